Context: an optimization exercise on an open-source flow, tuned for small area, a short achievable clock period and few clock cycles. The choices shown serve that exercise and are no tape-out recipe.
Only simulation tests tie the RTL to the original design; equivalence was not proved.
Runs are listed by start time; runs that overlapped did not see each other's results, and the first one shown may already differ from the original design.
Not every run is shown, and edits may drop behaviour that the tests do not exercise.

## flow/design.v

```verilog
`timescale 1ns / 1ps
`timescale 1ns / 1ps
 `timescale 1ns / 1ps
module ALU(
    input [3:0] ALUOp,
	 input isvari,
    input [31:0] A,
    input [31:0] B,
	 input [31:0] Instr,
    output reg [31:0] ALUout
    );
	 wire [4:0] s;
	 assign s = isvari ? A[4:0] : Instr[10:6];
	 always@(*) begin
	     case(ALUOp)
		      4'b0000  : ALUout = A + B;
				4'b0001  : ALUout = A - B;
				4'b0010   : ALUout = A | B;
				4'b0011  : ALUout = A & B;
				4'b0100  : ALUout = A ^ B;
				4'b0101  : ALUout = ~(A | B);
				4'b0110  : ALUout = ($signed(A) < $signed(B))? 32'b1 : 32'b0;
				4'b0111 : ALUout = (A < B)? 32'b1 : 32'b0;
				4'b1000  : ALUout = B << s;
				4'b1001  : ALUout = B >> s;
				4'b1010  : ALUout = $signed(B) >>> s;
				default:  ALUout= 32'b0;
		  endcase
	 end
endmodule
`timescale 1ns / 1ps
module CMP(
    input [31:0] A,
    input [31:0] B,
    output zero,
	 output isge,
	 output isgreat
    );
	 assign zero = (A==B)? 1'b1 : 1'b0;
	 assign isge = ($signed(A) >= $signed(0))? 1'b1 : 1'b0;
	 assign isgreat = ($signed(A) > $signed(0))? 1'b1 : 1'b0;
endmodule
`timescale 1ns / 1ps
 `timescale 1ns / 1ps
module ControllerD(
    input [5:0] op,
    input [5:0] funct,
	 input [31:0] Instr_D,
	 input zero,
	 input isge,
	 input isgreat,
    output [1:0] EXTOp,
    output [2:0] NPCOp,
	 output [1:0] M1Sel,
    output [1:0] Tuse_rs,
    output [1:0] Tuse_rt,
	 output isjump,
	 output ismuldiv
    );
	 wire add,addu,sub,subu,andr,orr,xorr,norr,slt,sltu;
	 wire sll,srl,sra,sllv,srlv,srav;
	 wire addi,addiu,andi,ori,xori,lui,slti,sltiu;
	 wire lb,lbu,lh,lhu,lw;
	 wire sb,sh,sw;
	 wire beq,bne,blez,bgtz,bltz,bgez;
	 wire j,jal,jalr,jr;
	 wire mfhi,mflo,mthi,mtlo;
	 wire mult,multu,div,divu;
	 assign add  = (op==6'b000000)&&(funct==6'b100000),
	        addu = (op==6'b000000)&&(funct==6'b100001),
			  sub  = (op==6'b000000)&&(funct==6'b100010),
			  subu = (op==6'b000000)&&(funct==6'b100011),
			  andr = (op==6'b000000)&&(funct==6'b100100),
			  orr  = (op==6'b000000)&&(funct==6'b100101),
			  xorr = (op==6'b000000)&&(funct==6'b100110),
			  norr = (op==6'b000000)&&(funct==6'b100111),
			  slt  = (op==6'b000000)&&(funct==6'b101010),
			  sltu = (op==6'b000000)&&(funct==6'b101011);
	 assign sll  = (op==6'b000000)&&(funct==6'b000000),
	        srl  = (op==6'b000000)&&(funct==6'b000010),
			  sra  = (op==6'b000000)&&(funct==6'b000011),
			  sllv = (op==6'b000000)&&(funct==6'b000100),
			  srlv = (op==6'b000000)&&(funct==6'b000110),
			  srav = (op==6'b000000)&&(funct==6'b000111);
	 assign addi = (op==6'b001000),
	        addiu = (op==6'b001001),
			  andi = (op==6'b001100),
			  ori  = (op==6'b001101),
			  xori = (op==6'b001110),
			  lui  = (op==6'b001111),
			  slti = (op==6'b001010),
			  sltiu = (op==6'b001011);
	 assign lb  = (op==6'b100000),
	        lbu = (op==6'b100100),
	        lh  = (op==6'b100001),
			  lhu = (op==6'b100101),
			  lw  = (op==6'b100011);
	 assign sw  = (op==6'b101011),
           sb  = (op==6'b101000),
           sh  = (op==6'b101001);   
    assign beq  = (op==6'b000100),
           bne  = (op==6'b000101),
			  blez = (op==6'b000110),
			  bgtz = (op==6'b000111),
			  bltz = (op==6'b000001)&&(Instr_D[20:16]==5'b0),
			  bgez = (op==6'b000001)&&(Instr_D[20:16]==5'b1);
	 assign j    = (op==6'b000010),
	        jal  = (op==6'b000011),
	        jr   = (op==6'b000000)&&(funct==6'b001000),
	        jalr = (op==6'b000000)&&(funct==6'b001001);  
	 assign mfhi = (op==6'b000000)&&(funct==6'b010000),
	        mflo = (op==6'b000000)&&(funct==6'b010010),
			  mthi = (op==6'b000000)&&(funct==6'b010001),
			  mtlo = (op==6'b000000)&&(funct==6'b010011);
	 assign mult  = (op==6'b000000)&&(funct==6'b011000),
	        multu = (op==6'b000000)&&(funct==6'b011001),
			  div   = (op==6'b000000)&&(funct==6'b011010),
			  divu  = (op==6'b000000)&&(funct==6'b011011);
    wire cal_r,cal_i,shif,shifv,load,store,branch,jump,md;
    assign cal_r = add || addu || sub || subu || andr || orr || xorr || norr || slt || sltu;
	 assign shif = sll || srl || sra; 
	 assign shifv = sllv || srlv || srav;
	 assign cal_i = addi || addiu || andi || ori || xori || lui || slti || sltiu;
	 assign load = lb || lbu || lh || lhu || lw;
	 assign store = sw || sb || sh;
	 assign branch = beq || bne || blez || bgtz || bltz || bgez;
	 assign jump = j || jal || jalr || jr;
	 assign md = mult || multu || div || divu;
    assign EXTOp = (andi || ori || xori) ? 2'b01 : 
                   lui ? 2'b10 :
						 2'b00; 
    assign NPCOp = branch ? 3'b001 : 
                   (j || jal) ? 3'b010 : 
                   (jalr || jr) ? 3'b011 : 
                   3'b000;
    assign M1Sel = (cal_r || shif || shifv || jalr || mfhi || mflo) ? 2'b01 : 
                   jal ? 2'b10 : 
                   (cal_i || load)? 2'b00 : 
                   2'b11;
	 assign Tuse_rs = (branch || jr || jalr)? 2'b00 : 
	                  (cal_r || shifv || cal_i || load || store || md || mthi || mtlo) ? 2'b01 : 
	                  2'b11;
	 assign Tuse_rt = (branch)? 2'b00 : 
	                  (cal_r || shif || shifv || md)? 2'b01 : 
	                  (store)? 2'b10 : 
							2'b11;
	 wire notequal,less,lessequal;
	 assign notequal = !zero;
	 assign less     = !isge;
	 assign lessequal = !isgreat;
	 assign isjump = (beq && zero) || (bne && notequal)|| (bgez && isge) ||
	                 (bgtz && isgreat) || (blez && lessequal) || (bltz && less) || 
						  j || jal || jr || jalr;
	 assign ismuldiv = mult || multu || div || divu || mfhi || mflo || mthi || mtlo;
endmodule
`timescale 1ns / 1ps
 `timescale 1ns / 1ps
module ControllerE(
    input [5:0] op,
    input [5:0] funct,
	 input [31:0] Instr_E,
	 output isjal,
	 output isvari,
	 output [1:0] ismd,
    output [3:0] ALUOp,
    output M3Sel,
	 output [2:0] MDop,
	 output [1:0] Tnew_E,
	 output [4:0] E_RFDst
    );
	 wire add,addu,sub,subu,andr,orr,xorr,norr,slt,sltu;
	 wire sll,srl,sra,sllv,srlv,srav;
	 wire addi,addiu,andi,ori,xori,lui,slti,sltiu;
	 wire lb,lbu,lh,lhu,lw;
	 wire sb,sh,sw;
	 wire beq,bne,blez,bgtz,bltz,bgez;
	 wire j,jal,jalr,jr;
	 wire mfhi,mflo,mthi,mtlo;
	 wire mult,multu,div,divu;
	 assign add  = (op==6'b000000)&&(funct==6'b100000),
	        addu = (op==6'b000000)&&(funct==6'b100001),
			  sub  = (op==6'b000000)&&(funct==6'b100010),
			  subu = (op==6'b000000)&&(funct==6'b100011),
			  andr = (op==6'b000000)&&(funct==6'b100100),
			  orr  = (op==6'b000000)&&(funct==6'b100101),
			  xorr = (op==6'b000000)&&(funct==6'b100110),
			  norr = (op==6'b000000)&&(funct==6'b100111),
			  slt  = (op==6'b000000)&&(funct==6'b101010),
			  sltu = (op==6'b000000)&&(funct==6'b101011);
	 assign sll  = (op==6'b000000)&&(funct==6'b000000),
	        srl  = (op==6'b000000)&&(funct==6'b000010),
			  sra  = (op==6'b000000)&&(funct==6'b000011),
			  sllv = (op==6'b000000)&&(funct==6'b000100),
			  srlv = (op==6'b000000)&&(funct==6'b000110),
			  srav = (op==6'b000000)&&(funct==6'b000111);
	 assign addi = (op==6'b001000),
	        addiu = (op==6'b001001),
			  andi = (op==6'b001100),
			  ori  = (op==6'b001101),
			  xori = (op==6'b001110),
			  lui  = (op==6'b001111),
			  slti = (op==6'b001010),
			  sltiu = (op==6'b001011);
	 assign lb  = (op==6'b100000),
	        lbu = (op==6'b100100),
	        lh  = (op==6'b100001),
			  lhu = (op==6'b100101),
			  lw  = (op==6'b100011);
	 assign sw  = (op==6'b101011),
           sb  = (op==6'b101000),
           sh  = (op==6'b101001);   
    assign beq  = (op==6'b000100),
           bne  = (op==6'b000101),
			  blez = (op==6'b000110),
			  bgtz = (op==6'b000111),
			  bltz = (op==6'b000001)&&(Instr_E[20:16]==5'b0),
			  bgez = (op==6'b000001)&&(Instr_E[20:16]==5'b1);
	 assign j    = (op==6'b000010),
	        jal  = (op==6'b000011),
	        jr   = (op==6'b000000)&&(funct==6'b001000),
	        jalr = (op==6'b000000)&&(funct==6'b001001);  
	 assign mfhi = (op==6'b000000)&&(funct==6'b010000),
	        mflo = (op==6'b000000)&&(funct==6'b010010),
			  mthi = (op==6'b000000)&&(funct==6'b010001),
			  mtlo = (op==6'b000000)&&(funct==6'b010011);
	 assign mult  = (op==6'b000000)&&(funct==6'b011000),
	        multu = (op==6'b000000)&&(funct==6'b011001),
			  div   = (op==6'b000000)&&(funct==6'b011010),
			  divu  = (op==6'b000000)&&(funct==6'b011011);
    wire cal_r,cal_i,shif,shifv,load,store,branch,jump,md;
    assign cal_r = add || addu || sub || subu || andr || orr || xorr || norr || slt || sltu;
	 assign shif = sll || srl || sra;
	 assign shifv = sllv || srlv || srav;
	 assign cal_i = addi || addiu || andi || ori || xori || lui || slti || sltiu;
	 assign load = lb || lbu || lh || lhu || lw;
	 assign store = sw || sb || sh;
	 assign branch = beq || bne || blez || bgtz || bltz || bgez;
	 assign jump = j || jal || jalr || jr;
    assign md = mult || multu || div || divu;
	 assign M3Sel = (cal_i || load || store)? 1'b1 : 1'b0;
    assign ALUOp = (sub || subu) ?  4'b0001 : 
	                (orr || ori) ?   4'b0010 : 
						 (andr || andi)?  4'b0011 : 
						 (xorr || xori)?  4'b0100 :
						 (norr)        ?  4'b0101 :
						 (slt || slti) ?  4'b0110 :
						 (sltu || sltiu)? 4'b0111 :
						 (sll || sllv)  ? 4'b1000 :
						 (srl || srlv)  ? 4'b1001 :
						 (sra || srav)  ? 4'b1010 :
						 4'b0000;
    assign MDop = mthi  ? 3'b001 : 
	               mtlo  ? 3'b010 :
						mult  ? 3'b011 :
						multu ? 3'b100 :
						div   ? 3'b101 :
						divu  ? 3'b110 : 
						3'b000;
	 assign isjal = jal || jalr;
	 assign isvari = sllv || srlv || srav; 
	 assign ismd = mfhi ? 2'b01 : 
	               mflo ? 2'b10 :
						2'b00;
	 assign E_RFDst = (cal_r || shif || shifv || jalr || mfhi || mflo) ? Instr_E[15:11] : 
                   jal ? 31 : 
                   (cal_i || load)? Instr_E[20:16] : 5'b0; 
    assign Tnew_E = (cal_r || shif || shifv || cal_i || jal || jalr || mfhi || mflo)? 2'b01 : 
                     load ? 2'b10 : 
                     2'b00;							
endmodule
`timescale 1ns / 1ps
 `timescale 1ns / 1ps
module ControllerM(
    input [5:0] op,
	 input [5:0] funct,
	 input [31:0] Instr_M,
	 output [4:0] M_RFDst,
	 output DMWr,
	 output [1:0] STOp,
	 output [1:0] Tnew_M
    );
	 wire add,addu,sub,subu,andr,orr,xorr,norr,slt,sltu;
	 wire sll,srl,sra,sllv,srlv,srav;
	 wire addi,addiu,andi,ori,xori,lui,slti,sltiu;
	 wire lb,lbu,lh,lhu,lw;
	 wire sb,sh,sw;
	 wire beq,bne,blez,bgtz,bltz,bgez;
	 wire j,jal,jalr,jr;
	 wire mfhi,mflo,mthi,mtlo;
	 wire mult,multu,div,divu;
	 assign add  = (op==6'b000000)&&(funct==6'b100000),
	        addu = (op==6'b000000)&&(funct==6'b100001),
			  sub  = (op==6'b000000)&&(funct==6'b100010),
			  subu = (op==6'b000000)&&(funct==6'b100011),
			  andr = (op==6'b000000)&&(funct==6'b100100),
			  orr  = (op==6'b000000)&&(funct==6'b100101),
			  xorr = (op==6'b000000)&&(funct==6'b100110),
			  norr = (op==6'b000000)&&(funct==6'b100111),
			  slt  = (op==6'b000000)&&(funct==6'b101010),
			  sltu = (op==6'b000000)&&(funct==6'b101011);
	 assign sll  = (op==6'b000000)&&(funct==6'b000000),
	        srl  = (op==6'b000000)&&(funct==6'b000010),
			  sra  = (op==6'b000000)&&(funct==6'b000011),
			  sllv = (op==6'b000000)&&(funct==6'b000100),
			  srlv = (op==6'b000000)&&(funct==6'b000110),
			  srav = (op==6'b000000)&&(funct==6'b000111);
	 assign addi = (op==6'b001000),
	        addiu = (op==6'b001001),
			  andi = (op==6'b001100),
			  ori  = (op==6'b001101),
			  xori = (op==6'b001110),
			  lui  = (op==6'b001111),
			  slti = (op==6'b001010),
			  sltiu = (op==6'b001011);
	 assign lb  = (op==6'b100000),
	        lbu = (op==6'b100100),
	        lh  = (op==6'b100001),
			  lhu = (op==6'b100101),
			  lw  = (op==6'b100011);
	 assign sw  = (op==6'b101011),
           sb  = (op==6'b101000),
           sh  = (op==6'b101001);   
    assign beq  = (op==6'b000100),
           bne  = (op==6'b000101),
			  blez = (op==6'b000110),
			  bgtz = (op==6'b000111),
			  bltz = (op==6'b000001)&&(Instr_M[20:16]==5'b0),
			  bgez = (op==6'b000001)&&(Instr_M[20:16]==5'b1);
	 assign j    = (op==6'b000010),
	        jal  = (op==6'b000011),
	        jr   = (op==6'b000000)&&(funct==6'b001000),
	        jalr = (op==6'b000000)&&(funct==6'b001001);  
	 assign mfhi = (op==6'b000000)&&(funct==6'b010000),
	        mflo = (op==6'b000000)&&(funct==6'b010010),
			  mthi = (op==6'b000000)&&(funct==6'b010001),
			  mtlo = (op==6'b000000)&&(funct==6'b010011);
	 assign mult  = (op==6'b000000)&&(funct==6'b011000),
	        multu = (op==6'b000000)&&(funct==6'b011001),
			  div   = (op==6'b000000)&&(funct==6'b011010),
			  divu  = (op==6'b000000)&&(funct==6'b011011);
    wire cal_r,shif,shifv,cal_i,load,store,branch,jump,md;
    assign cal_r = add || addu || sub || subu || andr || orr || xorr || norr || slt || sltu;
	 assign shif = sll || srl || sra;
	 assign shifv = sllv || srlv || srav;
	 assign cal_i = addi || addiu || andi || ori || xori || lui || slti || sltiu;
	 assign load = lb || lbu || lh || lhu || lw;
	 assign store = sw || sb || sh;
	 assign branch = beq || bne || blez || bgtz || bltz || bgez;
	 assign jump = j || jal || jalr || jr;
	 assign md = mult || multu || div || divu;
	 assign DMWr = store;
	 assign STOp = sw ? 2'b00 : 
	               sh ? 2'b01 :
						sb ? 2'b10 : 2'b11;
	 assign M_RFDst = (cal_r || shif || shifv || jalr || mfhi || mflo) ? Instr_M[15:11] : 
                   jal ? 31 : 
                   (cal_i || load)? Instr_M[20:16] : 5'b0;
	 assign Tnew_M = load ? 2'b01 : 2'b00;
endmodule
`timescale 1ns / 1ps
 `timescale 1ns / 1ps
module ControllerW(
    input [5:0] op,
    input [5:0] funct,
	 input [31:0] Instr_W,
	 output [4:0] W_RFDst,
    output RFWr,
	 output [1:0] M2Sel,
	 output [2:0] LDOp
    );
	 wire add,addu,sub,subu,andr,orr,xorr,norr,slt,sltu;
	 wire sll,srl,sra,sllv,srlv,srav;
	 wire addi,addiu,andi,ori,xori,lui,slti,sltiu;
	 wire lb,lbu,lh,lhu,lw;
	 wire sb,sh,sw;
	 wire beq,bne,blez,bgtz,bltz,bgez;
	 wire j,jal,jalr,jr;
	 wire mfhi,mflo,mthi,mtlo;
	 wire mult,multu,div,divu;
	 assign add  = (op==6'b000000)&&(funct==6'b100000),
	        addu = (op==6'b000000)&&(funct==6'b100001),
			  sub  = (op==6'b000000)&&(funct==6'b100010),
			  subu = (op==6'b000000)&&(funct==6'b100011),
			  andr = (op==6'b000000)&&(funct==6'b100100),
			  orr  = (op==6'b000000)&&(funct==6'b100101),
			  xorr = (op==6'b000000)&&(funct==6'b100110),
			  norr = (op==6'b000000)&&(funct==6'b100111),
			  slt  = (op==6'b000000)&&(funct==6'b101010),
			  sltu = (op==6'b000000)&&(funct==6'b101011);
	 assign sll  = (op==6'b000000)&&(funct==6'b000000),
	        srl  = (op==6'b000000)&&(funct==6'b000010),
			  sra  = (op==6'b000000)&&(funct==6'b000011),
			  sllv = (op==6'b000000)&&(funct==6'b000100),
			  srlv = (op==6'b000000)&&(funct==6'b000110),
			  srav = (op==6'b000000)&&(funct==6'b000111);
	 assign addi = (op==6'b001000),
	        addiu = (op==6'b001001),
			  andi = (op==6'b001100),
			  ori  = (op==6'b001101),
			  xori = (op==6'b001110),
			  lui  = (op==6'b001111),
			  slti = (op==6'b001010),
			  sltiu = (op==6'b001011);
	 assign lb  = (op==6'b100000),
	        lbu = (op==6'b100100),
	        lh  = (op==6'b100001),
			  lhu = (op==6'b100101),
			  lw  = (op==6'b100011);
	 assign sw  = (op==6'b101011),
           sb  = (op==6'b101000),
           sh  = (op==6'b101001);   
    assign beq  = (op==6'b000100),
           bne  = (op==6'b000101),
			  blez = (op==6'b000110),
			  bgtz = (op==6'b000111),
			  bltz = (op==6'b000001)&&(Instr_W[20:16]==5'b0),
			  bgez = (op==6'b000001)&&(Instr_W[20:16]==5'b1);
	 assign j    = (op==6'b000010),
	        jal  = (op==6'b000011),
	        jr   = (op==6'b000000)&&(funct==6'b001000),
	        jalr = (op==6'b000000)&&(funct==6'b001001);  
	 assign mfhi = (op==6'b000000)&&(funct==6'b010000),
	        mflo = (op==6'b000000)&&(funct==6'b010010),
			  mthi = (op==6'b000000)&&(funct==6'b010001),
			  mtlo = (op==6'b000000)&&(funct==6'b010011);
	 assign mult  = (op==6'b000000)&&(funct==6'b011000),
	        multu = (op==6'b000000)&&(funct==6'b011001),
			  div   = (op==6'b000000)&&(funct==6'b011010),
			  divu  = (op==6'b000000)&&(funct==6'b011011);
    wire cal_r,cal_i,shif,shifv,load,store,branch,jump,md;
    assign cal_r = add || addu || sub || subu || andr || orr || xorr || norr || slt || sltu;
	 assign shif = sll || srl || sra;
	 assign shifv = sllv || srlv || srav;
	 assign cal_i = addi || addiu || andi || ori || xori || lui || slti || sltiu;
	 assign load = lb || lbu || lh || lhu || lw;
	 assign store = sw || sb || sh;
	 assign branch = beq || bne || blez || bgtz || bltz || bgez;
	 assign jump = j || jal || jalr || jr;
	 assign md = mult || multu || div || divu;
	 assign RFWr = cal_r || shif || shifv || cal_i || load || (jal || jalr) || mfhi || mflo;
	 assign M2Sel = (cal_r || shif || shifv || cal_i || mfhi || mflo) ? 2'b00 :
	               (load)? 2'b01 : 
						(jal || jalr) ? 2'b10 : 
						2'b00;
	 assign LDOp = lw ? 3'b000 : 
	               lb ? 3'b001 : 
						lbu ? 3'b010 : 
						lh ? 3'b011 :
						lhu ? 3'b100 : 3'b101;
	 assign W_RFDst = (cal_r || shif || shifv || jalr || mfhi || mflo) ? Instr_W[15:11] : 
                   jal ? 31 : 
                   (cal_i || load)? Instr_W[20:16] : 5'b0;
endmodule
`timescale 1ns / 1ps
module Dreg(
    input Clk,
    input Reset,
    input DregEn,
    input [31:0] Instr_F,
    input [31:0] PC_F,
	 input [31:0] PC4F,
    output reg [31:0] Instr_D,
    output reg [31:0] PC_D,
	 output reg [31:0] PC4D
    );
	 always@(posedge Clk) begin
	     if(Reset) begin
		      Instr_D <= 32'b0;
				PC_D <= 32'b0;
				PC4D <= 32'b0;
		  end
		  else if(DregEn) begin
		      Instr_D <= Instr_F;
				PC_D <= PC_F;
				PC4D <= PC4F;
		  end
	 end
endmodule
`timescale 1ns / 1ps
module EXT(
    input [1:0] EXTOp,
    input [15:0] imm,
    output reg [31:0] EXTout
    );
	 parameter sign   = 2'b00,  
	           unsign = 2'b01,  
				  lui    = 2'b10;  
	always@(*) begin
	     case(EXTOp)
		      sign   : EXTout = {{16{imm[15]}},imm[15:0]};
				unsign : EXTout = {16'b0,imm[15:0]};
				lui    : EXTout = {imm[15:0],16'b0};
				default: EXTout = 32'b0;
		  endcase
	 end
endmodule
`timescale 1ns / 1ps
module Ereg(
    input Clk,
    input Reset,
    input EClr,
    input [31:0] Instr_D,
	 input [31:0] PC_D,
	 input [4:0] A3D,
    input [31:0] EXToutD,
	 input [31:0] RD1D,
    input [31:0] RD2D,
    output reg [31:0] Instr_E,
	 output reg [31:0] PC_E,
	 output reg [4:0] A3E,
    output reg [31:0] RD1E,
    output reg [31:0] RD2E,
    output reg [31:0] EXToutE
    );
	 always@(posedge Clk) begin
	     if(Reset || EClr) begin
		      Instr_E <= 32'b0;
				RD1E    <= 32'b0;
				RD2E    <= 32'b0;
				A3E     <= 5'b0;
				EXToutE <= 32'b0;
				PC_E    <= 32'b0;
		  end
		  else begin
		      Instr_E <= Instr_D;
				RD1E    <= RD1D;
				RD2E    <= RD2D;
				A3E     <= A3D;
				EXToutE <= EXToutD;
				PC_E    <= PC_D;
		  end
	 end
endmodule
`timescale 1ns / 1ps
module ForwardUnit(
    input [4:0] D_rs_addr,
    input [4:0] D_rt_addr,
    input [4:0] E_rs_addr,
    input [4:0] E_rt_addr,
    input [4:0] M_rt_addr,
    input [4:0] M_RFDst,
	 input [4:0] W_RFDst,
	 input [31:0] D_rs,
	 input [31:0] D_rt,
	 input [31:0] E_rs,
	 input [31:0] E_rt,
	 input [31:0] M_rt,
    input [31:0] WDM,
	 input [31:0] WDW,
    output [31:0] FWD_D1,
    output [31:0] FWD_D2,
    output [31:0] FWD_E1,
    output [31:0] FWD_E2,
    output [31:0] FWD_M
    );
	 assign FWD_D1 = (D_rs_addr==5'b0)? 0 : 
                    (D_rs_addr==M_RFDst)? WDM : 
						  D_rs;
	 assign FWD_D2 = (D_rt_addr==5'b0)? 0 : 
	                 (D_rt_addr==M_RFDst)? WDM :
						  D_rt;
	 assign FWD_E1 = (E_rs_addr==5'b0)? 0 :
	                 (E_rs_addr==M_RFDst)? WDM :
						  (E_rs_addr==W_RFDst)? WDW :
						  E_rs;
	 assign FWD_E2 = (E_rt_addr==5'b0)? 0 :
	                 (E_rt_addr==M_RFDst)? WDM :
						  (E_rt_addr==W_RFDst)? WDW :
						  E_rt;
	 assign FWD_M = (M_rt_addr==5'b0)? 0 :
	                (M_rt_addr==W_RFDst)? WDW : 
						 M_rt;
endmodule
`timescale 1ns / 1ps
module GRF(
    input Clk,
    input Reset,
    input RFWr,
    input [4:0] A1,
    input [4:0] A2,
    input [4:0] A3,
    input [31:0] WData,
    input [31:0] WPC,
    output [31:0] RD1,
    output [31:0] RD2
    );
	 reg [31:0] GRFreg [0:31];
	 integer i;
	 always@(posedge Clk) begin
	     if(Reset) begin
		      for(i = 0; i <= 31; i = i + 1)
				GRFreg[i] <= 32'b0;
		  end
		  else if(RFWr && (A3!=5'b0)) begin
		      GRFreg[A3] <= WData;
		  end
	 end
	 assign RD1 = (A3==A1&&A3!=0&&RFWr)? WData : GRFreg[A1];
	 assign RD2 = (A3==A2&&A3!=0&&RFWr)? WData : GRFreg[A2];
endmodule
`timescale 1ns / 1ps
module Load(
    input [31:0] DMreadW,
	 input [31:0] addr,
    input [2:0] LDOp,
    output reg [31:0] LoadData
    );
	 always@(*) begin
	     case(LDOp)
		      3'b000 : LoadData = DMreadW;   
				3'b001 : begin  
				    case(addr[1:0])
					     2'b00 : LoadData = {{24{DMreadW[7]}},DMreadW[7:0]};
						  2'b01 : LoadData = {{24{DMreadW[15]}},DMreadW[15:8]};
						  2'b10 : LoadData = {{24{DMreadW[23]}},DMreadW[23:16]};
						  2'b11 : LoadData = {{24{DMreadW[31]}},DMreadW[31:24]};
					 endcase
				end
				3'b010 : begin  
				    case(addr[1:0])
					     2'b00 : LoadData = {24'b0,DMreadW[7:0]};
						  2'b01 : LoadData = {24'b0,DMreadW[15:8]};
						  2'b10 : LoadData = {24'b0,DMreadW[23:16]};
						  2'b11 : LoadData = {24'b0,DMreadW[31:24]};
					 endcase
				end
				3'b011 : begin  
				    case(addr[1:0])
					     2'b00 : LoadData = {{16{DMreadW[15]}},DMreadW[15:0]};
						  2'b10 : LoadData = {{16{DMreadW[31]}},DMreadW[31:16]};
						  default : LoadData = DMreadW;
					 endcase
				end
				3'b100 : begin  
				    case(addr[1:0])
					     2'b00 : LoadData = {16'b0,DMreadW[15:0]};
						  2'b10 : LoadData = {16'b0,DMreadW[31:16]};
						  default : LoadData = DMreadW;
					 endcase
				end
				default : LoadData = DMreadW;
		  endcase
	 end
endmodule
`timescale 1ns / 1ps
module MD_Unit(
    input Clk,
	 input Reset,
    input [31:0] D1,
    input [31:0] D2,
    input [2:0] MDop,
	 output start,
	 output reg busy,
    output [31:0] HIE,
    output [31:0] LOE
    );
	 reg [2:0] state;
	 reg [5:0] cnt;
	 reg [31:0] HI,LO;
    reg [31:0] VHI,VLO;
	 reg [31:0] DVS;
	 reg neg_q,neg_r,dz;
	 parameter IDLE = 3'b000,MUL = 3'b001,DIV = 3'b010;
    parameter mthi = 3'b001,mtlo = 3'b010,
	           mult = 3'b011,multu = 3'b100,
				  div = 3'b101,divu = 3'b110;
	 wire [32:0] trial = {VHI,VLO[31]} - {1'b0,DVS};
	 always@(posedge Clk) begin
	     if(Reset) begin
		      HI  <= 32'b0;
				LO  <= 32'b0;
				VHI <= 32'b0;
				VLO <= 32'b0;
				DVS <= 32'b0;
				neg_q <= 1'b0;
				neg_r <= 1'b0;
				dz <= 1'b0;
				state <= IDLE;
				busy  <= 1'b0;
				cnt <= 6'b0;
		  end
		  else begin
		      case(state)
				    IDLE : begin
					     case(MDop)
						      mthi : begin
								    HI <= D1;
									 busy  <= 1'b0;
									 cnt   <= 4'b0;
								end
								mtlo : begin
								    LO <= D1;
									 busy  <= 1'b0;
									 cnt   <= 4'b0;
								end
								mult : begin   
								    state <= MUL;
									 busy <= 1'b1;
									 cnt  <= 6'b1;
									 {VHI,VLO} <= $signed(D1) * $signed(D2);
								end
								multu : begin
								    state <= MUL;
									 busy <= 1'b1;
									 cnt  <= 6'b1;
									 {VHI,VLO} <= D1 * D2;
								end
								div : begin
								    state <= DIV;
									 busy <= 1'b1;
									 cnt  <= 6'b1;
									 VHI   <= 32'b0;
									 VLO   <= D1[31] ? -D1 : D1;
									 DVS   <= D2[31] ? -D2 : D2;
									 neg_q <= D1[31] ^ D2[31];
									 neg_r <= D1[31];
									 dz    <= (D2 == 32'b0);
								end
								divu : begin
								    state <= DIV;
									 busy <= 1'b1;
									 cnt  <= 6'b1;
									 VHI   <= 32'b0;
									 VLO   <= D1;
									 DVS   <= D2;
									 neg_q <= 1'b0;
									 neg_r <= 1'b0;
									 dz    <= (D2 == 32'b0);
								end
						  endcase
					 end
					 MUL : begin
					     if(cnt==5) begin
								HI <= VHI;
								LO <= VLO;
								cnt <= 6'b0;
								busy <= 1'b0;
								state <= IDLE;
						  end
						  else begin
						      cnt <= cnt + 6'b1;
						  end
					 end
					 DIV : begin
					     if(cnt==33) begin
						      HI <= neg_r ? -VHI : VHI;
								LO <= dz ? 32'hffff_ffff : neg_q ? -VLO : VLO;
								cnt <= 6'b0;
								busy <= 1'b0;
								state <= IDLE;
						  end
						  else begin
						      cnt <= cnt + 6'b1;
						      if(trial[32]) begin
						          VHI <= {VHI[30:0],VLO[31]};
						          VLO <= {VLO[30:0],1'b0};
						      end
						      else begin
						          VHI <= trial[31:0];
						          VLO <= {VLO[30:0],1'b1};
						      end
						  end
					 end
				endcase
		  end
	 end
	 assign start = (MDop==3'b011) || (MDop==3'b100) || (MDop==3'b101) || (MDop==3'b110);
	 assign HIE = HI;
	 assign LOE = LO;
endmodule
`timescale 1ns / 1ps
module MUX1(
    input [4:0] rt,
    input [4:0] rd,
    input [1:0] M1Sel,
    output [4:0] M1out
    );
	 assign M1out = (M1Sel==2'b00)? rt :
	                (M1Sel==2'b01)? rd :
						 (M1Sel==2'b10)? 31 :
						                    5'b00000; 
endmodule
`timescale 1ns / 1ps
module MUX2(
    input [31:0] ALUout,
    input [31:0] DMread,
    input [31:0] PCeg,
    input [1:0] M2Sel,
    output [31:0] M2out
    );
	 assign M2out = (M2Sel==2'b00)? ALUout : 
	                (M2Sel==2'b01)? DMread :
						 (M2Sel==2'b10)? PCeg   :
						                        32'b0;
endmodule
`timescale 1ns / 1ps
module MUX3(
    input [31:0] grf,
    input [31:0] EXTout,
    input M3Sel,
    output [31:0] M3out
    );
	 assign M3out = (M3Sel==1)? EXTout : grf;
endmodule
`timescale 1ns / 1ps
module Mreg(
    input Clk,
    input Reset,
    input [31:0] Instr_E,
    input [4:0] A3E,
    input [31:0] PC_E,
	 input [31:0] ALUoutE,
	 input [31:0] RD2E,
    output reg [31:0] Instr_M,
    output reg [4:0] A3M,
    output reg [31:0] PC_M,
    output reg [31:0] ALUoutM,
	 output reg [31:0] RD2M
    );
	 always@(posedge Clk) begin
	     if(Reset) begin
		      Instr_M <= 32'b0;
				A3M     <= 5'b0;
				PC_M    <= 32'b0;
				ALUoutM <= 32'b0;
				RD2M    <= 32'b0;
		  end
		  else begin
		      Instr_M <= Instr_E;
				A3M     <= A3E;
				PC_M    <= PC_E;
				ALUoutM <= ALUoutE;
				RD2M    <= RD2E;		   
		  end
	 end
endmodule
`timescale 1ns / 1ps
module NPC(
    input [31:0] PC,
    input [2:0] NPCOp,
    input [31:0] Instr,
    input [31:0] RA,
    output reg [31:0] NPC
    );
	 parameter PC_4 = 3'b000,
	           Branch  = 3'b001,
				  JJAL  = 3'b010,
				  JR   = 3'b011;
	 always@(*) begin
	     case(NPCOp)
		      PC_4 : NPC = PC + 4;
				Branch  : NPC = PC + {{14{Instr[15]}},Instr[15:0],2'b00};
				JJAL : NPC = {PC[31:28],Instr[25:0],2'b00};
				JR   : NPC = RA;
				default : NPC = PC + 4;	      
		  endcase
	 end
endmodule
`timescale 1ns / 1ps
module PC(
    input Clk,
    input Reset,
    input [31:0] NPC,
    input PCEn,
    output reg [31:0] PC
    );
	 always@(posedge Clk) begin
	     if (Reset) begin
		      PC <= 32'h0000_3000;
		  end
		  else if(PCEn) begin
		      PC <= NPC;
		  end
	 end
endmodule
`timescale 1ns / 1ps
module PartD(
    input Clk,
    input Reset,
	 input RFWr,
    input [31:0] Instr_D,
    input [31:0] PC_D,
	 input [31:0] PC4D,
    input [31:0] FWD_D1,
    input [31:0] FWD_D2,
	 input [31:0] PC_W,
    input [4:0] A3W,
    input [31:0] WData,
	 output [31:0] Instr_D2E,
	 output [31:0] PC_D2E,
	 output [4:0] A3D2E,
    output [31:0] EXToutD,
    output [31:0] RD1D,
    output [31:0] RD2D,	 
	 output [31:0] NPC,
	 output [4:0] D_rs_addr,
	 output [4:0] D_rt_addr,
	 output [1:0] Tuse_rs,
	 output [1:0] Tuse_rt,
	 output isjump,
	 output ismuldiv
    );
	 assign D_rs_addr = Instr_D[25:21];
	 assign D_rt_addr = Instr_D[20:16];
	 wire [1:0] EXTOp;
	 wire [2:0] NPCOp;
	 wire [1:0] M1Sel;
	 wire zero;
	 wire isge;
	 wire isgreat;
	 ControllerD CtrlD_instance(
	 .op(Instr_D[31:26]),
	 .funct(Instr_D[5:0]),
	 .Instr_D(Instr_D),
	 .zero(zero),
	 .isge(isge),
	 .isgreat(isgreat),
	 .EXTOp(EXTOp),
	 .NPCOp(NPCOp),
	 .M1Sel(M1Sel),
	 .Tuse_rs(Tuse_rs),
	 .Tuse_rt(Tuse_rt),
	 .isjump(isjump),
	 .ismuldiv(ismuldiv)
	 );
	 CMP CMP_instance(
	 .A(FWD_D1),
	 .B(FWD_D2),
	 .zero(zero),
	 .isge(isge),
	 .isgreat(isgreat)
	 );
	 wire [4:0] A1,A2;
	 assign A1 = Instr_D[25:21];
	 assign A2 = Instr_D[20:16];
	 assign Instr_D2E = Instr_D;
	 assign PC_D2E = PC_D;
	 MUX1 MUX1_instance(
	 .rt(Instr_D[20:16]),
	 .rd(Instr_D[15:11]),
	 .M1Sel(M1Sel),
	 .M1out(A3D2E)
	 );
    GRF GRF_instance(
	 .Clk(Clk),
	 .Reset(Reset),
	 .RFWr(RFWr),
	 .A1(A1),
	 .A2(A2),
	 .A3(A3W),
	 .WData(WData),
	 .WPC(PC_W),
	 .RD1(RD1D),
	 .RD2(RD2D)
	 );
	 EXT EXT_instance(
	 .EXTOp(EXTOp),
	 .imm(Instr_D[15:0]),
	 .EXTout(EXToutD)
	 );
	 NPC NPC_instance(
	 .PC(PC4D),
	 .NPCOp(NPCOp),
	 .Instr(Instr_D),
	 .RA(FWD_D1),
	 .NPC(NPC)
	 );
endmodule
`timescale 1ns / 1ps
module PartE(
    input Clk,
	 input Reset,
    input [31:0] Instr_E,
    input [31:0] PC_E,
    input [4:0] A3E,
    input [31:0] EXToutE,
	 input [31:0] FWD_E1,
	 input [31:0] FWD_E2,
	 output [4:0] E_rs_addr,
	 output [4:0] E_rt_addr,
	 output [4:0] E_RFDst,
	 output [1:0] Tnew_E,
	 output start,
	 output busy,
    output [31:0] ALUoutE,
    output [31:0] RD2E2M,
    output [31:0] Instr_E2M,
    output [31:0] PC_E2M,
    output [4:0] A3E2M
    );
	 assign E_rs_addr = Instr_E[25:21];
	 assign E_rt_addr = Instr_E[20:16];
	 wire [3:0] ALUOp;
	 wire M3Sel;
	 wire isjal;
	 wire isvari;
	 wire [2:0] MDop;
	 wire [1:0] ismd;
	 wire [4:0] E_Dst;
	 assign E_RFDst = A3E;
	 ControllerE CtrlE_instance(
	 .op(Instr_E[31:26]),
	 .funct(Instr_E[5:0]),
	 .Instr_E(Instr_E),
	 .isjal(isjal),
	 .isvari(isvari),
	 .ismd(ismd),
	 .ALUOp(ALUOp),
	 .M3Sel(M3Sel),
	 .MDop(MDop),
	 .Tnew_E(Tnew_E),
	 .E_RFDst(E_Dst)
	 );
	 wire [31:0] M3out;
	 MUX3 MUX3instance(
	 .grf(FWD_E2),
	 .EXTout(EXToutE),
	 .M3Sel(M3Sel),
	 .M3out(M3out)
	 );
	 wire [31:0] ALUout;
	 ALU ALUinstance(
	 .ALUOp(ALUOp),
	 .isvari(isvari),
	 .A(FWD_E1),
	 .B(M3out),
	 .Instr(Instr_E),
	 .ALUout(ALUout)
	 );
	 wire [31:0] HIE,LOE;
	 MD_Unit MD_instance(
	 .Clk(Clk),
	 .Reset(Reset),
	 .D1(FWD_E1),
	 .D2(FWD_E2),
	 .MDop(MDop),
	 .start(start),
	 .busy(busy),
	 .HIE(HIE),
	 .LOE(LOE)
	 );
    assign RD2E2M = FWD_E2;
	 assign Instr_E2M = Instr_E;
	 assign PC_E2M = PC_E;
	 assign A3E2M = A3E;
	 assign ALUoutE = isjal ? (PC_E + 8) : 
	                  (ismd==2'b01)? HIE : 
							(ismd==2'b10)? LOE :
							ALUout;
endmodule
`timescale 1ns / 1ps
module PartM(
    input Clk,
    input Reset,
    input [31:0] Instr_M,
    input [31:0] PC_M,
    input [4:0] A3M,
    input [31:0] ALUoutM,
    input [31:0] RD2M,
    input [31:0] FWD_M,
	 input [31:0] m_data_rdata,
	 output [31:0] m_data_addr,
	 output reg [31:0] m_data_wdata,
	 output reg [3:0] m_data_byteen,
	 output [31:0] m_inst_addr,
	 output [4:0] M_rt_addr,
	 output [4:0] M_RFDst,
	 output [1:0] Tnew_M,
    output [31:0] Instr_M2W,
    output [31:0] PC_M2W,
    output [4:0] A3M2W,
    output [31:0] DMread,
    output [31:0] ALUoutM2W
    );
	 assign M_rt_addr = Instr_M[20:16];
	 wire DMWr;
	 wire [1:0] STOp;
	 wire [4:0] M_Dst;
	 assign M_RFDst = A3M;
	 ControllerM CtrlM_instance(
	 .op(Instr_M[31:26]),
	 .funct(Instr_M[5:0]),
	 .Instr_M(Instr_M),
	 .M_RFDst(M_Dst),
	 .DMWr(DMWr),
	 .STOp(STOp),
	 .Tnew_M(Tnew_M)
	 );
	 assign m_data_addr = ALUoutM;
	 assign m_inst_addr = PC_M;
	 assign DMread = m_data_rdata;
	 always@(*) begin
	     m_data_byteen = 4'b0000;
	     m_data_wdata = FWD_M;
	     if(DMWr) begin
	         case(STOp)
	             2'b01 : begin   
	                 m_data_byteen = ALUoutM[1] ? 4'b1100 : 4'b0011;
	                 m_data_wdata = {FWD_M[15:0],FWD_M[15:0]};
	             end
	             2'b10 : begin   
	                 m_data_byteen = 4'b0001 << ALUoutM[1:0];
	                 m_data_wdata = {FWD_M[7:0],FWD_M[7:0],FWD_M[7:0],FWD_M[7:0]};
	             end
	             default : begin   
	                 m_data_byteen = 4'b1111;
	                 m_data_wdata = FWD_M;
	             end
	         endcase
	     end
	 end
	 assign Instr_M2W = Instr_M;
	 assign PC_M2W = PC_M;
	 assign A3M2W = A3M;
	 assign ALUoutM2W = ALUoutM;
endmodule
`timescale 1ns / 1ps
module PartW(
    input [31:0] Instr_W,
    input [31:0] PC_W,
    input [4:0] A3W,
    input [31:0] ALUoutW,
    input [31:0] DMread,
	 output [4:0] W_RFDst,
	 output RFWr,
    output [31:0] WData,
    output [4:0] A3W2D,
    output [31:0] PC_W2D
    );
	 wire [1:0] M2Sel;
	 wire [2:0] LDOp;
	 wire [4:0] W_Dst;
	 assign W_RFDst = A3W;
	 ControllerW CtrlW_instance(
	 .op(Instr_W[31:26]),
	 .funct(Instr_W[5:0]),
	 .Instr_W(Instr_W),
	 .W_RFDst(W_Dst),
	 .RFWr(RFWr),
	 .M2Sel(M2Sel),
	 .LDOp(LDOp)
	 );
	 wire [31:0] LoadData;
	 Load Load_instance(
	 .DMreadW(DMread),
	 .addr(ALUoutW),
	 .LDOp(LDOp),
	 .LoadData(LoadData)
	 );
	 wire [31:0] PCeg;
	 assign PCeg = PC_W + 8;
	 MUX2 MUX2_instance(
	 .ALUout(ALUoutW),
	 .DMread(LoadData),
	 .PCeg(PCeg),
	 .M2Sel(M2Sel),
	 .M2out(WData)
	 );
	 assign PC_W2D = PC_W;
	 assign A3W2D = A3W;
endmodule
`timescale 1ns / 1ps
module Stall(
    input [1:0] Tuse_rs,
    input [1:0] Tuse_rt,
    input [1:0] Tnew_E,
    input [1:0] Tnew_M,
    input [4:0] D_rs_addr,
    input [4:0] D_rt_addr,
	 input [4:0] E_RFDst,
    input [4:0] M_RFDst,
	 input start,
	 input busy,
	 input ismuldiv,
    output stall
    );
	 wire stall_rs_e,stall_rs_m;
	 wire stall_rt_e,stall_rt_m;
	 wire stall_rs,stall_rt;
	 wire stall_md;
	 assign stall_rs_e = (Tuse_rs < Tnew_E) && (D_rs_addr!=0 && D_rs_addr==E_RFDst);
	 assign stall_rs_m = (Tuse_rs < Tnew_M) && (D_rs_addr!=0 && D_rs_addr==M_RFDst);
	 assign stall_rt_e = (Tuse_rt < Tnew_E) && (D_rt_addr!=0 && D_rt_addr==E_RFDst);
	 assign stall_rt_m = (Tuse_rt < Tnew_M) && (D_rt_addr!=0 && D_rt_addr==M_RFDst);
    assign stall_rs = stall_rs_e || stall_rs_m;
	 assign stall_rt = stall_rt_e || stall_rt_m;
	 assign stall_md = ismuldiv && (start | busy);
	 assign stall = stall_rs || stall_rt || stall_md;
endmodule
`timescale 1ns / 1ps
module Wreg(
    input Clk,
    input Reset,
    input [31:0] Instr_M,
    input [4:0] A3M,
    input [31:0] PC_M,
    input [31:0] DMreadM,
	 input [31:0] ALUoutM,
    output reg [31:0] Instr_W,
    output reg [4:0] A3W,
    output reg [31:0] PC_W,
    output reg [31:0] ALUoutW,
	 output reg [31:0] DMreadW
    );
	 always@(posedge Clk) begin
	     if(Reset) begin
		      Instr_W <= 32'b0;
				A3W     <= 5'b0;
				PC_W    <= 32'b0;
				ALUoutW <= 32'b0;
				DMreadW <= 32'b0;
		  end
		  else begin
		      Instr_W <= Instr_M;
				A3W     <= A3M;		
				PC_W    <= PC_M;
				ALUoutW <= ALUoutM;
				DMreadW <= DMreadM;
		  end
	 end
endmodule
`timescale 1ns / 1ps
module mips(
    input wire clk,
    input wire reset,
    input wire [31:0] i_inst_rdata,
    output wire [31:0] i_inst_addr,
    input wire [31:0] m_data_rdata,
    output wire [31:0] m_data_addr,
    output wire [31:0] m_data_wdata,
    output wire [3:0] m_data_byteen,
    output wire [31:0] m_inst_addr,
    output wire w_grf_we,
    output wire [4:0] w_grf_addr,
    output wire [31:0] w_grf_wdata,
    output wire [31:0] w_inst_addr
    );
	 wire PCEn,DregEn,EClr;
	 wire [31:0] RD1D2E,RD2D2E;
	 wire [31:0] RD1E,RD2E;
	 wire [31:0] RD2M;
	 wire [31:0] ALUoutM;
	 wire RFWr;
	 wire [31:0] WData;
	 wire [4:0] A3W2D;
	 wire [31:0] PC_W2D;
	 wire [31:0] PC,Instr_F;
	 wire [31:0] PCin,Npcout;
	 wire [31:0] PC4F;
	 wire isjump;
	 assign PCin = isjump? Npcout : (PC+4);
	 assign PC4F = PC + 4;
	 PC PCinstance(
	 .Clk(clk),
	 .Reset(reset),
	 .NPC(PCin),
	 .PCEn(PCEn),
	 .PC(PC)
	 );
	 assign i_inst_addr = PC;
	 assign Instr_F = i_inst_rdata;
	 wire [4:0] D_rs_addr,D_rt_addr;
	 wire [4:0] E_rs_addr,E_rt_addr;
    wire [4:0] M_rt_addr;
	 wire [4:0] E_RFDst;
    wire [4:0] M_RFDst;
	 wire [4:0] W_RFDst;
	 wire [31:0] FWD_D1,FWD_D2;
	 wire [31:0] FWD_E1,FWD_E2;
	 wire [31:0] FWD_M;
	 ForwardUnit FWDinstance(
	 .D_rs_addr(D_rs_addr),
	 .D_rt_addr(D_rt_addr),
	 .E_rs_addr(E_rs_addr),
	 .E_rt_addr(E_rt_addr),
	 .M_rt_addr(M_rt_addr),
	 .M_RFDst(M_RFDst),
	 .W_RFDst(W_RFDst),
	 .D_rs(RD1D2E),
	 .D_rt(RD2D2E),
	 .E_rs(RD1E),
	 .E_rt(RD2E),
	 .M_rt(RD2M),
	 .WDM(ALUoutM),
	 .WDW(WData),
	 .FWD_D1(FWD_D1),
	 .FWD_D2(FWD_D2),
	 .FWD_E1(FWD_E1),
	 .FWD_E2(FWD_E2),
	 .FWD_M(FWD_M)
	 );
	 wire [1:0] Tuse_rs,Tuse_rt;
	 wire [1:0] Tnew_E;
	 wire [1:0] Tnew_M;
	 wire stall;
	 wire start,busy;
	 wire ismuldiv;
	 Stall stall_Unit(
	 .Tuse_rs(Tuse_rs),
	 .Tuse_rt(Tuse_rt),
	 .Tnew_E(Tnew_E),
	 .Tnew_M(Tnew_M),
	 .D_rs_addr(D_rs_addr),
	 .D_rt_addr(D_rt_addr),
	 .E_RFDst(E_RFDst),
	 .M_RFDst(M_RFDst),
	 .start(start),
	 .busy(busy),
	 .ismuldiv(ismuldiv),
	 .stall(stall)
	 );
	 assign PCEn = ~stall;
	 assign DregEn = ~stall;
	 assign EClr = stall;
	 wire [31:0] Instr_D,PC_D;
	 wire [31:0] PC4D;
	 Dreg Dreg_instance(
	 .Clk(clk),
	 .Reset(reset),
	 .DregEn(DregEn),  
	 .Instr_F(Instr_F),
	 .PC_F(PC),
	 .PC4F(PC4F),
	 .Instr_D(Instr_D),
	 .PC_D(PC_D),
	 .PC4D(PC4D)
	 );
	 wire [31:0] Instr_D2E;
	 wire [31:0] PC_D2E;
	 wire [4:0] A3D2E; 	 
	 wire [31:0] EXToutD2E;
	 PartD PartD_instance(
	 .Clk(clk),
	 .Reset(reset),
	 .RFWr(RFWr),   
	 .Instr_D(Instr_D),
	 .PC_D(PC_D),
	 .PC4D(PC4D),
	 .FWD_D1(FWD_D1),   
	 .FWD_D2(FWD_D2),   
	 .PC_W(PC_W2D),
	 .A3W(A3W2D),
	 .WData(WData),
	 .Instr_D2E(Instr_D2E),
	 .PC_D2E(PC_D2E),
	 .A3D2E(A3D2E),
	 .EXToutD(EXToutD2E),
	 .RD1D(RD1D2E),
	 .RD2D(RD2D2E),
	 .NPC(Npcout),
	 .D_rs_addr(D_rs_addr),
	 .D_rt_addr(D_rt_addr),
	 .Tuse_rs(Tuse_rs),
	 .Tuse_rt(Tuse_rt),
	 .isjump(isjump),
	 .ismuldiv(ismuldiv)
	 );
	 wire [31:0] Instr_E,PC_E;
	 wire [4:0] A3E;
	 wire [31:0] EXToutE;
	 Ereg Ereg_instance(
	 .Clk(clk),
	 .Reset(reset),
	 .EClr(EClr),   
	 .Instr_D(Instr_D2E),
	 .PC_D(PC_D2E),
	 .A3D(A3D2E),
	 .EXToutD(EXToutD2E),
	 .RD1D(FWD_D1),
	 .RD2D(FWD_D2),
	 .Instr_E(Instr_E),
	 .PC_E(PC_E),
	 .A3E(A3E), 
	 .RD1E(RD1E),
	 .RD2E(RD2E), 
	 .EXToutE(EXToutE)	 	 
	 );
	 wire [31:0] ALUoutE2M;
	 wire [31:0] Instr_E2M,PC_E2M;
	 wire [4:0] A3E2M;
	 wire [31:0] RD2E2M;
	 PartE PartE_instance(
	 .Clk(clk),
	 .Reset(reset),
	 .Instr_E(Instr_E),
	 .PC_E(PC_E),
	 .A3E(A3E),
	 .EXToutE(EXToutE),
	 .FWD_E1(FWD_E1),  
	 .FWD_E2(FWD_E2),  
	 .E_rs_addr(E_rs_addr),
	 .E_rt_addr(E_rt_addr),
	 .E_RFDst(E_RFDst),
	 .Tnew_E(Tnew_E),   
	 .start(start),
	 .busy(busy),
	 .ALUoutE(ALUoutE2M),
	 .RD2E2M(RD2E2M),
	 .Instr_E2M(Instr_E2M),
	 .PC_E2M(PC_E2M),
	 .A3E2M(A3E2M)
	 );
	 wire [31:0] Instr_M,PC_M;
	 wire [4:0] A3M;
	 Mreg Mreg_instance(
	 .Clk(clk),
	 .Reset(reset),
	 .Instr_E(Instr_E2M),
	 .A3E(A3E2M),
	 .PC_E(PC_E2M),
	 .ALUoutE(ALUoutE2M),
	 .RD2E(RD2E2M),
	 .Instr_M(Instr_M),
	 .A3M(A3M),
	 .PC_M(PC_M),
	 .ALUoutM(ALUoutM),
	 .RD2M(RD2M)
	 );
	 wire [31:0] Instr_M2W,PC_M2W;
	 wire [4:0] A3M2W;
	 wire [31:0] ALUoutM2W;
	 wire [31:0] DMreadM2W;
	 PartM PartM_instance(
	 .Clk(clk),
	 .Reset(reset),
	 .Instr_M(Instr_M),
	 .PC_M(PC_M),
	 .A3M(A3M),
	 .ALUoutM(ALUoutM),
	 .RD2M(RD2M),
	 .FWD_M(FWD_M),  
	 .m_data_rdata(m_data_rdata),
	 .m_data_addr(m_data_addr),
	 .m_data_wdata(m_data_wdata),
	 .m_data_byteen(m_data_byteen),
	 .m_inst_addr(m_inst_addr),
	 .M_rt_addr(M_rt_addr),
	 .M_RFDst(M_RFDst),
	 .Tnew_M(Tnew_M),
	 .Instr_M2W(Instr_M2W),
	 .PC_M2W(PC_M2W),
	 .A3M2W(A3M2W),
	 .DMread(DMreadM2W),
	 .ALUoutM2W(ALUoutM2W)
	 );
	 wire [31:0] Instr_W,PC_W;
	 wire [4:0] A3W;
	 wire [31:0] ALUoutW,DMreadW;
	 Wreg Wreg_instance(
	 .Clk(clk),
	 .Reset(reset),
	 .Instr_M(Instr_M2W),
	 .A3M(A3M2W),
	 .PC_M(PC_M2W),
	 .ALUoutM(ALUoutM2W),
	 .DMreadM(DMreadM2W),
	 .Instr_W(Instr_W),	 
	 .A3W(A3W),
	 .PC_W(PC_W),
	 .ALUoutW(ALUoutW),
	 .DMreadW(DMreadW)
	 );
	 PartW PartW_instance(
	 .Instr_W(Instr_W),
	 .PC_W(PC_W),
	 .A3W(A3W),
	 .ALUoutW(ALUoutW),
	 .DMread(DMreadW),
	 .W_RFDst(W_RFDst),
	 .RFWr(RFWr),
	 .WData(WData),
	 .A3W2D(A3W2D),
	 .PC_W2D(PC_W2D)
	 );
	 assign w_grf_we = RFWr;
	 assign w_grf_addr = A3W2D;
	 assign w_grf_wdata = WData;
	 assign w_inst_addr = PC_W2D;
endmodule
```

## flow/run.sh

```bash
#!/bin/bash
# synth_recipe.tcl (not shown) runs the flow's synth.tcl, then flattens the netlist and writes it again
# the make line also repeats each setting of config.mk as NAME=value (left out here)
make -C /OpenROAD-flow-scripts/flow DESIGN_CONFIG=/design/flow/config.mk WORK_HOME=/design/flow/orfs CLKGATE_MAP_FILE= SYNTH_SCRIPT=/design/flow/synth_recipe.tcl finish
```

## flow/config.mk

```make
export PLATFORM = sky130hd
export DESIGN_NAME = mips
export DESIGN_NICKNAME = mips
export VERILOG_FILES = /design/flow/design.v
export SDC_FILE = /design/flow/constraint.sdc
export NUM_CORES = 4
export LEC_CHECK = 0
export CAP_MARGIN = 20
export CORE_MARGIN = 2
export CORE_UTILIZATION = 40
export SLEW_MARGIN = 20
```

## flow/constraint.sdc

```tcl
create_clock -name core_clock -period 15.0 [get_ports {clk}]
set_input_delay 3.0000 -clock core_clock [delete_from_list [all_inputs] [get_ports {clk}]]
set_output_delay 3.0000 -clock core_clock [all_outputs]
set_load 0.01 [all_outputs]
```

==> results.ini, run 1 <==
[yosys]
async_reset_ff_frac=0
synth-seq-cells=1723
ys_types=112
ys_warn_count=12
syn_avg_cell_area_sq_um=9.46
synth_edf_count=1024
syn_inst=16014
netlist_area_sq_um=151000
ys.flop_type=edfxtp_1
synth-seq-area-share=0.295

[finish]
largest_register_ffs=1024
layout.nets=17957
top_register=PartD_instance.GRF_instance.GRFreg
final_common_cell=nor2_1
post-route-util=0.443
area_growth_pct=10.1
fin_area_sq_um=167000
drive_gt1_frac=0.0959
most-common-layout-cells=2,360 x nor2_1, 1,786 x inv_1, 1,444 x fa_1

[sta]
finalSetupViolCount=0
slew_headroom=0.0837
post-route-period-util=0.965
fmax_ghz=0.0690
hold_violations=0
tns_ns=0
rsz0062_at_grt=no
fin_crit_ns=14.48
slew_viol_final=0
clock_skew_ns=0.0892
worst_pin_slew_ns=1.37

[cts]
clk_latency_ns=0.90
clk_pin_slew_ns=0.06
cts_buffers=184
cts_sinks=1723
clockBufferDepth=4
postCtsSetupBuffers=0
hold_buffers=0
cts_resized=0
cts_max_level=4
tritoncts=done
clockRootBuffer=clkbuf_16

[route]
drc=0
drt-wirelength-per-cell_um=33.8
ant_nets=0
drt_iter0_markers=18685
num_vias=132373
drt_pre_antenna_iters=8
via_per_inst=6.30
wl_mm=711

[global_routing]
grt_pass1_vias=128426
grt_first_pass_wirelength_mm=989
antenna_found_initial=63
grt_overflow_total=0
grtUsageTotal=0.366
grt_max_degree=205

[placed_design]
place_hpwl_mm=516
placed_cell_area_sq_um=161000
port_buffers=267
gp_congestion=1.05

[critical_path]
worstPathMaxFanout=18
cpPeakStageDelay_ns=1.09
critPathLaunchType=flip-flop
cp.arrival_ns=15.21
cpMostUsedCell=fa_1
worstSetupPathType=reg -> reg
critical_path_required_ns=15.73
cp_slowest_cell=clkinv_1
endpoint_kind=flip-flop

[die]
fp-row-count=225
die_h_um=619
fp.dieW_um=619
initial_utilization=0.402
io_pins=268
dieArea_sq_um=384000
coreArea_sq_um=376000

[run]
cap_violations=0

[min_path]
hp-class=reg -> reg

[run_status]
outcome=finished clean

## per-layer routing
metal	track usage	wire length, um
met4	0.299	72300
met3	0.119	93800
met1	0.448	251000
met2	0.525	294000
met5	0.00492	392
## worst max-delay path, delay by kind of cell, from the launching register on
| kind | cells | cell delay [ns] |
|---|---|---|
| buffers and inverters | 3 | 1.20 |
| DFF | 1 | 0.52 |
| AOI/OAI and AO/OA | 15 | 5.33 |
| xor gates and xnor gates | 1 | 0.10 |
| adders and majority gates | 9 | 4.44 |
| and+or+nand+nor | 6 | 2.72 |
## final cells by class
cell class | instances | area (sq um)
Sequential cell | 1723 | 44800
Antenna cell | 42 | 105
Inverter | 1811 | 6800
Timing Repair Buffer | 766 | 6530
Fill cell | 36155 | 210000
Clock inverter | 86 | 912
Clock buffer | 236 | 5030
Multi-Input combinational cell | 11366 | 96400
Tap cell | 4994 | 6250
## through the flow
| step | instances | hold slack [ns] | setup WS, ns |
|---|---|---|---|
| floorplan | 16045 | 0.414 | 4.27 |
| global placement | 20655 | 0.440 | 1.22 |
| detailed placement | 20656 | 0.443 | 1.08 |
| CTS | 20978 | 0.452 | 1.04 |
| global route | 20987 | 0.468 | 0.178 |
| finish | 21024 | 0.452 | 0.518 |
## kinds of logic after synthesis
logic type,count (synthesis),synth area share
buffers and inverters,2956,0.0746
other,1,0.0000248
AO/OA/AOI/OAI,2881,0.127
adder cells (fa/ha/maj),2039,0.240
AND/OR/NAND/NOR,5140,0.147
multiplexers,861,0.0924
XOR/XNOR,413,0.0239
flip-flops,1723,0.295
## worst paths after layout
kind,start,to,slack (ns),cells past startpoint
worst max-delay path,Wreg_instance.Instr_W[26],PartE_instance.MD_instance.VHI[30],0.52,34
worst min-delay path,Dreg_instance.PC_D[5],Dreg_instance.PC_D[5],0.45,2
worst max register to register,Wreg_instance.Instr_W[26],PartE_instance.MD_instance.VHI[30],0.52,34
worst min register to register,Dreg_instance.PC_D[5],Dreg_instance.PC_D[5],0.45,2
## synthesized netlist by cell type (all sizes together) (168+ instances only)
cell    number  share of area
fa        1444           0.19
dfxtp      699          0.092
nor3       194         0.0065
mux2i      392          0.026
ha         595          0.049
mux4       425          0.063
a21oi      720          0.024
inv       1795          0.044
nor2b      232         0.0096
nor2      2384          0.059
edfxtp    1024           0.20
nand2     1483          0.037
a21o       168         0.0083
nand3      220         0.0073
buf        259         0.0078
clkbuf     886          0.022
o21ai      542          0.018
xnor2      265          0.015
Testbench counts, summed over its fixed seeds: cycles 81,048.
Power of run 1 is not shown: the default activity estimate is doubtful for this run.
==> run 2, diff against run 1 <==
==> flow/design.v (replaced) <==
`timescale 1ns / 1ps
module mips(
    input wire clk,
    input wire reset,
    input wire [31:0] i_inst_rdata,
    output wire [31:0] i_inst_addr,
    input wire [31:0] m_data_rdata,
    output wire [31:0] m_data_addr,
    output wire [31:0] m_data_wdata,
    output wire [3:0] m_data_byteen,
    output wire [31:0] m_inst_addr,
    output wire w_grf_we,
    output wire [4:0] w_grf_addr,
    output wire [31:0] w_grf_wdata,
    output wire [31:0] w_inst_addr
    );
    reg  [29:0] pcF;
    reg         vD;
    reg  [31:0] irD;
    reg  [29:0] pcD;
    reg  [4:0]  dstE;
    reg         ldE, stE;
    reg  [1:0]  szE;         
    reg         lsuE;        
    reg  [31:0] aE, bE;
    reg         fwdAE, fwdBE;
    reg  [15:0] immE;
    reg         useImmE;
    reg  [1:0]  extE;        
    reg  [29:0] pcE;
    reg         subE;
    reg  [2:0]  rselE;       
    reg  [1:0]  lopE;        
    reg         shLeftE, shArithE, shVarE;
    reg         brE, jrE;
    reg  [2:0]  bcE;         
    reg         mdStE, mdDivE, mdSgnE, mthiE, mtloE;
    reg  [31:0] resM;
    reg  [4:0]  dstM;
    reg         ldM;
    reg  [1:0]  szM;
    reg         lsuM;
    reg  [3:0]  beM;
    reg  [31:0] wdM;
    reg  [29:0] pcM;
    reg  [31:0] resW;
    reg  [4:0]  dstW;
    reg  [29:0] pcW;
    reg  [31:0] grf [1:31];
    reg  [31:1] gv;
    reg  [31:0] HI, LO, MDr;
    reg  [1:0]  accx;
    reg         busy, mdiv, msgn, nneg, dneg;
    reg  [4:0]  cnt;
    reg  [1:0]  ph;          
    assign i_inst_addr = {pcF, 2'b00};
    wire [5:0] op = irD[31:26];
    wire [5:0] fn = irD[5:0];
    wire [4:0] rs = irD[25:21];
    wire [4:0] rt = irD[20:16];
    wire [4:0] rd = irD[15:11];
    wire rtype   = (op == 6'b000000);
    wire d_ralu  = rtype & fn[5];                     
    wire d_sh    = rtype & (fn[5:3] == 3'b000);       
    wire d_jr    = rtype & (fn[5:1] == 5'b00100);     
    wire d_jalr  = d_jr & fn[0];
    wire d_mfmt  = rtype & (fn[5:2] == 4'b0100);
    wire d_mf    = d_mfmt & ~fn[0];
    wire d_mt    = d_mfmt & fn[0];
    wire d_md    = rtype & (fn[5:2] == 4'b0110);
    wire d_regimm= (op == 6'b000001);
    wire d_br    = d_regimm | (op[5:2] == 4'b0001);
    wire d_j     = (op[5:1] == 5'b00001);
    wire d_jal   = (op == 6'b000011);
    wire d_ialu  = (op[5:3] == 3'b001);
    wire d_ld    = (op[5:3] == 3'b100);
    wire d_st    = (op[5:3] == 3'b101);
    wire [4:0] d_dst = (d_ralu | d_sh | d_jalr | d_mf) ? rd :
                       (d_ialu | d_ld) ? rt :
                       d_jal ? 5'd31 : 5'd0;
    wire d_use_rs = ~(d_j | d_mf | (d_sh & ~fn[2]));
    wire d_use_rt = rtype | (op[5:1] == 5'b00010) | d_st;
    wire ld_haz = ldE & (((dstE == rs) & d_use_rs) | ((dstE == rt) & d_use_rt));
    wire md_last;
    wire md_haz = (d_md | d_mfmt) & (mdStE | (busy & ~md_last));
    wire stall  = vD & (ld_haz | md_haz);
    wire go     = vD & ~stall;
    wire [31:0] r1 = (rs != 5'd0 && gv[rs]) ? grf[rs] : 32'b0;
    wire [31:0] r2 = (rt != 5'd0 && gv[rt]) ? grf[rt] : 32'b0;
    wire [31:0] ldval;
    wire [31:0] valM = ldM ? ldval : resM;
    wire weE = (dstE != 5'd0);
    wire weM = (dstM != 5'd0);
    wire weW = (dstW != 5'd0);
    wire fa_e = weE & (dstE == rs);
    wire fb_e = weE & (dstE == rt);
    wire [31:0] fa = (weM & (dstM == rs)) ? valM : (weW & (dstW == rs)) ? resW : r1;
    wire [31:0] fb = (weM & (dstM == rt)) ? valM : (weW & (dstW == rt)) ? resW : r2;
    wire [31:0] A  = fwdAE ? resM : aE;
    wire [31:0] Bv = fwdBE ? resM : bE;
    wire [31:0] immx = (extE == 2'd2) ? {immE, 16'b0} :
                       (extE == 2'd1) ? {16'b0, immE} : {{16{immE[15]}}, immE};
    wire [31:0] B  = useImmE ? immx : Bv;
    wire [32:0] sum = {1'b0, A} + {1'b0, subE ? ~B : B} + {32'b0, subE};
    wire lt  = (A[31] ^ B[31]) ? A[31] : sum[31];
    wire ltu = ~sum[32];
    reg  [31:0] lg;
    always @(*) begin
        case (lopE)
            2'd0: lg = A & B;
            2'd1: lg = A | B;
            2'd2: lg = A ^ B;
            default: lg = ~(A | B);
        endcase
    end
    wire [4:0]  sa = shVarE ? A[4:0] : immE[10:6];
    wire [31:0] Brev;
    genvar gi;
    generate for (gi = 0; gi < 32; gi = gi + 1) begin : g_rev
        assign Brev[gi] = B[31-gi];
    end endgenerate
    wire [31:0] shin = shLeftE ? Brev : B;
    wire [32:0] shx  = {shArithE & B[31], shin};
    wire [32:0] shr  = $signed(shx) >>> sa;
    wire [31:0] shres;
    generate for (gi = 0; gi < 32; gi = gi + 1) begin : g_rev2
        assign shres[gi] = shLeftE ? shr[31-gi] : shr[gi];
    end endgenerate
    wire [29:0] tgt = pcE + {{14{immE[15]}}, immE} + 30'd1;
    reg [31:0] resE;
    always @(*) begin
        case (rselE)
            3'd0: resE = sum[31:0];
            3'd1: resE = {31'b0, lt};
            3'd2: resE = {31'b0, ltu};
            3'd3: resE = lg;
            3'd4: resE = shres;
            3'd5: resE = {tgt, 2'b00};
            3'd6: resE = HI;
            default: resE = LO;
        endcase
    end
    wire eq   = (A == Bv);
    wire zA   = (A == 32'b0);
    reg  cond;
    always @(*) begin
        case (bcE)
            3'd0: cond = eq;
            3'd1: cond = ~eq;
            3'd2: cond = A[31] | zA;
            3'd3: cond = ~A[31] & ~zA;
            3'd4: cond = A[31];
            default: cond = ~A[31];
        endcase
    end
    wire taken = (brE & cond) | jrE;
    wire [29:0] rtgt = jrE ? A[31:2] : tgt;
    wire [1:0] ea = sum[1:0];
    wire [3:0] be_e = ~stE ? 4'b0000 :
                      (szE == 2'd2) ? 4'b1111 :
                      (szE == 2'd1) ? (ea[1] ? 4'b1100 : 4'b0011) :
                      (4'b0001 << ea);
    wire [31:0] wd_e = (szE == 2'd0) ? {4{Bv[7:0]}} :
                       (szE == 2'd1) ? {2{Bv[15:0]}} : Bv;
    assign m_data_addr   = resM;
    assign m_data_wdata  = wdM;
    assign m_data_byteen = beM;
    assign m_inst_addr   = {pcM, 2'b00};
    wire [7:0]  lbyte = resM[1] ? (resM[0] ? m_data_rdata[31:24] : m_data_rdata[23:16])
                                : (resM[0] ? m_data_rdata[15:8]  : m_data_rdata[7:0]);
    wire [15:0] lhalf = resM[1] ? m_data_rdata[31:16] : m_data_rdata[15:0];
    assign ldval = (szM == 2'd2) ? m_data_rdata :
                   (szM == 2'd1) ? {{16{~lsuM & lhalf[15]}}, lhalf} :
                                   {{24{~lsuM & lbyte[7]}}, lbyte};
    assign w_grf_we    = weW;
    assign w_grf_addr  = dstW;
    assign w_grf_wdata = resW;
    assign w_inst_addr = {pcW, 2'b00};
    wire [35:0] mext = {{4{msgn & MDr[31]}}, MDr};
    wire mlast = (cnt == 5'd15);
    wire dz = (MDr == 32'b0);
    wire needQ = (nneg ^ dneg) & ~dz;
    reg  [35:0] P, Q, R;
    reg         cin;
    always @(*) begin
        P = 36'b0; Q = 36'b0; R = 36'b0; cin = 1'b0;
        if (!mdiv) begin
            P = {{2{accx[1]}}, accx, HI};
            Q = LO[0] ? mext : 36'b0;
            R = LO[1] ? ((mlast & msgn) ? ~{mext[34:0], 1'b0} : {mext[34:0], 1'b0}) : 36'b0;
            cin = LO[1] & mlast & msgn;
        end else if (ph == 2'd0) begin
            P = {3'b0, HI, LO[31]};
            Q = dneg ? {4'b1111, MDr} : ~{4'b0000, MDr};
            cin = ~dneg;
        end else if (ph == 2'd3) begin
            Q = ~{4'b0000, HI};
            cin = 1'b1;
        end else begin
            Q = ~{4'b0000, LO};
            cin = 1'b1;
        end
    end
    wire [35:0] S = P + Q + R + {35'b0, cin};
    wire ge = ~S[35];
    assign md_last = ~mdiv ? mlast :
                     (ph == 2'd0) ? ((cnt == 5'd31) & ~needQ & ~nneg) :
                     (ph == 2'd2) ? ~nneg :
                     (ph == 2'd3);
    always @(posedge clk) begin
        if (reset) begin
            HI <= 32'b0; LO <= 32'b0; busy <= 1'b0; mdiv <= 1'b0; cnt <= 5'd0; ph <= 2'd0;
        end else if (busy) begin
            if (!mdiv) begin
                HI <= S[33:2];
                LO <= {S[1:0], LO[31:2]};
                cnt <= cnt + 5'd1;
                if (mlast) busy <= 1'b0;
            end else begin
                case (ph)
                    2'd0: begin
                        HI <= ge ? S[31:0] : {HI[30:0], LO[31]};
                        LO <= {LO[30:0], ge};
                        cnt <= cnt + 5'd1;
                        if (cnt == 5'd31) begin
                            if (needQ) ph <= 2'd2;
                            else if (nneg) ph <= 2'd3;
                            else busy <= 1'b0;
                        end
                    end
                    2'd1: begin
                        LO <= S[31:0];
                        ph <= 2'd0;
                    end
                    2'd2: begin
                        LO <= S[31:0];
                        if (nneg) ph <= 2'd3;
                        else begin busy <= 1'b0; ph <= 2'd0; end
                    end
                    default: begin
                        HI <= S[31:0];
                        busy <= 1'b0;
                        ph <= 2'd0;
                    end
                endcase
            end
        end else if (mdStE) begin
            busy <= 1'b1;
            mdiv <= mdDivE;
            cnt  <= 5'd0;
            HI   <= 32'b0;
            if (mdDivE) begin
                LO  <= A;
                MDr <= Bv;
                ph  <= (mdSgnE & A[31]) ? 2'd1 : 2'd0;
            end else begin
                LO  <= Bv;
                MDr <= A;
            end
        end else if (mthiE) begin
            HI <= A;
        end else if (mtloE) begin
            LO <= A;
        end
    end
    always @(posedge clk) begin
        if (mdStE & ~busy) begin
            msgn <= mdSgnE;
            accx <= 2'b00;
            nneg <= mdSgnE & A[31];
            dneg <= mdSgnE & Bv[31];
        end else if (busy & ~mdiv) begin
            accx <= S[35:34];
        end
    end
    wire [29:0] jtgt = {pcF[29:26], irD[25:0]};
    always @(posedge clk) begin
        if (reset) begin
            pcF <= 30'h0000_0c00;
            vD  <= 1'b0;
        end else begin
            if (taken) pcF <= rtgt;
            else if (!stall) pcF <= (vD & d_j) ? jtgt : pcF + 30'd1;
            if (!stall) vD <= ~taken;
        end
        if (!stall) begin
            irD <= i_inst_rdata;
            pcD <= pcF;
        end
    end
    always @(posedge clk) begin
        if (reset | ~go) begin
            dstE <= 5'd0; ldE <= 1'b0; stE <= 1'b0; brE <= 1'b0; jrE <= 1'b0;
            mdStE <= 1'b0; mthiE <= 1'b0; mtloE <= 1'b0;
        end else begin
            dstE  <= d_dst;
            ldE   <= d_ld;
            stE   <= d_st;
            brE   <= d_br;
            jrE   <= d_jr;
            mdStE <= d_md;
            mthiE <= d_mt & ~fn[1];
            mtloE <= d_mt & fn[1];
        end
        aE      <= fa;
        bE      <= fb;
        fwdAE   <= fa_e;
        fwdBE   <= fb_e;
        immE    <= (d_jal | d_jalr) ? 16'd1 : irD[15:0];
        pcE     <= pcD;
        useImmE <= ~rtype;
        extE    <= (op == 6'b001111) ? 2'd2 : (op[5:2] == 4'b0011) ? 2'd1 : 2'd0;
        szE     <= (op[1:0] == 2'b11) ? 2'd2 : {1'b0, op[0]};
        lsuE    <= op[2];
        subE    <= rtype ? fn[1] : (op[5:1] == 5'b00101);
        rselE   <= (d_jal | d_jalr) ? 3'd5 :
                   d_mf ? (fn[1] ? 3'd7 : 3'd6) :
                   d_sh ? 3'd4 :
                   (rtype ? (fn[3:1] == 3'b101) : (op[5:1] == 5'b00101)) ? ((rtype ? fn[0] : op[0]) ? 3'd2 : 3'd1) :
                   ((rtype & fn[2]) | (~rtype & op[5:2] == 4'b0011)) ? 3'd3 : 3'd0;
        lopE    <= rtype ? fn[1:0] : ((op[1:0] == 2'b11) ? 2'd1 : op[1:0]);
        shLeftE <= ~fn[1];
        shArithE<= fn[0];
        shVarE  <= fn[2];
        bcE     <= d_regimm ? (rt[0] ? 3'd5 : 3'd4) : {1'b0, op[1:0]};
        mdDivE  <= fn[1];
        mdSgnE  <= ~fn[0];
    end
    always @(posedge clk) begin
        if (reset) begin
            dstM <= 5'd0; ldM <= 1'b0; beM <= 4'b0;
        end else begin
            dstM <= dstE;
            ldM  <= ldE;
            beM  <= be_e;
        end
        resM <= resE;
        szM  <= szE;
        lsuM <= lsuE;
        wdM  <= wd_e;
        pcM  <= pcE;
    end
    always @(posedge clk) begin
        if (reset) dstW <= 5'd0;
        else dstW <= dstM;
        resW <= valM;
        pcW  <= pcM;
    end
    integer k;
    always @(posedge clk) begin
        for (k = 1; k < 32; k = k + 1)
            if (weW && dstW == k) grf[k] <= resW;
    end
    always @(posedge clk) begin
        if (reset) gv <= 31'b0;
        else if (weW) gv[dstW] <= 1'b1;
    end
endmodule
==> run 2 against run 1 <==
  * Routed wire length is 40% lower
  * Worst setup slack better by 8.2 ns
  * Non-clock buffer count fell by 208
  * Clock skew fell by 0.029 ns
  * Maximum frequency increased by 130%
  * Highest routed layer unchanged
  * Global-route usage grew 4.0 points
  * Critical endpoint is now resM[0]
  * Worst hold slack got worse by 0.12 ns
  * Sequential share of layout area is 18 points higher
  * Via count down 43%
  * Largest cell class is now registers
  * Utilization is 2.2 points higher
  * Critical path depth decreased by 16
  * First-iteration DRC count shrank 25%
==> results.ini, run 2 <==
[cts]
postCtsSetupBuffers=0  ; unchanged
cts_buffers=167  ; -9.2%
tritoncts=done
clockRootBuffer=clkbuf_16
clockBufferDepth=3  ; -1
cts_resized=0  ; unchanged
hold_buffers=0  ; unchanged
cts_sinks=1544  ; -10%
clk_pin_slew_ns=0.07  ; about the same
clk_latency_ns=0.88  ; -0.02 ns
cts_max_level=4  ; unchanged

[finish]
most-common-layout-cells=1,089 x edfxtp_1, 529 x a21oi_1, 479 x nand2_1
drive_gt1_frac=0.104  ; +0.00842
multi_input_area_sq_um=36700  ; -62%
fillCellCount=18395  ; -49%
layout.nets=8003  ; -55%
area_growth_pct=15.4
seq_area_sq_um=41800  ; -6.6%
final_common_cell=edfxtp_1
top_register=grf
largest_register_ffs=992  ; -3.1%
fin_area_sq_um=93100  ; -44%

[placed_design]
placed_cell_area_sq_um=87500  ; -46%
port_buffers=261  ; -2.2%
gp_congestion=1.09  ; +3.9%
place_hpwl_mm=274  ; -47%

[global_routing]
grt_first_pass_wirelength_mm=581  ; -41%
grt_overflow_total=0  ; unchanged
grt-busiest-layer=met2
grtUsageTotal=0.406  ; +0.0402
use_met3=0.153  ; +0.0337
met2_usage=0.591  ; +0.0665
grt_max_degree=105  ; -49%
grt_pass1_vias=70409  ; -45%
antenna_found_initial=31  ; -51%
met1_usage=0.470  ; +0.0213

[sta]
worst_pin_slew_ns=1.36  ; -0.00209 ns
finalSetupViolCount=0  ; unchanged
fin_crit_ns=6.32  ; -8.16 ns
whs_ns=0.329  ; -0.123 ns
tns_ns=0  ; unchanged
post-route-period-util=0.422  ; -0.544
clock_skew_ns=0.0600  ; -0.0292 ns
rsz0062_at_grt=no
slew_viol_final=0  ; unchanged
fmax_ghz=0.158  ; +130%
hold_violations=0  ; unchanged
slew_headroom=0.0885  ; +0.00473

[critical_path]
endpoint_kind=flip-flop
worstPathMaxFanout=47  ; +29
critPathLaunchType=flip-flop
worstSetupPathType=reg -> reg
critical_path_required_ns=15.70  ; -0.03 ns
cp.arrival_ns=7.02  ; -8.19 ns

[run]
cap_violations=0  ; unchanged

[route]
drt-wirelength-per-cell_um=40.8  ; +21%
drt_pre_antenna_iters=9  ; +1
ant_nets=0  ; unchanged
drc=0  ; unchanged
wl_mm=430  ; -40%
num_vias=75443  ; -43%
via_per_inst=7.17  ; +14%
drt_iter0_markers=14019  ; -25%

[yosys]
async_reset_ff_frac=0  ; unchanged
synth-seq-area-share=0.518  ; +0.223
ys_types=97  ; -13%
synth_top_area_cell=edfxtp_1
syn_avg_cell_area_sq_um=10.7  ; +13%
syn_inst=7537  ; -53%
netlist_top_cells_count=1,089 x edfxtp_1, 566 x nor2_1, 534 x a21oi_1, 480 x nand2_1, 456 x a221oi_1
ys_top_cells_by_area=edfxtp_1 41%, dfxtp_1 11%, a221oi_1 5.0%
ys_warn_count=34  ; +22
netlist_area_sq_um=80600  ; -47%
yosysMostFrequentCell=edfxtp_1
synth-seq-cells=1544  ; -10%
synth_top_area_frac=0.406  ; +0.203
synth_edf_count=1089  ; +6.3%
ys.flop_type=edfxtp_1

[die]
coreArea_sq_um=200000  ; -47%
fp.dieW_um=453  ; -27%
initial_utilization=0.403  ; +0.000628
fp-row-count=164  ; -27%
die_h_um=453  ; -27%
dieArea_sq_um=205000  ; -47%
io_pins=268  ; unchanged

[min_path]
hp-class=reg -> reg

[run_status]
outcome=finished clean

## run 2: logic make-up after synthesis
group           count (synthesis)  share of synthesized area
compound gates               2595                      0.229
simple gates                 1822                      0.105
flops                        1544                      0.518
buf+inv                       792                     0.0382
xor+xnor                      305                     0.0331
mux                           252                     0.0369
fa+ha+maj                     226                     0.0385
other cells                     1                  0.0000465
## run 2: final cells by class
cell class | count | share of cell area
multi-input cells | 5206 | 0.394
clock buffers | 204 | 0.0472
inverters | 234 | 0.00944
clock inverters | 106 | 0.0115
repair buffers | 558 | 0.0520
diodes | 19 | 0.000511
well taps | 2656 | 0.0357
flip-flops and latches | 1544 | 0.449
## run 2: metrics by stage
step / setup WS [ns] / instances / util
2_1_floorplan: 9.60 / 7542 / -
3_3_place_gp: 8.97 / 10198 / 0.437
3_5_place_dp: 8.93 / 10198 / 0.437
4_1_cts: 8.91 / 10508 / 0.465
5_1_grt: 8.35 / 10513 / 0.465
6_report: 8.68 / 10527 / 0.465
## run 2: path summary, 6_finish.rpt
check	startpoint	to	slack (ns)	cells after the start
worst max-delay path	useImmE	resM[0]	8.68	18
worst min-delay path	pcM[2]	pcW[2]	0.33	0
worst max register to register	useImmE	resM[0]	8.68	18
worst min register to register	pcM[2]	pcW[2]	0.33	0
## run 2: critical path, cell delays in order, from the launching register on
cell      delay, ns
dfxtp_2        0.31
buf_4          0.49
clkinv_1       0.34
buf_4          0.35
nor2_2         0.40
a22o_1         0.30
xor2_1         0.22
inv_1          0.09
fa_1           0.46
nor2b_1        0.20
o31a_1         0.22
o31ai_1        0.13
o41ai_2        0.52
a41oi_1        0.43
o31ai_1        0.69
a221o_1        0.28
a21o_1         0.12
a31oi_1        0.07
or4_1          0.51
## run 2: routing by layer
metal  share of wire  up-vias
met3            0.14     2213
met1            0.33    36232
met2            0.42     7170
met5         0.00057        -
li1                -    29802
met4            0.11       26
Testbench counts for the RTL of run 2, summed over its fixed seeds: cycles 83,841.
Power of run 2 is not shown: the default activity estimate is doubtful for this run.
==> run 3, diff against run 2 <==
--- a/flow/design.v
+++ b/flow/design.v
@@ -50,9 +50,9 @@
     reg  [31:1] gv;
     reg  [31:0] HI, LO, MDr;
     reg  [1:0]  accx;
-    reg         busy, mdiv, msgn, nneg, dneg;
+    reg         sMul, sDiv, sNegLO, sNegHI, post;
+    reg         msgn, nneg, dneg, xb, qx, mlast, mneg;
     reg  [4:0]  cnt;
-    reg  [1:0]  ph;          
     assign i_inst_addr = {pcF, 2'b00};
     wire [5:0] op = irD[31:26];
     wire [5:0] fn = irD[5:0];
@@ -89,9 +89,7 @@
     wire [31:0] r2 = (rt != 5'd0 && gv[rt]) ? grf[rt] : 32'b0;
     wire [31:0] ldval;
     wire [31:0] valM = ldM ? ldval : resM;
-    wire weE = (dstE != 5'd0);
-    wire weM = (dstM != 5'd0);
-    wire weW = (dstW != 5'd0);
+    reg weE, weM, weW;
     wire fa_e = weE & (dstE == rs);
     wire fb_e = weE & (dstE == rt);
     wire [31:0] fa = (weM & (dstM == rs)) ? valM : (weW & (dstW == rs)) ? resW : r1;
@@ -176,101 +174,117 @@
     assign w_grf_addr  = dstW;
     assign w_grf_wdata = resW;
     assign w_inst_addr = {pcW, 2'b00};
-    wire [35:0] mext = {{4{msgn & MDr[31]}}, MDr};
-    wire mlast = (cnt == 5'd15);
-    wire dz = (MDr == 32'b0);
+    wire busy = sMul | sDiv | sNegLO | sNegHI;
+    wire [35:0] mext = {{4{xb}}, MDr};
+    wire dz    = (MDr == 32'b0);
     wire needQ = (nneg ^ dneg) & ~dz;
-    reg  [35:0] P, Q, R;
-    reg         cin;
-    always @(*) begin
-        P = 36'b0; Q = 36'b0; R = 36'b0; cin = 1'b0;
-        if (!mdiv) begin
-            P = {{2{accx[1]}}, accx, HI};
-            Q = LO[0] ? mext : 36'b0;
-            R = LO[1] ? ((mlast & msgn) ? ~{mext[34:0], 1'b0} : {mext[34:0], 1'b0}) : 36'b0;
-            cin = LO[1] & mlast & msgn;
-        end else if (ph == 2'd0) begin
-            P = {3'b0, HI, LO[31]};
-            Q = dneg ? {4'b1111, MDr} : ~{4'b0000, MDr};
-            cin = ~dneg;
-        end else if (ph == 2'd3) begin
-            Q = ~{4'b0000, HI};
-            cin = 1'b1;
-        end else begin
-            Q = ~{4'b0000, LO};
-            cin = 1'b1;
-        end
-    end
+    wire skipM = sMul & (LO[7:0] == 8'b0) & (cnt <= 5'd12);
+    wire skipD = sDiv & (HI == 32'b0) & (LO[31:24] == 8'b0) & ~dz & (cnt <= 5'd24);
+    wire mdone = sMul & (mlast | (skipM & (cnt == 5'd12)));
+    wire ddone = sDiv & (skipD ? (cnt == 5'd24) : (cnt == 5'd31));
+    wire qa    = (sMul & LO[0]) | sDiv;
+    wire ra    = sMul & LO[1];
+    wire [35:0] P = ({36{sMul}}   & {{2{accx[1]}}, accx, HI}) |
+                    ({36{sDiv}}   & {3'b0, HI, LO[31]}) |
+                    ({36{sNegLO}} & ~{4'b0, LO}) |
+                    ({36{sNegHI}} & ~{4'b0, HI});
+    wire qxe   = qx & sDiv;
+    wire [35:0] Q = (mext & {36{qa}}) ^ {36{qxe}};
+    wire [35:0] R = ({mext[34:0], 1'b0} & {36{ra}}) ^ {36{ra & mneg}};
+    wire cin = qxe | sNegLO | sNegHI | (ra & mneg);
     wire [35:0] S = P + Q + R + {35'b0, cin};
     wire ge = ~S[35];
-    assign md_last = ~mdiv ? mlast :
-                     (ph == 2'd0) ? ((cnt == 5'd31) & ~needQ & ~nneg) :
-                     (ph == 2'd2) ? ~nneg :
-                     (ph == 2'd3);
+    assign md_last = mdone | (ddone & ~needQ & ~nneg) | (sNegLO & post & ~nneg) | sNegHI;
+    wire mswap = (A[31:24] == 8'b0) & (Bv[31:24] != 8'b0);
     always @(posedge clk) begin
         if (reset) begin
-            HI <= 32'b0; LO <= 32'b0; busy <= 1'b0; mdiv <= 1'b0; cnt <= 5'd0; ph <= 2'd0;
-        end else if (busy) begin
-            if (!mdiv) begin
-                HI <= S[33:2];
-                LO <= {S[1:0], LO[31:2]};
-                cnt <= cnt + 5'd1;
-                if (mlast) busy <= 1'b0;
-            end else begin
-                case (ph)
-                    2'd0: begin
-                        HI <= ge ? S[31:0] : {HI[30:0], LO[31]};
-                        LO <= {LO[30:0], ge};
-                        cnt <= cnt + 5'd1;
-                        if (cnt == 5'd31) begin
-                            if (needQ) ph <= 2'd2;
-                            else if (nneg) ph <= 2'd3;
-                            else busy <= 1'b0;
-                        end
-                    end
-                    2'd1: begin
-                        LO <= S[31:0];
-                        ph <= 2'd0;
-                    end
-                    2'd2: begin
-                        LO <= S[31:0];
-                        if (nneg) ph <= 2'd3;
-                        else begin busy <= 1'b0; ph <= 2'd0; end
-                    end
-                    default: begin
-                        HI <= S[31:0];
-                        busy <= 1'b0;
-                        ph <= 2'd0;
-                    end
-                endcase
+            HI <= 32'b0; LO <= 32'b0;
+            sMul <= 1'b0; sDiv <= 1'b0; sNegLO <= 1'b0; sNegHI <= 1'b0;
+        end else begin
+            if (sMul) begin
+                if (skipM) begin
+                    HI <= {{6{accx[1]}}, accx, HI[31:8]};
+                    LO <= {HI[7:0], LO[31:8]};
+                end else begin
+                    HI <= S[33:2];
+                    LO <= {S[1:0], LO[31:2]};
+                end
+                if (mdone) sMul <= 1'b0;
             end
-        end else if (mdStE) begin
-            busy <= 1'b1;
-            mdiv <= mdDivE;
-            cnt  <= 5'd0;
-            HI   <= 32'b0;
-            if (mdDivE) begin
-                LO  <= A;
-                MDr <= Bv;
-                ph  <= (mdSgnE & A[31]) ? 2'd1 : 2'd0;
-            end else begin
-                LO  <= Bv;
-                MDr <= A;
+            if (sDiv) begin
+                if (skipD) begin
+                    LO <= {LO[23:0], 8'b0};
+                end else begin
+                    HI <= ge ? S[31:0] : {HI[30:0], LO[31]};
+                    LO <= {LO[30:0], ge};
+                end
+                if (ddone) begin
+                    sDiv <= 1'b0;
+                    if (needQ) sNegLO <= 1'b1;
+                    else if (nneg) sNegHI <= 1'b1;
+                end
+            end
+            if (sNegLO) begin
+                LO <= S[31:0];
+                sNegLO <= 1'b0;
+                if (!post) sDiv <= 1'b1;
+                else if (nneg) sNegHI <= 1'b1;
+            end
+            if (sNegHI) begin
+                HI <= S[31:0];
+                sNegHI <= 1'b0;
+            end
+            if (!busy) begin
+                if (mdStE) begin
+                    HI <= 32'b0;
+                    if (mdDivE) begin
+                        LO <= A;
+                        if (mdSgnE & A[31]) sNegLO <= 1'b1;
+                        else sDiv <= 1'b1;
+                    end else begin
+                        LO <= mswap ? A : Bv;
+                        sMul <= 1'b1;
+                    end
+                end else if (mthiE) begin
+                    HI <= A;
+                end else if (mtloE) begin
+                    LO <= A;
+                end
             end
-        end else if (mthiE) begin
-            HI <= A;
-        end else if (mtloE) begin
-            LO <= A;
         end
     end
     always @(posedge clk) begin
-        if (mdStE & ~busy) begin
-            msgn <= mdSgnE;
-            accx <= 2'b00;
-            nneg <= mdSgnE & A[31];
-            dneg <= mdSgnE & Bv[31];
-        end else if (busy & ~mdiv) begin
-            accx <= S[35:34];
+        if (!busy) begin
+            cnt   <= 5'd0;
+            accx  <= 2'b00;
+            mlast <= 1'b0;
+            mneg  <= 1'b0;
+            post  <= 1'b0;
+            if (mdStE) begin
+                msgn <= mdSgnE;
+                nneg <= mdSgnE & A[31];
+                dneg <= mdSgnE & Bv[31];
+                if (mdDivE) begin
+                    MDr <= Bv;
+                    xb  <= mdSgnE & Bv[31];
+                    qx  <= ~(mdSgnE & Bv[31]);
+                end else begin
+                    MDr <= mswap ? Bv : A;
+                    xb  <= mdSgnE & (mswap ? Bv[31] : A[31]);
+                    qx  <= 1'b0;
+                end
+            end
+        end else begin
+            if (sMul) begin
+                cnt   <= cnt + (skipM ? 5'd4 : 5'd1);
+                accx  <= skipM ? {2{accx[1]}} : S[35:34];
+                mlast <= ~mdone & (skipM ? (cnt == 5'd11) : (cnt == 5'd14));
+                mneg  <= ~mdone & msgn & (skipM ? (cnt == 5'd11) : (cnt == 5'd14));
+            end
+            if (sDiv) begin
+                cnt <= cnt + (skipD ? 5'd8 : 5'd1);
+                if (ddone) begin post <= 1'b1; qx <= 1'b0; end
+            end
         end
     end
     wire [29:0] jtgt = {pcF[29:26], irD[25:0]};
@@ -290,10 +304,11 @@
     end
     always @(posedge clk) begin
         if (reset | ~go) begin
-            dstE <= 5'd0; ldE <= 1'b0; stE <= 1'b0; brE <= 1'b0; jrE <= 1'b0;
+            dstE <= 5'd0; weE <= 1'b0; ldE <= 1'b0; stE <= 1'b0; brE <= 1'b0; jrE <= 1'b0;
             mdStE <= 1'b0; mthiE <= 1'b0; mtloE <= 1'b0;
         end else begin
             dstE  <= d_dst;
+            weE   <= (d_dst != 5'd0);
             ldE   <= d_ld;
             stE   <= d_st;
             brE   <= d_br;
@@ -328,9 +343,10 @@
     end
     always @(posedge clk) begin
         if (reset) begin
-            dstM <= 5'd0; ldM <= 1'b0; beM <= 4'b0;
+            dstM <= 5'd0; weM <= 1'b0; ldM <= 1'b0; beM <= 4'b0;
         end else begin
             dstM <= dstE;
+            weM  <= weE;
             ldM  <= ldE;
             beM  <= be_e;
         end
@@ -341,8 +357,8 @@
         pcM  <= pcE;
     end
     always @(posedge clk) begin
-        if (reset) dstW <= 5'd0;
-        else dstW <= dstM;
+        if (reset) begin dstW <= 5'd0; weW <= 1'b0; end
+        else begin dstW <= dstM; weW <= weM; end
         resW <= valM;
         pcW  <= pcM;
     end
==> run 3 against run 2 <==
  * Sequential share of layout area decreased by 0.62 points
  * Final area up 1.8%
  * Die area up 2.2%
  * First-iteration DRC count increased by 9.8%
  * Cell count is 1.9% higher
  * Synthesized cell count up 3.1%
  * Sequential cell count rose by 8
  * Area after synthesis grew 2.2%
  * Utilization shrank 0.25 points
  * Worst setup slack got worse by 0.45 ns
  * Maximum frequency down 6.7%
  * Critical endpoint is now HI[31]
==> results.ini, run 3 <==
[global_routing]
grt_overflow_total=0  ; unchanged
grt-busiest-layer=met2
grt_first_pass_wirelength_mm=609  ; +4.7%
met1_usage=0.531  ; +0.0612
met2_usage=0.574  ; -0.0173
grt_pass1_vias=72731  ; +3.3%
antenna_found_initial=32  ; +3.2%
use_met3=0.177  ; +0.0243
grt_max_degree=102  ; -2.9%
grtUsageTotal=0.416  ; +0.0100

[yosys]
netlist_area_sq_um=82500  ; +2.2%
ys_warn_count=34  ; unchanged
ys_top_cells_by_area=edfxtp_1 40%, dfxtp_1 11%, a221oi_1 5.1%
syn_inst=7769  ; +3.1%
ys.flop_type=edfxtp_1
synth-seq-cells=1552  ; +0.52%
synth_top_area_cell=edfxtp_1
yosysMostFrequentCell=edfxtp_1
netlist_top_cells_count=1,091 x edfxtp_1, 616 x nor2_1, 609 x a21oi_1, 578 x nand2_1, 480 x a221oi_1
ys_types=111  ; +14%
synth_top_area_frac=0.397  ; -0.00819
syn_avg_cell_area_sq_um=10.6  ; -0.81%
synth-seq-area-share=0.509  ; -0.00922
async_reset_ff_frac=0  ; unchanged
synth_edf_count=1091  ; +0.18%

[critical_path]
critical_path_required_ns=15.73  ; +0.03 ns
worstPathMaxFanout=51  ; +8.5%
endpoint_kind=flip-flop
worstSetupPathType=reg -> reg
cp.arrival_ns=7.51  ; +0.49 ns
critPathLaunchType=flip-flop

[finish]
post-route-util=0.463  ; -0.00245
top_register=grf
layout.nets=8171  ; +2.1%
most-common-layout-cells=1,091 x edfxtp_1, 604 x a21oi_1, 578 x nand2_1
largest_register_ffs=992  ; unchanged
final_common_cell=edfxtp_1
area_growth_pct=14.9
drive_gt1_frac=0.104  ; -0.000439

[placed_design]
gp_congestion=1.09  ; +0.56%
port_buffers=261  ; unchanged
place_hpwl_mm=288  ; +5.1%

[die]
die_h_um=458  ; +1.1%
initial_utilization=0.403  ; -0.000446
io_pins=268  ; unchanged
dieArea_sq_um=210000  ; +2.2%
coreArea_sq_um=205000  ; +2.4%
fp-row-count=166  ; +1.2%
fp.dieW_um=458  ; +1.1%

[cts]
tritoncts=done
clk_latency_ns=0.89  ; about the same
clockBufferDepth=3  ; unchanged
clockRootBuffer=clkbuf_16
postCtsSetupBuffers=0  ; unchanged
cts_max_level=4  ; unchanged
cts_resized=0  ; unchanged
cts_buffers=167  ; unchanged
cts_sinks=1552  ; +0.52%
hold_buffers=0  ; unchanged
clk_pin_slew_ns=0.06  ; about the same

[sta]
slew_headroom=0.163  ; +0.0742
fin_crit_ns=6.77  ; +0.451 ns
post-route-period-util=0.452  ; +0.0301
clock_skew_ns=0.0714  ; +0.0114 ns
finalSetupViolCount=0  ; unchanged
rsz0062_at_grt=no
worst_pin_slew_ns=1.26  ; -0.108 ns
hold_violations=0  ; unchanged
tns_ns=0  ; unchanged
slew_viol_final=0  ; unchanged
fmax_ghz=0.148  ; -6.7%

[route]
drt_pre_antenna_iters=9  ; unchanged
wl_mm=454  ; +5.6%
num_vias=78958  ; +4.7%
drt_iter0_markers=15389  ; +9.8%
drc=0  ; unchanged
via_per_inst=7.36  ; +2.7%
ant_nets=0  ; unchanged
drt-wirelength-per-cell_um=42.3  ; +3.6%

[run_status]
outcome=finished clean

[run]
cap_violations=0  ; unchanged

[min_path]
hp-class=reg -> reg

run 3: cells by family after synthesis:
| logic type | after synthesis | share of synthesized area |
|---|---|---|
| muxes | 244 | 0.0369 |
| buffers and inverters | 878 | 0.0430 |
| other | 1 | 0.0000455 |
| adders and majority gates | 223 | 0.0372 |
| AOI/OAI and AO/OA | 2729 | 0.239 |
| DFF | 1552 | 0.509 |
| xor gates and xnor gates | 266 | 0.0283 |
| and+or+nand+nor | 1876 | 0.106 |
run 3: area by class of cell:
| class | count | area (sq um) |
|---|---|---|
| sequential | 1552 | 42000 |
| clock buffer | 219 | 4580 |
| inverter | 277 | 1050 |
| antenna | 17 | 42.5 |
| timing repair buffer | 540 | 4710 |
| clock inverter | 88 | 1190 |
| fill | 18824 | 110000 |
| tap | 2688 | 3360 |
| multi-input combinational | 5344 | 37800 |
run 3: critical path, cell delays in order, from the launching register on:
cell      delay (ns)
dfxtp_1         0.31
buf_4           0.50
nand2_1         0.70
o22ai_2         0.27
buf_4           0.44
a21oi_1         0.17
fa_1            0.52
inv_1           0.04
ha_1            0.33
o211ai_1        0.12
o211a_1         0.27
nor3_1          0.51
o21a_1          0.30
a21oi_1         0.17
o211a_1         0.27
o21ai_1         0.65
nor2_1          0.33
a221o_1         0.43
o221a_2         0.24
run 3: per-layer routing:
metal	vias up	wire length, um
li1	30507	-
met1	38156	163000
met2	8064	178000
met3	2191	74300
met4	40	37600
met5	-	538
run 3: metrics by stage:
| stage | hold WS [ns] | instances | area (sq um) | setup WS, ns |
|---|---|---|---|---|
| after floorplan | 0.310 | 7774 | 82500 | 10.19 |
| after global placement | 0.317 | 10399 | 88900 | 8.48 |
| after detailed placement | 0.324 | 10400 | 88900 | 8.47 |
| after CTS | 0.337 | 10707 | 94700 | 8.45 |
| after global routing | 0.341 | 10710 | 94700 | 8.03 |
| final | 0.329 | 10725 | 94800 | 8.23 |
run 3: final timing paths:
kind | startpoint | depth (start not counted) | slack, ns | to
max | sMul | 18 | 8.23 | HI[31]
min | pcD[8] | 0 | 0.33 | pcE[8]
max reg2reg | sMul | 18 | 8.23 | HI[31]
min reg2reg | pcD[8] | 0 | 0.33 | pcE[8]
Testbench counts for the RTL of run 3, summed over its fixed seeds: cycles 78,624.
Power of run 3 is not shown: the default activity estimate is doubtful for this run.
==> run 4, diff against run 3 <==
--- a/flow/design.v
+++ b/flow/design.v
@@ -92,8 +92,8 @@
     reg weE, weM, weW;
     wire fa_e = weE & (dstE == rs);
     wire fb_e = weE & (dstE == rt);
-    wire [31:0] fa = (weM & (dstM == rs)) ? valM : (weW & (dstW == rs)) ? resW : r1;
-    wire [31:0] fb = (weM & (dstM == rt)) ? valM : (weW & (dstW == rt)) ? resW : r2;
+    wire [31:0] fa = (weM & (dstM == rs)) ? valM : r1;
+    wire [31:0] fb = (weM & (dstM == rt)) ? valM : r2;
     wire [31:0] A  = fwdAE ? resM : aE;
     wire [31:0] Bv = fwdBE ? resM : bE;
     wire [31:0] immx = (extE == 2'd2) ? {immE, 16'b0} :
@@ -179,7 +179,13 @@
     wire dz    = (MDr == 32'b0);
     wire needQ = (nneg ^ dneg) & ~dz;
     wire skipM = sMul & (LO[7:0] == 8'b0) & (cnt <= 5'd12);
-    wire skipD = sDiv & (HI == 32'b0) & (LO[31:24] == 8'b0) & ~dz & (cnt <= 5'd24);
+    wire lg8   = dneg ? ~&MDr[31:8]  : |MDr[31:8];
+    wire lg16  = dneg ? ~&MDr[31:16] : |MDr[31:16];
+    wire lg24  = dneg ? ~&MDr[31:24] : |MDr[31:24];
+    wire skipD = sDiv & ~dz & (cnt <= 5'd24) &
+                 (((HI == 32'b0) & ((LO[31:24] == 8'b0) | lg8)) |
+                  ((HI[31:8] == 24'b0) & lg16) |
+                  ((HI[31:16] == 16'b0) & lg24));
     wire mdone = sMul & (mlast | (skipM & (cnt == 5'd12)));
     wire ddone = sDiv & (skipD ? (cnt == 5'd24) : (cnt == 5'd31));
     wire qa    = (sMul & LO[0]) | sDiv;
@@ -213,6 +219,7 @@
             end
             if (sDiv) begin
                 if (skipD) begin
+                    HI <= {HI[23:0], LO[31:24]};
                     LO <= {LO[23:0], 8'b0};
                 end else begin
                     HI <= ge ? S[31:0] : {HI[30:0], LO[31]};
@@ -365,10 +372,10 @@
     integer k;
     always @(posedge clk) begin
         for (k = 1; k < 32; k = k + 1)
-            if (weW && dstW == k) grf[k] <= resW;
+            if (weM && dstM == k) grf[k] <= valM;
     end
     always @(posedge clk) begin
         if (reset) gv <= 31'b0;
-        else if (weW) gv[dstW] <= 1'b1;
+        else if (weM) gv[dstM] <= 1'b1;
     end
 endmodule
==> flow/flow/run.sh (new file) <==
#!/bin/bash
# Layout flow: the standard flow (standard.sh) step by step. Synthesis, floorplan and
# placement are run unchanged; clock tree synthesis and routing then run with
# SETUP_SLACK_MARGIN, so that ORFS's repair_timing keeps sizing and buffering the slowest
# paths until they have that much slack at the design's own clock period and constraints.
set -euo pipefail
MARGIN=10.3
bash standard.sh synth > flow_synth.log 2>&1
bash standard.sh floorplan place > flow_place.log 2>&1
bash standard.sh SETUP_SLACK_MARGIN=$MARGIN cts > flow_cts.log 2>&1
bash standard.sh SETUP_SLACK_MARGIN=$MARGIN finish > flow_finish.log 2>&1
==> flow/standard.sh (new file) <==
#!/bin/bash
# synth_recipe.tcl (not shown) runs the flow's synth.tcl, then flattens the netlist and writes it again
# the make line also repeats each setting of config.mk as NAME=value (left out here)
make -C /OpenROAD-flow-scripts/flow DESIGN_CONFIG=/design/flow/config.mk WORK_HOME=/design/flow/orfs CLKGATE_MAP_FILE= SYNTH_SCRIPT=/design/flow/synth_recipe.tcl "${@:-finish}"
--- a/flow/config.mk
+++ b/flow/config.mk
@@ -7,5 +7,7 @@
 export LEC_CHECK = 0
 export CAP_MARGIN = 20
 export CORE_MARGIN = 2
-export CORE_UTILIZATION = 40
+export CORE_UTILIZATION = 45
+export CTS_CLUSTER_DIAMETER = 100
+export CTS_CLUSTER_SIZE = 25
 export SLEW_MARGIN = 20
removed: flow/run.sh
==> run 4 against run 3 <==
  * Critical path depth is 3 higher
  * Via count fell by 0.67%
  * Largest cell class unchanged
  * Area after synthesis fell by 0.62%
  * Critical endpoint is now HI[21]
==> results.ini, run 4 <==
[critical_path]
endpoint_kind=flip-flop
worstPathMaxFanout=5  ; -90%
critical_path_required_ns=15.72  ; about the same
worstSetupPathType=reg -> reg
critPathLaunchType=flip-flop
cp.arrival_ns=5.59  ; -1.92 ns

[route]
num_vias=78428  ; -0.67%
via_per_inst=7.53  ; +2.3%
drt_pre_antenna_iters=10  ; +1
drt_iter0_markers=15614  ; +1.5%
drt-wirelength-per-cell_um=42.4  ; +0.12%
drc=0  ; unchanged
wl_mm=441  ; -2.8%
ant_nets=0  ; unchanged

[yosys]
synth-seq-cells=1552  ; unchanged
syn_inst=7783  ; +0.18%
synth_edf_count=1091  ; unchanged
ys_warn_count=34  ; unchanged
ys_types=96  ; -14%
synth-seq-area-share=0.512  ; +0.00319
synth_top_area_cell=edfxtp_1
yosysMostFrequentCell=edfxtp_1
synth_top_area_frac=0.400  ; +0.00249
netlist_top_cells_count=1,091 x edfxtp_1, 646 x nand2_1, 612 x nor2_1, 553 x a21oi_1, 496 x clkbuf_1
ys_top_cells_by_area=edfxtp_1 40%, dfxtp_1 11%, a221oi_1 3.9%
async_reset_ff_frac=0  ; unchanged
ys.flop_type=edfxtp_1
syn_avg_cell_area_sq_um=10.5  ; -0.80%
netlist_area_sq_um=81900  ; -0.62%

[die]
fp-row-count=156  ; -6.0%
dieArea_sq_um=186000  ; -12%
fp.dieW_um=431  ; -6.0%
die_h_um=431  ; -6.0%
io_pins=268  ; unchanged
coreArea_sq_um=181000  ; -12%
initial_utilization=0.453  ; +0.0507

[sta]
clock_skew_ns=0.0497  ; -0.0217 ns
post-route-period-util=0.325  ; -0.127
finalSetupViolCount=0  ; unchanged
rsz0062_at_grt=yes
fmax_ghz=0.205  ; +39%
fin_crit_ns=4.87  ; -1.90 ns
tns_ns=0  ; unchanged
slew_viol_final=0  ; unchanged
worst_pin_slew_ns=1.35  ; +0.0903 ns
slew_headroom=0.0930  ; -0.0697
hold_violations=0  ; unchanged

[cts]
clk_pin_slew_ns=0.10  ; +0.04 ns
tritoncts=done
clockBufferDepth=3  ; unchanged
cts_max_level=3  ; -1
cts_sinks=1552  ; unchanged
clockRootBuffer=clkbuf_16
clk_latency_ns=0.82  ; -0.07 ns
cts_buffers=77  ; -54%

[finish]
area_growth_pct=15.0  ; about the same
largest_register_ffs=992  ; unchanged
top_register=grf
final_common_cell=edfxtp_1
drive_gt1_frac=0.143  ; +0.0387
most-common-layout-cells=1,091 x edfxtp_1, 635 x nand2_1, 517 x nor2_1
layout.nets=8250  ; +0.97%
fillCellCount=16004  ; -15%

[placed_design]
port_buffers=261  ; unchanged
gp_congestion=1.06  ; -2.9%
place_hpwl_mm=276  ; -4.0%

[global_routing]
grt_first_pass_wirelength_mm=590  ; -3.0%
grt_pass1_vias=72588  ; -0.20%
grt_overflow_total=0  ; unchanged
grt_max_degree=80  ; -22%
grtUsageTotal=0.456  ; +0.0398
antenna_found_initial=35  ; +9.4%

[run_status]
outcome=finished clean

[run]
cap_violations=0  ; unchanged

[min_path]
hp-class=reg -> reg

run 4: changes by cell type after synthesis, sizes merged, moves of 21 or more:
cell,before,now
mux4,36,61
o21ai,345,382
a221oi,483,369
nand2,578,648
nand3,72,128
a211o,60,9
o221ai,55,32
a22oi,195,388
and3,71,38
mux2i,163,134
a21oi,613,554
a222oi,3,41
o22ai,67,46
a22o,408,334
run 4: kinds of logic (layout without fill, tap and decap cells):
logic type,count (synthesis),in the layout,share of synthesized area
compound gates,2677,2677,0.233
fa+ha+maj,223,223,0.0374
flops,1552,1552,0.512
mux,232,232,0.0389
other cells,1,22,0.0000458
xor+xnor,269,269,0.0288
buf+inv,886,1122,0.0419
simple gates,1943,1943,0.108
run 4: final cells by class:
cell class	count	area [sq um]	share of cell area
clock inverters	18	333	0.00353
well taps	2370	2970	0.0315
repair inverters	9	60.1	0.000637
multi-input cells	5350	38700	0.411
diodes	16	40.0	0.000425
repair buffers	695	6720	0.0713
flip-flops and latches	1552	42200	0.448
inverters	276	1070	0.0114
clock buffers	124	2150	0.0229
run 4: worst paths after layout:
check | to | from | slack (ns) | cells past startpoint
setup / recovery | HI[21] | sDiv | 10.13 | 21
hold / removal | pcE[17] | pcD[17] | 0.35 | 0
setup reg to reg | HI[21] | sDiv | 10.13 | 21
hold reg to reg | pcE[17] | pcD[17] | 0.35 | 0
run 4: metrics by stage:
step | util | setup WS [ns] | hold slack (ns) | cell area (sq um) | cells
floorplan | - | 9.63 | 0.310 | 82000 | 7788
global placement | 0.488 | 8.28 | 0.323 | 88300 | 10105
detailed placement | 0.488 | 8.33 | 0.327 | 88300 | 10105
CTS | 0.512 | 10.30 | 0.345 | 92500 | 10328
global route | 0.521 | 9.98 | 0.355 | 94200 | 10394
finish | 0.522 | 10.13 | 0.348 | 94300 | 10410
run 4: layer usage:
metal	track usage	routed length [um]
met5	0	331
met2	0.656	180000
met1	0.527	143000
met3	0.177	65900
met4	0.405	51900
run 4: critical path, stage by stage (launching register included):
cell        delay, ns
dfxtp_4          0.37
buf_12           0.11
clkinvlp_4       0.17
o22ai_4          0.26
buf_12           0.16
buf_12           0.12
a21oi_4          0.05
fa_1             0.58
inv_2            0.05
ha_4             0.27
o211ai_1         0.10
o211ai_1         0.43
a31oi_4          0.17
a21boi_4         0.24
buf_4            0.15
o21ai_0          0.07
a21oi_1          0.19
xor2_1           0.62
o221ai_1         0.24
a21oi_1          0.18
a221oi_1         0.07
nor2_1           0.16
run 4: timing repair:
action	in CTS	in global routing
hold endpoints to repair	0	0
gates resized for setup	383	241
cloned	16	12
setup endpoints to repair	513	446
hold buffers	0	0
pin swaps	29	102
setup buffers	65	54
Testbench counts for the RTL of run 4, summed over its fixed seeds: cycles 76,896.
Power of run 4 is not shown: the default activity estimate is doubtful for this run.
==> run 5, diff against run 4 <==
--- a/flow/flow/run.sh
+++ b/flow/flow/run.sh
@@ -4,7 +4,7 @@
 # SETUP_SLACK_MARGIN, so that ORFS's repair_timing keeps sizing and buffering the slowest
 # paths until they have that much slack at the design's own clock period and constraints.
 set -euo pipefail
-MARGIN=10.3
+MARGIN=10.4
 bash standard.sh synth > flow_synth.log 2>&1
 bash standard.sh floorplan place > flow_place.log 2>&1
 bash standard.sh SETUP_SLACK_MARGIN=$MARGIN cts > flow_cts.log 2>&1
--- a/flow/config.mk
+++ b/flow/config.mk
@@ -9,5 +9,5 @@
 export CORE_MARGIN = 2
 export CORE_UTILIZATION = 45
 export CTS_CLUSTER_DIAMETER = 100
-export CTS_CLUSTER_SIZE = 25
+export CTS_CLUSTER_SIZE = 20
 export SLEW_MARGIN = 20
==> run 5 against run 4 <==
  * Synthesized cell count is the same
  * Final area is 0.75% higher
  * Die area is the same
  * Critical path type unchanged
  * Utilization increased by 0.39 points
  * Highest routed layer unchanged
  * Clock skew grew 0.032 ns
  * Maximum frequency is 1.0% higher
  * Still clean on timing, DRC and antenna
==> results.ini, run 5 <==
[run_status]
outcome=finished clean

[cts]
clockRootBuffer=clkbuf_16
clk_latency_ns=0.85  ; +0.03 ns
cts_max_level=3  ; unchanged
cts_sinks=1552  ; unchanged
clk_pin_slew_ns=0.10  ; about the same
clockBufferDepth=3  ; unchanged
tritoncts=done
cts_buffers=94  ; +22%

[yosys]
synth_top_area_frac=0.400  ; unchanged
yosysMostFrequentCell=edfxtp_1
ys_top_cells_by_area=edfxtp_1 40%, dfxtp_1 11%, a221oi_1 3.9%
async_reset_ff_frac=0  ; unchanged
syn_inst=7783  ; unchanged
ys_warn_count=34  ; unchanged
synth_edf_count=1091  ; unchanged
netlist_top_cells_count=1,091 x edfxtp_1, 646 x nand2_1, 612 x nor2_1, 553 x a21oi_1, 496 x clkbuf_1
netlist_area_sq_um=81900  ; unchanged
synth-seq-cells=1552  ; unchanged
syn_avg_cell_area_sq_um=10.5  ; unchanged
ys_types=96  ; unchanged
ys.flop_type=edfxtp_1
synth-seq-area-share=0.512  ; unchanged
synth_top_area_cell=edfxtp_1

[die]
initial_utilization=0.453  ; unchanged
io_pins=268  ; unchanged
dieArea_sq_um=186000  ; unchanged
coreArea_sq_um=181000  ; unchanged
fp.dieW_um=431  ; unchanged
die_h_um=431  ; unchanged
fp-row-count=156  ; unchanged

[critical_path]
critical_path_required_ns=15.73  ; about the same
critPathLaunchType=flip-flop
worstPathMaxFanout=6  ; +1
worst-r2r-setup-slack_ns=10.18  ; +0.05 ns
timing.rr.start=sDiv
endpoint_kind=flip-flop
worstSetupPathType=reg -> reg
ff2ff_path_depth=24  ; +14%
r2r_end=HI[14]
cp.arrival_ns=5.56  ; -0.03 ns

[route]
wl_mm=442  ; +0.21%
highest_layer=met5
met2_length_mm=180  ; about the same
drt-wirelength-per-cell_um=42.2  ; -0.30%
via_per_inst=7.50  ; -0.43%
drc=0  ; unchanged
drt_iter0_markers=14893  ; -4.6%
num_vias=78495  ; +0.085%
drt_pre_antenna_iters=12  ; +2
route.met3.wl_mm=65.6  ; -0.36%
met1Wirelength_mm=143  ; +0.42%
ant_nets=0  ; unchanged

[finish]
fillCellCount=15922  ; -0.51%
fin_area_sq_um=95000  ; +0.75%
largest_register_ffs=992  ; unchanged
drive_gt1_frac=0.149  ; +0.00670
most-common-layout-cells=1,091 x edfxtp_1, 639 x nand2_1, 512 x nor2_1
post-route-util=0.525  ; +0.00390
layout.nets=8288  ; +0.46%
area_growth_pct=15.9
final_common_cell=edfxtp_1
top_register=grf

[global_routing]
grt_pass1_vias=73237  ; +0.89%
grt_first_pass_wirelength_mm=595  ; +0.74%
antenna_found_initial=33  ; -5.7%
grt_max_degree=80  ; unchanged
grtUsageTotal=0.459  ; +0.00337
grt_overflow_total=0  ; unchanged

[run]
cap_violations=0  ; unchanged

[min_path]
holdCritStartpoint=pcD[18]
hp-class=reg -> reg
hold_end=pcE[18]
hold_depth=0  ; unchanged

[sta]
worst_pin_slew_ns=1.21  ; -0.141 ns
rsz0062_at_grt=yes
fin_crit_ns=4.82  ; -0.0483 ns
fmax_ghz=0.207  ; +1.0%
slew_viol_final=0  ; unchanged
finalSetupViolCount=0  ; unchanged
clock_skew_ns=0.0817  ; +0.0320 ns
post-route-period-util=0.321  ; -0.00322
tns_ns=0  ; unchanged
slew_headroom=0.188  ; +0.0947
hold_violations=0  ; unchanged

[placed_design]
gp_congestion=1.06  ; unchanged
place_hpwl_mm=276  ; unchanged
port_buffers=261  ; unchanged
placed_cell_area_sq_um=88300  ; unchanged

-- run 5: cell counts after synthesis --
No cell type changed its count.
-- run 5: metal layers --
layer / up-vias / track usage
met2: 7650 / 0.658
met1: 37601 / 0.529
met3: 2633 / 0.180
met4: 26 / 0.415
li1: 30585 / -
met5: - / 0.00703
-- run 5: what timing repair did --
action / in CTS / in global routing
endpoints found under the setup margin: 672 / 472
pin swaps: 68 / 92
gates cloned: 29 / 5
buffers inserted: 70 / 64
gates resized for setup: 611 / 192
hold endpoints to repair: 0 / 0
hold buffers: 0 / 0
-- run 5: stage by stage --
| stage | hold WS [ns] | setup slack (ns) | std cells |
|---|---|---|---|
| 2_1_floorplan | 0.310 | 9.63 | 7788 |
| 3_3_place_gp | 0.323 | 8.28 | 10105 |
| 3_5_place_dp | 0.327 | 8.33 | 10105 |
| 4_1_cts | 0.341 | 10.29 | 10380 |
| 5_1_grt | 0.349 | 10.03 | 10453 |
| 6_report | 0.338 | 10.18 | 10464 |
-- run 5: area by class of cell --
cell class                 instances  area (sq um)  share of cell area
sequential                      1552         42200               0.445
multi-input combinational       5352         39000               0.410
timing repair buffer             713          6690              0.0705
tap                             2370          2970              0.0312
clock buffer                     156          2610              0.0274
inverter                         276          1070              0.0113
clock inverter                    20           330             0.00348
timing repair inverter            10          67.6            0.000711
antenna                           15          37.5            0.000395
-- run 5: how the worst max path moves through the flow --
stage | from | end | slack, ns | depth (start not counted)
global route | sDiv | HI[28] | 10.03 | 23
detailed placement | sMul | HI[25] | 8.33 | 20
floorplan | sDiv | HI[13] | 9.63 | 23
global placement | sMul | HI[25] | 8.28 | 20
finish | sDiv | HI[14] | 10.18 | 24
CTS | sDiv | HI[29] | 10.29 | 23
-- run 5: worst max-delay path, stage by stage, from the launching register on --
cell        delay [ns]
dfxtp_4           0.38
buf_12            0.12
clkinvlp_4        0.16
o22ai_4           0.27
buf_4             0.17
buf_12            0.12
a21oi_2           0.06
fa_1              0.54
inv_2             0.07
ha_4              0.22
a211oi_4          0.26
o211ai_1          0.13
buf_4             0.16
a31oi_4           0.20
a21boi_4          0.11
a311oi_4          0.34
a211oi_2          0.12
buf_4             0.17
nor2_4            0.14
buf_12            0.18
buf_16            0.15
a31oi_1           0.11
nor3_2            0.25
a22oi_1           0.12
a21oi_1           0.17
-- run 5: cell families (layout without fill, tap and decap cells) --
group | after synthesis | in the layout | share of synthesized area
AO/OA/AOI/OAI | 2677 | 2679 | 0.233
XOR/XNOR | 269 | 269 | 0.0288
adder cells (fa/ha/maj) | 223 | 223 | 0.0374
buffers and inverters | 886 | 1175 | 0.0419
flip-flops | 1552 | 1552 | 0.512
multiplexers | 232 | 232 | 0.0389
other | 1 | 21 | 0.0000458
AND/OR/NAND/NOR | 1943 | 1943 | 0.108
Power of run 5 is not shown: the default activity estimate is doubtful for this run.

-- separate check: timing with driven ports --
No port has a modelled driver above. Below, the same layouts with a new extraction and two added sets of constraints.
Step 1 assumes that a clkbuf_16 drives the clock port and a buf_2 every other input.
Step 2, shift: input delay + t, output delay - t, t = (earliest + latest rising clock arrival at the registers) / 2. This alone moves slack from input paths to output paths.
a / b / c = ideal ports / drivers / drivers and shift; a / b = the first two.
run | t, ns | setup WS [ns] | latest minus earliest clock arrival (ns)
run 1 | 0.956 | 0.518 / 0.518 / 0.518 | 0.091 / 0.091
run 2 | 0.933 | 8.677 / 8.677 / 8.677 | 0.069 / 0.069
run 3 | 0.950 | 8.226 / 8.226 / 8.226 | 0.071 / 0.071
run 4 | 0.895 | 10.131 / 10.131 / 9.426 | 0.053 / 0.054
run 5 | 0.904 | 10.179 / 10.179 / 9.496 | 0.082 / 0.082
After both steps setup and hold are still met in every run listed. For run 4, which loses most, drivers alone change the setup slack by 0.000 ns; drivers and shift together by -0.705 ns.
